This design comes from an exercise in tuning for small area on the open sky130 flow, not from production work.
RTL that was checked went through simulation tests only; none was proved equivalent to the original.
Order is by start time. A run may have started before the one above it ended, and the first run may already hold edits.
Not every run is shown, and edits may drop behaviour that the tests do not exercise.
No functional check of the RTL was part of runs 4 and 10.
No driver is modelled on the clock port, so clocking that relies on it looks cheaper here than on a real chip.

==> flow/run.sh <==
#!/bin/bash
# synth_recipe.tcl (not shown) runs the flow's synth.tcl, then flattens the netlist and writes it again
# the make line also repeats each setting of config.mk as NAME=value (left out here)
make -C /OpenROAD-flow-scripts/flow DESIGN_CONFIG=/design/flow/config.mk WORK_HOME=/design/flow/orfs CLKGATE_MAP_FILE= SYNTH_SCRIPT=/design/flow/synth_recipe.tcl finish
==> flow/config.mk <==
export PLATFORM = sky130hd
export DESIGN_NAME = I2C_Master
export DESIGN_NICKNAME = I2C_Master
export VERILOG_FILES = /design/flow/design.v
export SDC_FILE = /design/flow/constraint.sdc
export NUM_CORES = 4
export LEC_CHECK = 0
export CAP_MARGIN = 20
export CORE_MARGIN = 2
export CORE_UTILIZATION = 40
export SLEW_MARGIN = 20
==> flow/constraint.sdc <==
create_clock -name core_clock -period 5.0 [get_ports {clk}]
set_input_delay 1.0000 -clock core_clock [delete_from_list [all_inputs] [get_ports {clk}]]
set_output_delay 1.0000 -clock core_clock [all_outputs]
set_load 0.01 [all_outputs]
==> flow/design.v <==
module I2C_Master (
input	wire [7:0] _Data_in,
input	wire [7:0] _Reg_addr,
input	wire [6:0] _Dev_addr,
input	wire	   clk,rst,_RW_sel,
input	wire	 _SDA_in,
output	reg	 	 SDA_out,
output	reg	 	 SCL_out
);
localparam STATE_IDLE 				= 4'd0;
localparam STATE_START 				= 4'd1;
localparam STATE_DEV_SEL 			= 4'd2;
localparam STATE_RW					= 4'd3;
localparam STATE_ACK_RW			 	= 4'd4;
localparam STATE_REG_SEL	 		= 4'd5;
localparam STATE_ACK_REG		 	= 4'd6;
localparam STATE_READ 				= 4'd7;
localparam STATE_WRITE		 		= 4'd8;
localparam STATE_ACK_DATA			= 4'd9;
localparam STATE_RESTART			= 4'd10;
localparam STATE_NACK		 		= 4'd11;
localparam STATE_STOP				= 4'd12;
reg [7:0]  Data_in;
reg [7:0]  Reg_addr;
reg [6:0]  Dev_addr;
reg 	   RW_sel;
reg [3:0]  state;
reg [3:0]  next_state;
reg [3:0]  bit_count;
reg [3:0]  SCL_count;
reg 	   SDA_in;
wire	   SDA;
wire	   SCL;
reg [8:0] count;
reg [3:0] count1;
wire [7:0] Dev_addr8 = {1'b0, Dev_addr};
always @ (posedge clk) begin
	if(!rst)begin
		state <= STATE_IDLE;
	end
	else begin
		state <= next_state;
	end
end
always @ (*) begin
	case (state)
		STATE_IDLE : 				
		if (count == 9'd5) begin
			next_state = STATE_START;
		end
		else begin
			next_state = STATE_IDLE;
		end
		STATE_START : 
		if (count == 9'd10) begin
			next_state = STATE_DEV_SEL;
		end
		else if (count <= 9'd9)begin
			next_state = STATE_START;
		end
		else  begin
			next_state = STATE_IDLE;
		end
		STATE_DEV_SEL :
		if (count == 9'd66) begin
			next_state = STATE_RW;
		end
		else if((count == 9'd218) & RW_sel == 1'b1) begin
			next_state = STATE_RW;
		end
		else begin
			next_state = STATE_DEV_SEL;
		end
		STATE_RW:
		if (count == 9'd74 ) begin
			next_state = STATE_ACK_RW;
		end
		else if ((count == 9'd226) & (RW_sel == 1'b1)) begin
			next_state = STATE_ACK_RW;
		end
		else begin
			next_state = STATE_RW;
            	end
		STATE_ACK_RW :  				
		if (count == 9'd82 & (SDA_in == 1'b0)) begin
			next_state = STATE_REG_SEL;
		end
		else if ((count <= 9'd81) & (SDA_in == 1'b0)) begin
			next_state = STATE_ACK_RW;
		end
		else if((count == 9'd234) & (SDA_in == 1'b0) & (RW_sel == 1'b1)) begin
			next_state = STATE_READ;
		end
		else if((count <= 9'd233) & (SDA_in == 1'b0)) begin
			next_state = STATE_ACK_RW;
		end
		else begin
			next_state = STATE_IDLE;
		end
		STATE_REG_SEL : 				
		if (count == 9'd146 ) begin
			next_state = STATE_ACK_REG;
		end
		else begin
			next_state = STATE_REG_SEL;
		end
		STATE_ACK_REG : 				
		if (count == 9'd154 & (SDA_in == 1'b0)) begin
			if(RW_sel) begin
				next_state = STATE_RESTART;
			end
			else begin
				next_state = STATE_WRITE;
			end
		end
		else if((count<= 9'd154) & (SDA_in == 1'b0)) begin
			next_state = STATE_ACK_REG;
		end
		else begin
			next_state = STATE_IDLE;
		end
		STATE_READ :  				
		if (count == 9'd298) begin
			next_state = STATE_NACK;
		end
		else begin
			next_state = STATE_READ;
		end
		STATE_WRITE : 				
		if (count == 9'd218 ) begin
			next_state = STATE_ACK_DATA;
		end
		else begin
			next_state = STATE_WRITE;
		end
		STATE_ACK_DATA : 				
		if ((count == 9'd226) & (SDA_in == 1'b0)) begin
			next_state = STATE_STOP;
		end
		else if ((count <= 9'd225) & (SDA_in == 1'b0)) begin
			next_state = STATE_ACK_DATA;
		end
		else begin
			next_state = STATE_IDLE;
		end
		STATE_NACK : 				
		if (count == 9'd306) begin
			next_state = STATE_STOP;
		end
		else begin
			next_state = STATE_NACK;
		end
		STATE_STOP : 		
		if ((SCL_out == 1'b1) & (SDA_out == 1'b1)) begin
			next_state = STATE_IDLE;
		end
		else begin
			next_state = STATE_STOP;
		end
		STATE_RESTART :
		if ( (count == 8'd162) & (SDA_out == 1'b0) ) begin
			next_state = STATE_DEV_SEL;
		end
		else begin
			next_state = STATE_RESTART;
		end
		default next_state = STATE_IDLE;
	endcase
end
always @ (posedge clk) begin
	case (state)  
		STATE_IDLE :  
		begin
			Data_in <= _Data_in;
			Reg_addr <= _Reg_addr;
			Dev_addr <= _Dev_addr;
			RW_sel <= _RW_sel;
			bit_count <= 4'd0;
			if(SCL_out == 1'b1)begin
				SDA_out <= 1'b1;
			end
			else begin
				SDA_out <= 1'b0;
			end
		end
		STATE_START :  
		begin
			if(count == 9'd10) begin
				bit_count <= 4'd7;
				SDA_out <= 1'b0;
			end
			else begin
				SDA_out <= 1'b0;
			end
		end
		STATE_DEV_SEL :  
		begin
			if(bit_count) begin
				if(Dev_addr8[bit_count - 4'd1]) begin
					SDA_out <= 1'b1;
				end
				else begin
					SDA_out <= 1'b0;
				end
			end
			else begin
				SDA_out <= 1'd0;
			end
		end
		STATE_RW :	 
		begin	
			if((count >= 9'd218) & (RW_sel == 1'b1)) begin
				SDA_out <= 1'b1;
			end
			else begin
				SDA_out <= 1'b0;
			end
		end
		STATE_ACK_RW :			 
		begin	
			SDA_in <= _SDA_in;
			if(count == 9'd82) begin
				SDA_out <= 1'b0;
				bit_count <= 4'd8;
			end
			else if(count == 9'd234) begin
				SDA_out <= 1'b0;
				bit_count <= 4'd8;
			end
			else begin
				SDA_out <= 1'b0;
			end	
		end
		STATE_REG_SEL :  
		begin
			if(bit_count) begin
				if(Reg_addr[bit_count - 4'd1]) begin
					SDA_out <= 1'b1;
				end
				else begin
					SDA_out <= 1'b0;
				end
			end
			else begin
				SDA_out <= 1'd0;
			end
		end
		STATE_ACK_REG :			 
		begin	
			SDA_in <= _SDA_in;
			if(count == 9'd154 ) begin
				SDA_out <= 1'b0;
				bit_count <= 4'd8;
			end
			else begin
				SDA_out <= 1'b0;
			end
		end
		STATE_WRITE :  
		begin
			if(bit_count) begin
				if(Data_in[bit_count - 4'd1]) begin
					SDA_out <= 1'b1;
				end
				else begin
					SDA_out <= 1'b0;
				end
			end
			else begin
				SDA_out <= 1'd0;
			end
		end
		STATE_READ :  
		begin
			SDA_out <= 1'b0;
			SDA_in <= _SDA_in;
		end
		STATE_ACK_DATA : 	 
		begin
			SDA_out <= 1'b0;
		end
		STATE_NACK : 		 
		begin
			SDA_out <= 1'b1;
		end
		STATE_STOP :  
		begin
			if(SCL_out == 1'b1) begin
				SDA_out <= 1'b1;
			end
			else begin
				SDA_out <= 1'b0;
			end
		end
		STATE_RESTART :  
		begin
			bit_count <= 4'd8;
			if(count >= 9'd159) begin
				SDA_out <= 1'b0;
			end
			else begin
				SDA_out <= 1'b1;
			end
		end
	endcase
	if(rst & (bit_count > 4'd0) & (count1 == 4'd7)) begin
		bit_count <= bit_count - 4'd1;
	end
	if(!rst) begin
		SDA_in <= 1'b0;
	end
end
always @ (posedge clk) begin					     					 
	if(!rst) begin						        						 
		count <= 8'd0;					     							 
	end							        								 
	else begin															 
		if( (SDA_in == 1'b1) & (state != STATE_READ) ) begin													   
			count <= 9'd0;																						   
		end																										   
		else begin																								   
			if( (state == STATE_STOP) & (SCL_out & SDA_out)) begin							   					   
				count <= 9'd0;										   											   
			end												   													   
			else begin											   												   
				count <= count + 8'd1;									   										   
			end																									   
		end									  			   														   
	end													   														   
end														   														   
always @ (posedge clk) begin						 				 
	if ( STATE_START <= state ) begin								 
		if (SCL_count == 3) begin									 
			SCL_count <= 4'd0;										 
			SCL_out <= !SCL_out;									 
		end															 
		else begin													 
			SCL_count <= SCL_count + 4'd1;							 
		end															 
	end																											   
	else begin																				   					   
		SCL_count <= 4'd0;											  	 									       
		SCL_out <= 1'b1;											   											   
	end														   									  				   
end														   													   	   
always @ (posedge clk) begin					  				    
	if(rst)begin						   						    
		if(bit_count >0) begin				   					    
			if ( count1 == 4'd7) begin		  					    
				count1 <= 4'd0;			   						    
			end					   								    
			else begin				  							    
				count1 <= count1 + 4'd1;	  					    
			end					  								    
		end												   														   
		else begin											   													   
			count1 <= 4'd0;										   												   
		end												   														   
	end													   														   
	else begin												   													   
		count1 <= 4'd0;											  												   
	end													   														   
end														   														   
assign SDA = SDA_in + SDA_out;						      				  
assign SCL = SCL_out;							      				      
endmodule
==> run notes, run 1 <==
status timing/DRC/antenna clean; EDFF count, synth 29; family with the most delay on the worst path compound AO/OA/AOI/OAI gates; diode count 0; syn nets 339; metal2 WL 3.38 mm; reg2reg end bit_count[3]; Peak Freq 0.378 GHz; clock latency (worst-skew pair) 0.32 ns; synth top area cells edfxtp_1 29%, dfxtp_1 15%, nor2_1 4.1%; drt wl/cell 16.4 µm; Starting DRT DRC Count 236; DRC violations left 0; Max FO, Critical Path 9; Hold Vio Cnt, Final 0; synthesized area per cell 9.81 µm²; CTS tree yes; asr flop ratio synth 0%; GRT Residual Overflow 0; hold path start SCL_count[0]; Inserted Clock Buffers 5; R2R cell count 6; Final HPWL DP 5.03 mm; Slew HR 40.5%; post-cts hold buffer count 0; share of the synthesized area in the top cell type 29.0%; Unique masters post-synth 66; overall routing resource usage 17.5%; max_cap viols 0; Vias 2483; initial antenna violation count 0; depth of the worst hold-timing path 1; Worst path max stage delay 0.61 ns; DRT Pass-1 Iters 7; number of global-route vias before repair 2404; Tcrit/Tclk final 52.9%; Die X-Extent 90.6 µm; num rows 31; WL met3 347 µm; flop and latch count out of synthesis 52; kind of critical path reg -> reg; Reg clk slew, reported paths 0.11 ns; # clock sinks 52; Final Hold Slack 0.458 ns; share of cells above drive strength 1 10.2%; clk_skew 0.0147 ns; Buffers & Inverters on Critical Path 0; Top Layer Used met4; Critical Path, Cell by Cell ha_1 -> nor3b_1 -> a32oi_1 -> o211ai_1 -> a21oi_1 -> o21ai_0; first-pass GRT wire length 11.6 mm; required time of the critical path 4.96 ns; Synth area leader edfxtp_1; Antenna Nets Post-Route 0; Critical-path top delay cell o21ai_0; reg2reg start count[1]; Tightest Pin Transition 0.892 ns; Slew Viols, Final 0; post-route met1 wirelength 3.02 mm; sequential fraction of the synthesis area 44.3%; die area 8220 µm²; commonest cells after routing, fill and taps aside 33 x nor2_1, 29 x edfxtp_1, 28 x clkdlybuf4s50_1; Syn Inst Count 306; H-tree Lvls 2; CTS root buf clkbuf_8; area grow syn2layout 15.0%; Startpoint Class flop; Die Y-Extent 90.6 µm; largest net degree at the start of global routing 30; Hold EP SCL_count[0]; synth warn 1; nets 357; arrival time worst endpoint 2.61 ns; most common cell after layout, fill and taps aside nor2_1; final setup vio count 0; Clock Path Buffers 2; Mapped Area 3000 µm²; initial core utilization 41.4%; RSZ-0062 raised after global routing no; final wirelength 6.96 mm; Worst R2R Setup Slack 2.36 ns; # IOs 29; Via density 5.86; min Tclk post-route 2.64 ns; TNS Setup 0 ns; top_reg_cell synth edfxtp_1; post-CTS setup buffers 0; Worst setup EP type flop; gpl congestion 0.868; core box area 7250 µm²; hold crit path type reg -> reg; IO buf count 28; post-CTS resize count 0
how the worst max path moves through the flow:
stage / endpoint / slack, ns / startpoint / cells past startpoint
after detailed placement: bit_count[2] / 2.27 / rst / 5
after CTS: bit_count[0] / 2.36 / count[1] / 6
after global placement: bit_count[1] / 2.37 / rst / 5
final: bit_count[3] / 2.36 / count[1] / 6
after floorplan: Data_in[0] / 1.83 / state[1] / 3
after global routing: bit_count[0] / 2.14 / count[1] / 6
synthesized netlist by cell type (all sizes together), types with 9 or more instances:
cell,count
a21oi,9
a221oi,9
a31oi,10
clkbuf,10
dfxtp,23
edfxtp,29
inv,13
nand2,17
nand2b,13
nand3,11
nor2,33
nor3,11
o21ai,11
state kept, by name, summed over array words and instances, names as in the netlist:
name	cells
SDA_out	1
SDA_in	1
SCL_out	1
count1	4
Reg_addr	8
count	9
RW_sel	1
Dev_addr	7
SCL_count	4
Data_in	8
bit_count	4
state	4
cells by family after synthesis:
group / after synthesis / synth area share, %
adders and majority gates: 6 / 2.50
and+or+nand+nor: 134 / 25.7
buffers and inverters: 31 / 5.04
muxes: 3 / 1.46
xor gates and xnor gates: 13 / 3.79
DFF: 52 / 44.3
AOI/OAI and AO/OA: 67 / 17.2
layout make-up:
class / instances / area, µm²
fill: 699 / 3800
multi-input combinational: 223 / 1530
sequential: 52 / 1330
timing repair buffer: 29 / 288
tap: 99 / 124
clock buffer: 5 / 68.8
clock inverter: 3 / 68.8
inverter: 13 / 48.8
through the flow:
stage | worst slack, ns | area (µm²) | cells | util (%)
2_1_floorplan | 1.83 | 3000 | 306 | -
3_3_place_gp | 2.37 | 3320 | 416 | 45.7
3_5_place_dp | 2.27 | 3320 | 416 | 45.7
4_1_cts | 2.36 | 3450 | 424 | 47.6
5_1_grt | 2.14 | 3450 | 424 | 47.6
6_report | 2.36 | 3450 | 424 | 47.6
metal layers:
layer | track usage [%] | vias to the layer above
li1 | - | 1193
met1 | 22.3 | 1175
met2 | 28.9 | 95
met3 | 3.01 | 20
met4 | 8.33 | 0
met5 | 0 | -
Power of run 1 is not shown: the default activity estimate is doubtful for this run.
==> run 2, diff against run 1 <==
==> flow/design.v (replaced) <==
module I2C_Master (
input	wire [7:0] _Data_in,
input	wire [7:0] _Reg_addr,
input	wire [6:0] _Dev_addr,
input	wire	   clk,rst,_RW_sel,
input	wire	 _SDA_in,
output	reg	 	 SDA_out,
output	reg	 	 SCL_out
);
reg [7:0] Data_in;
reg [7:0] Reg_addr;
reg [6:0] Dev_addr;
reg       RW_sel;
reg [8:0] U;
reg       SDA_in;
wire [5:0] b = U[8:3];
wire [2:0] j = U[5:3];
wire idle = (U <= 9'd10);
wire [7:0] dev1 = {Dev_addr[1], Dev_addr[2], Dev_addr[3], Dev_addr[4], Dev_addr[5], Dev_addr[6], 1'b0, Dev_addr[0]};       
wire [7:0] regv = {Reg_addr[3], Reg_addr[4], Reg_addr[5], Reg_addr[6], Reg_addr[7], Reg_addr[0], Reg_addr[1], Reg_addr[2]};  
wire [7:0] datv = {Data_in[4], Data_in[5], Data_in[6], Data_in[7], Data_in[0], Data_in[1], Data_in[2], Data_in[3]};          
wire [7:0] dev2 = {Dev_addr[4], Dev_addr[5], Dev_addr[6], 1'b0, Dev_addr[0], Dev_addr[1], Dev_addr[2], Dev_addr[3]};         
reg sda_n;
always @(*) begin
	if (idle)                 sda_n = SCL_out;
	else if (b <= 6'd1)       sda_n = 1'b0;
	else if (b <= 6'd8)       sda_n = dev1[j];
	else if (b <= 6'd10)      sda_n = 1'b0;
	else if (b <= 6'd18)      sda_n = regv[j];
	else if (b == 6'd19)      sda_n = 1'b0;
	else if (!RW_sel) begin
		if (b <= 6'd27)       sda_n = datv[j];
		else if (b == 6'd29)  sda_n = SCL_out;
		else                  sda_n = 1'b0;
	end
	else begin
		if (b == 6'd20)       sda_n = SDA_in | ~U[2];
		else if (b <= 6'd27)  sda_n = dev2[j];
		else if (b == 6'd28)  sda_n = 1'b1;
		else if (b == 6'd38)  sda_n = 1'b1;
		else if (b == 6'd39)  sda_n = SCL_out;
		else                  sda_n = 1'b0;
	end
end
wire ack_fail = SDA_in & ((b == 6'd10) | (b == 6'd19) | (RW_sel & (b == 6'd29)));
wire stop_end = RW_sel ? (U == 9'd316) : (U == 9'd236);
wire hold = SDA_in & ((b == 6'd0) | (RW_sel & (b == 6'd20)) | (!RW_sel & (b == 6'd28)) | (RW_sel & (b == 6'd38)) | (b == 6'd51));
wire jump = SDA_in & (U == 9'd151);
wire sample = (b == 6'd10) | (b == 6'd19) | (RW_sel & (b >= 6'd29) & (b <= 6'd37));
always @(posedge clk) begin
	if (!rst | ack_fail | stop_end)
		U <= 9'd5;
	else if (hold)
		U <= {U[8:3], U[2:0] + 3'd1};
	else if (jump)
		U <= {3'b110, 6'b011000};
	else
		U <= U + 9'd1;
	if (!rst)
		SDA_in <= 1'b0;
	else if (sample)
		SDA_in <= _SDA_in;
	if (idle) begin
		Data_in <= _Data_in;
		Reg_addr <= _Reg_addr;
		Dev_addr <= _Dev_addr;
		RW_sel <= _RW_sel;
	end
	SDA_out <= sda_n;
	SCL_out <= idle | (SCL_out ^ (U[1:0] == 2'd2));
end
endmodule
--- a/flow/config.mk
+++ b/flow/config.mk
@@ -5,6 +5,7 @@
 export SDC_FILE = /design/flow/constraint.sdc
 export NUM_CORES = 4
 export LEC_CHECK = 0
+export ABC_AREA = 1
 export CAP_MARGIN = 20
 export CORE_MARGIN = 2
 export CORE_UTILIZATION = 40
==> run 2 against run 1 <==
Synthesized area down 37%. Worst setup slack gained 0.31 ns. Largest cell class is now registers. Synthesized cell count shrank 25%. Still clean on timing, DRC and antenna. Count of clock-buffer cells in the layout did not move. Clock skew decreased by 0.0071 ns.
==> run notes, run 2 <==
max_cap viols 0; Inserted Clock Buffers 5; max reg flops 9; die area 5320 µm²; Vias 1615; share of cells above drive strength 1 8.88%; Via density 5.16; overall routing resource usage 18.0%; synthesized area per cell 8.34 µm²; Hold Vio Cnt, Final 0; Critical Path, Cell by Cell clkdlybuf4s50_1; core box area 4660 µm²; min Tclk post-route 2.33 ns; nets 288; Unique masters post-synth 35; CTS root buf clkbuf_8; first-pass GRT wire length 7.16 mm; Buffers & Inverters on Critical Path 1; largest net degree at the start of global routing 26; family with the most delay on the worst path buffers and inverters; kind of critical path reg -> out; Mapped Area 1900 µm²; flop and latch count out of synthesis 36; clock latency (worst-skew pair) 0.29 ns; area grow syn2layout 21.1%; arrival time worst endpoint 1.33 ns; required time of the critical path 4.00 ns; Starting DRT DRC Count 174; Startpoint Class flop; diode count 0; Tightest Pin Transition 0.944 ns; Largest regs U x9, Data_in x8, Reg_addr x8; commonest cells after routing, fill and taps aside 57 x nand2_1, 28 x clkdlybuf4s50_1, 26 x inv_1; DRC violations left 0; most common cell after layout, fill and taps aside nand2_1; Antenna Nets Post-Route 0; # clock sinks 36; synth warn 1; synth top area cells edfxtp_1 38%, dfxtp_1 13%, nand2_1 11%; final setup vio count 0; Peak Freq 0.429 GHz; IO buf count 28; count leader, synth nand2_1; Tcrit/Tclk final 46.7%; sequential fraction of the synthesis area 50.6%; number of global-route vias before repair 1504; share of the synthesized area in the top cell type 37.9%; top_reg_cell synth edfxtp_1; GRT Residual Overflow 0; initial antenna violation count 0; Slew HR 37.0%; clk_skew 0.00761 ns; Die X-Extent 72.9 µm; RSZ-0062 raised after global routing no; Max FO, Critical Path 5; Reg clk slew, reported paths 0.08 ns; H-tree Lvls 2; TNS Setup 0 ns; Worst R2R Setup Slack 2.80 ns; post-CTS resize count 0; Worst setup EP type output pin; Worst path max stage delay 0.58 ns; final wirelength 4.30 mm; CTS tree yes; num rows 25; syn nets 258; Final HPWL DP 3.10 mm; # IOs 29; gpl congestion 0.938; Post-synth top cells 57 x nand2_1, 26 x inv_1, 24 x edfxtp_1; hold crit path type reg -> reg; Slew Viols, Final 0; post-CTS setup buffers 0; status timing/DRC/antenna clean; EDFF count, synth 24; Clock Path Buffers 2; initial core utilization 40.8%; largest register by flop count U; Syn Inst Count 228; post-cts hold buffer count 0; asr flop ratio synth 0%; Synth area leader edfxtp_1; drt wl/cell 13.7 µm; Die Y-Extent 72.9 µm; Critical-path top delay cell clkdlybuf4s50_1; DRT Pass-1 Iters 4
## run 2: cell count changes after synthesis, sizes merged, moves of 6 or more
cell    previous run  this run
nand2b            13         0
dfxtp             23        12
nand2             17        59
a221oi             9         0
nor2              33        25
inv               13        33
xnor2              7         1
clkbuf            10         0
nor3              11         5
## run 2: final timing paths
path / start / endpoint / cells past startpoint
worst max-delay path: SCL_out / SCL_out / 1
worst min-delay path: U[0] / U[0] / 1
worst max register to register: U[5] / Data_in[6] / 5
worst min register to register: U[0] / U[0] / 1
## run 2: routing by layer
layer	track usage [%]	routed length, µm	up-vias
met5	0	0	-
met4	9.47	97	0
met3	6.63	378	10
met2	26.0	1950	79
met1	23.6	1880	701
li1	-	-	825
## run 2: final cells by class
class / count / area (µm²)
Tap cell: 54 / 67.6
Sequential cell: 36 / 961
Timing Repair Buffer: 28 / 280
Fill cell: 446 / 2360
Multi-Input combinational cell: 153 / 773
Inverter: 34 / 128
Clock inverter: 3 / 23.8
Clock buffer: 5 / 68.8
## run 2: stage by stage
step	util [%]	std cells	area, µm²	worst slack, ns	hold slack, ns
3_5_place_dp	47.4	305	2210	2.76	0.495
3_3_place_gp	47.4	305	2210	2.84	0.482
5_1_grt	49.4	313	2300	2.60	0.539
6_report	49.4	313	2300	2.67	0.505
2_1_floorplan	-	228	1900	3.19	0.455
4_1_cts	49.4	313	2300	2.66	0.507
## run 2: logic make-up (layout without fill, tap and decap cells)
family	after synthesis	count (layout)	share of synthesized area, %
simple gates	112	112	26.6
buf+inv	39	70	8.76
compound gates	36	36	11.2
flops	36	36	50.6
fa+ha+maj	3	3	1.98
xor+xnor	2	2	0.922
Power of run 2 is not shown: the default activity estimate is doubtful for this run.
==> run 3, diff against run 2 <==
==> flow/design.v (replaced) <==
module I2C_Master (
input	wire [7:0] _Data_in,
input	wire [7:0] _Reg_addr,
input	wire [6:0] _Dev_addr,
input	wire	   clk,rst,_RW_sel,
input	wire	 _SDA_in,
output	reg	 	 SDA_out,
output	reg	 	 SCL_out
);
reg [7:0] Data_in;
reg [7:0] Reg_addr;
reg [6:0] Dev_addr;
reg       RW_sel;
reg [5:0] b;
reg [2:0] u;
reg       SDA_in;
wire [2:0] j = b[2:0];
wire idle = (b[5] & ~b[4] & ~b[3] & ~b[0]) | (b[5] & ~b[4] & ~b[3] & ~u[2] & ~u[0]) | (b[5] & ~b[4] & ~b[3] & ~u[2] & ~u[1]);
wire selSCL = (b[5] & ~b[4] & ~b[3] & ~b[0]) | (~RW_sel & ~b[5] & b[1] & b[0]) | (~b[5] & b[3] & b[2] & b[0]) | (b[5] & ~b[4] & ~b[3] & ~u[2] & ~u[0]) | (b[5] & ~b[4] & ~b[3] & ~u[2] & ~u[1]);
wire sel1 = (~b[5] & b[3] & b[2] & ~b[0]) | (RW_sel & ~b[4] & ~b[3] & ~b[2] & b[1] & ~b[0]);
wire selR = (RW_sel & b[4] & b[3] & ~b[2] & b[1] & ~b[0]);
wire gDEV1 = (b[5] & ~b[4] & ~b[2]) | (b[5] & ~b[4] & ~b[1]) | (b[5] & ~b[4] & b[3] & ~b[0]);
wire gREG = (b[4] & ~b[3] & b[0]) | (b[4] & ~b[3] & b[2]) | (b[4] & ~b[3] & b[1]) | (b[4] & b[3] & ~b[2] & ~b[1] & ~b[0]);
wire gWR = (~RW_sel & b[4] & b[3] & b[2]) | (~RW_sel & ~b[5] & ~b[4] & ~b[1]) | (~RW_sel & b[4] & b[3] & b[1]);
wire gDEV2 = (RW_sel & b[4] & b[3] & b[2]) | (RW_sel & ~b[4] & ~b[3] & ~b[2] & ~b[1]) | (RW_sel & b[4] & b[3] & b[1] & b[0]);
wire A = (b[5] & ~b[4]) | (b[4] & ~b[3] & ~b[2] & ~b[1] & ~b[0]) | (b[5] & b[3] & ~b[2] & ~b[1] & b[0]) | (RW_sel & ~b[4] & ~b[3] & ~b[2]);
wire stop_end = (~RW_sel & ~b[5] & b[1] & b[0] & u[2]) | (~b[5] & b[3] & b[2] & b[0] & u[2]);
wire holdR = (~b[5] & b[4]) | (~b[5] & b[3] & b[2]) | (~RW_sel & ~b[5] & b[1]) | (RW_sel & b[5] & b[3] & b[1]);
wire jumpc = (b[5] & b[3] & ~b[2] & ~b[1] & ~b[0] & u[2] & u[1] & u[0]);
wire sample = (~b[5] & ~b[3] & b[2]) | (~b[5] & ~b[4] & b[3] & ~b[2]) | (b[4] & ~b[3] & ~b[2] & ~b[1] & ~b[0]) | (b[5] & b[4] & b[3] & ~b[2] & ~b[1] & b[0]) | (RW_sel & ~b[5] & b[1] & b[0]);
wire [7:0] dev1 = {1'b0, Dev_addr[0], Dev_addr[1], Dev_addr[2], Dev_addr[3], Dev_addr[4], Dev_addr[5], Dev_addr[6]};
wire [7:0] regv = {Reg_addr[1], Reg_addr[2], Reg_addr[3], Reg_addr[4], Reg_addr[5], Reg_addr[6], Reg_addr[7], Reg_addr[0]};
wire [7:0] datv = {Data_in[2], Data_in[3], Data_in[4], Data_in[5], Data_in[6], Data_in[7], Data_in[0], Data_in[1]};
wire [7:0] dev2 = {Dev_addr[2], Dev_addr[3], Dev_addr[4], Dev_addr[5], Dev_addr[6], 1'b0, Dev_addr[0], Dev_addr[1]};
wire sda_d = (gDEV1 & dev1[j]) | (gREG & regv[j]) | (gWR & datv[j]) | (gDEV2 & dev2[j]);
wire force0 = ~rst | (SDA_in & A) | stop_end;
wire hold = SDA_in & holdR;
wire jump = SDA_in & jumpc;
always @(posedge clk) begin
	if (force0) begin
		u <= 3'd5;
		b <= 6'd38;
	end
	else begin
		u <= u + 3'd1;
		if (jump)
			b <= 6'd25;
		else if ((u == 3'd7) & ~hold)
			b <= b + 6'd1;
	end
	if (~rst)
		SDA_in <= 1'b0;
	else if (sample)
		SDA_in <= _SDA_in;
	if (idle) begin
		Data_in <= _Data_in;
		Reg_addr <= _Reg_addr;
		Dev_addr <= _Dev_addr;
		RW_sel <= _RW_sel;
	end
	SDA_out <= (selSCL & SCL_out) | sel1 | (selR & (SDA_in | ~u[2])) | sda_d;
	SCL_out <= idle | (SCL_out ^ (u[1] & ~u[0]));
end
endmodule
==> run 3 against run 2 <==
Synthesized area shrank 3.3%. Routed wire length shrank 15%. Critical path depth is the same.
==> run notes, run 3 <==
status timing/DRC/antenna clean; drt wl/cell 12.2 µm; core box area 4380 µm²; Reg clk slew, reported paths 0.08 ns; hold crit path type reg -> reg; flop and latch count out of synthesis 36; Die Y-Extent 71.8 µm; Worst path max stage delay 0.55 ns; synthesized area per cell 8.47 µm²; IO buf count 28; required time of the critical path 4.00 ns; Unique masters post-synth 27; area grow syn2layout 22.5%; most common cell after layout, fill and taps aside nand2_1; RSZ-0062 raised after global routing no; TNS Setup 0 ns; Fillers 438; asr flop ratio synth 0%; Clock Path Buffers 2; xor/xnor cell area share of the yosys netlist 2.38%; Worst setup EP type output pin; # clock sinks 36; share of cells above drive strength 1 6.91%; Largest regs Data_in x8, Reg_addr x8, Dev_addr x7; kind of critical path reg -> out; initial antenna violation count 0; number of global-route vias before repair 1402; EDFF count, synth 24; Via density 5.09; Startpoint Class flop; Tightest Pin Transition 0.866 ns; die area 5150 µm²; first-pass GRT wire length 6.22 mm; largest net degree at the start of global routing 25; post-CTS resize count 0; Post-synth top cells 58 x nand2_1, 28 x nor2_1, 27 x nand3_1; GRT Residual Overflow 0; Die X-Extent 71.8 µm; Buffers & Inverters on Critical Path 1; arrival time worst endpoint 1.21 ns; clock latency (worst-skew pair) 0.29 ns; gpl congestion 0.834; Hold Vio Cnt, Final 0; min Tclk post-route 2.21 ns; Slew HR 42.2%; share of the synthesized area in the top cell type 39.2%; CTS root buf clkbuf_8; Critical-path top delay cell clkdlybuf4s50_1; max_cap viols 0; commonest cells after routing, fill and taps aside 58 x nand2_1, 28 x nor2_1, 28 x clkdlybuf4s50_1; largest family of logic cells by synthesized area simple AND/OR/NAND/NOR gates; clk_skew 0.00713 ns; nets 276; Antenna Nets Post-Route 0; Max FO, Critical Path 3; Inserted Clock Buffers 5; multiplexer area fraction after synthesis 0%; # IOs 29; sequential fraction of the synthesis area 52.3%; final setup vio count 0; Tcrit/Tclk final 44.1%; Synth area leader edfxtp_1; final wirelength 3.64 mm; CTS tree yes; initial core utilization 41.9%; Final HPWL DP 2.59 mm; synth warn 1; compound-cell area share of the yosys netlist 6.40%; count leader, synth nand2_1; Post-Synth Simple-Gate Area 30.5%; Mapped Area 1840 µm²; post-cts hold buffer count 0; post-CTS setup buffers 0; synth top area cells edfxtp_1 39%, dfxtp_1 13%, nand2_1 12%; diode count 0; overall routing resource usage 15.5%; top_reg_cell synth edfxtp_1; syn nets 248; num rows 24; Peak Freq 0.453 GHz; Slew Viols, Final 0; Starting DRT DRC Count 93; Critical Path, Cell by Cell clkdlybuf4s50_1; family with the most delay on the worst path buffers and inverters; Vias 1517; DRC violations left 0; Syn Inst Count 217; H-tree Lvls 2; Adder-Cell Fraction of Synth Area 2.72%; DRT Pass-1 Iters 5
==> run 3: cell count changes in the layout (fill, tap and decap cells not counted), moves of 4 or more <==
cell,delta
a21oi_1,-4
a31oi_1,-5
inv_1,-17
nand3_1,+15
nor2_1,+7
o21ai_0,-6
o21ai_1,+4
==> run 3: cells by family after synthesis <==
kind of cell               Yosys count
AOI/OAI and AO/OA                   21
buffers and inverters               22
and+or+nand+nor                    129
xor gates and xnor gates             5
adders and majority gates            4
DFF                                 36
==> run 3: worst reg2reg max path, cell delays in order (launching register included) <==
cell	delay [ns]
dfxtp_1	0.35
inv_1	0.21
nand2_1	0.13
nor2_1	0.11
nand2_1	0.09
inv_1	0.64
==> run 3: worst paths after layout <==
kind | cells after the start | slack, ns | end | startpoint
max | 1 | 2.79 | SCL_out | SCL_out
min | 1 | 0.46 | u[0] | u[0]
max reg2reg | 5 | 3.10 | Data_in[1] | b[4]
min reg2reg | 1 | 0.46 | u[0] | u[0]
==> run 3: per-stage QoR <==
| step | hold slack (ns) | instances | setup WS, ns | util, % | area [µm²] |
|---|---|---|---|---|---|
| after CTS | 0.469 | 298 | 2.78 | 51.3 | 2250 |
| final | 0.465 | 298 | 2.79 | 51.3 | 2250 |
| after global routing | 0.509 | 298 | 2.76 | 51.3 | 2250 |
| after floorplan | 0.418 | 217 | 3.37 | - | 1840 |
| after global placement | 0.454 | 290 | 2.96 | 48.7 | 2130 |
| after detailed placement | 0.449 | 290 | 2.94 | 48.7 | 2130 |
==> run 3: final cells by class <==
type | instances | area (µm²) | share of cell area (%)
multi-input cells | 159 | 772 | 34.3
clock buffers | 6 | 82.6 | 3.67
flip-flops and latches | 36 | 961 | 42.7
repair buffers | 28 | 280 | 12.5
well taps | 52 | 65.1 | 2.89
inverters | 15 | 56.3 | 2.50
clock inverters | 2 | 33.8 | 1.50
==> run 3: routing by layer <==
metal  track usage [%]  up-vias  wire, µm
met5                 0        -         0
met4              6.71        0        69
li1                  -      786         -
met2              24.0       46      1720
met3              4.08        9       180
met1              20.4      676      1670
Power of run 3 is not shown: the default activity estimate is doubtful for this run.
==> run 4, diff against run 3 <==
==> flow/design.v (replaced) <==
module I2C_Master (
input	wire [7:0] _Data_in,
input	wire [7:0] _Reg_addr,
input	wire [6:0] _Dev_addr,
input	wire	   clk,rst,_RW_sel,
input	wire	 _SDA_in,
output	reg	 	 SDA_out,
output	reg	 	 SCL_out
);
reg       RW_sel;
reg [5:0] b;
reg [2:0] u;
reg       SDA_in;
wire [2:0] j = b[2:0];
wire idle = (b[5] & ~b[4] & ~b[3] & ~b[0]) | (b[5] & ~b[4] & ~b[3] & ~u[2] & ~u[0]) | (b[5] & ~b[4] & ~b[3] & ~u[2] & ~u[1]);
wire selSCL = (b[5] & ~b[4] & ~b[3] & ~b[0]) | (~RW_sel & ~b[5] & b[1] & b[0]) | (~b[5] & b[3] & b[2] & b[0]) | (b[5] & ~b[4] & ~b[3] & ~u[2] & ~u[0]) | (b[5] & ~b[4] & ~b[3] & ~u[2] & ~u[1]);
wire sel1 = (~b[5] & b[3] & b[2] & ~b[0]) | (RW_sel & ~b[4] & ~b[3] & ~b[2] & b[1] & ~b[0]);
wire selR = (RW_sel & b[4] & b[3] & ~b[2] & b[1] & ~b[0]);
wire dp = (b[4] & b[2]) | (b[5] & ~b[4] & ~b[2]) | (~RW_sel & ~b[4] & ~b[1]) | (b[4] & ~b[3] & b[0]) | (~RW_sel & b[4] & b[1]) | (b[5] & b[3] & ~b[1] & ~b[0]) | (~b[4] & ~b[3] & ~b[2] & ~b[1]) | (b[5] & ~b[4] & b[3] & ~b[0]) | (b[5] & b[2] & ~b[1]) | (b[4] & b[1] & b[0]) | (b[4] & ~b[3] & b[1]);
wire shift = (b[4] & b[2] & u[2] & u[1] & u[0]) | (b[5] & ~b[4] & ~b[1] & u[2] & u[1] & u[0]) | (RW_sel & b[5] & b[4] & b[3] & ~b[2] & ~b[1] & b[0]) | (~RW_sel & b[5] & ~b[2] & b[1] & u[2] & u[1] & u[0]) | (~b[4] & ~b[3] & ~b[2] & ~b[1] & u[2] & u[1] & u[0]) | (RW_sel & b[5] & ~b[2] & b[0] & u[2] & u[1] & u[0]) | (b[5] & ~b[4] & b[3] & ~b[0] & u[2] & u[1] & u[0]) | (b[4] & b[3] & ~b[1] & ~b[0] & u[2] & u[1] & u[0]) | (b[4] & ~b[3] & b[0] & u[2] & u[1] & u[0]) | (b[4] & ~b[3] & b[1] & u[2] & u[1] & u[0]);
wire A = (b[5] & ~b[4]) | (b[4] & ~b[3] & ~b[2] & ~b[1] & ~b[0]) | (b[5] & b[3] & ~b[2] & ~b[1] & b[0]) | (RW_sel & ~b[4] & ~b[3] & ~b[2]);
wire stop_end = (~RW_sel & ~b[5] & b[1] & b[0] & u[2]) | (~b[5] & b[3] & b[2] & b[0] & u[2]);
wire holdR = (~b[5] & b[4]) | (~b[5] & b[3] & b[2]) | (~RW_sel & ~b[5] & b[1]) | (RW_sel & b[5] & b[3] & b[1]);
wire jumpc = (b[5] & b[3] & ~b[2] & ~b[1] & ~b[0] & u[2] & u[1] & u[0]);
wire sample = (~b[5] & ~b[3] & b[2]) | (~b[5] & ~b[4] & b[3] & ~b[2]) | (b[4] & ~b[3] & ~b[2] & ~b[1] & ~b[0]) | (b[5] & b[4] & b[3] & ~b[2] & ~b[1] & b[0]) | (RW_sel & ~b[5] & b[1] & b[0]);
reg [22:0] ch;
wire sda_d = dp & ch[22];
wire force0 = ~rst | (SDA_in & A) | stop_end;
wire hold = SDA_in & holdR;
wire jump = SDA_in & jumpc;
always @(posedge clk) begin
	if (force0) begin
		u <= 3'd5;
		b <= 6'd38;
	end
	else begin
		u <= u + 3'd1;
		if (jump)
			b <= 6'd25;
		else if ((u == 3'd7) & ~hold)
			b <= b + 6'd1;
	end
	if (~rst)
		SDA_in <= 1'b0;
	else if (sample)
		SDA_in <= _SDA_in;
	if (idle) begin
		ch <= {_Dev_addr, _Reg_addr, _Data_in};
		RW_sel <= _RW_sel;
	end
	else if (shift)
		ch <= {ch[21:0], ch[22]};
	SDA_out <= (selSCL & SCL_out) | sel1 | (selR & (SDA_in | ~u[2])) | sda_d;
	SCL_out <= idle | (SCL_out ^ (u[1] & ~u[0]));
end
endmodule
==> run 4 against run 3 <==
Still clean. First-iteration DRC count is 14% lower. Non-clock buffer count unchanged. Hold slack lost 0.015 ns. Synthesized area is 10% higher. Critical path depth rose by 4. Sequential share of layout area down 2.3 points. Cell count up 15%. Count of clock-buffer cells in the layout is the same. Clock skew increased by 0.00091 ns. Critical path type is now reg -> reg. Critical endpoint is now ch[2].
==> run notes, run 4 <==
IO buf count 28; synth top area cells edfxtp_1 36%, nand2_1 19%, dfxtp_1 12%; die area 5650 µm²; Inserted Clock Buffers 5; largest net degree at the start of global routing 27; clk_skew 0.00804 ns; final wirelength 4.08 mm; Max FO, Critical Path 23; # clock sinks 36; initial antenna violation count 0; arrival time worst endpoint 2.12 ns; Vias 1635; largest register by flop count ch; sequential fraction of the synthesis area 47.5%; DP Area 2290 µm²; Worst setup EP type flop; Fillers 487; DRT Pass-1 Iters 4; Final HPWL DP 2.91 mm; kind of critical path reg -> reg; fin util 49.4%; Hold Vio Cnt, Final 0; diode count 0; Post-synth top cells 103 x nand2_1, 24 x edfxtp_1, 20 x nor2_1; post-cts hold buffer count 0; clock latency (worst-skew pair) 0.29 ns; post-CTS resize count 0; Clock Path Buffers 2; TNS Setup 0 ns; pre-CTS WS 2.44 ns; # IOs 29; Tcrit/Tclk final 45.3%; required time of the critical path 4.86 ns; core box area 4820 µm²; max_cap viols 0; Startpoint Class flop; count leader, synth nand2_1; num rows 25; Slew Viols, Final 0; Via density 4.78; Starting DRT DRC Count 80; final setup vio count 0; Antenna Nets Post-Route 0; hold crit path type reg -> reg; H-tree Lvls 2; synthesized area per cell 8.10 µm²; Peak Freq 0.441 GHz; first-pass GRT wire length 6.57 mm; EDFF count, synth 24; area grow syn2layout 17.5%; status timing/DRC/antenna clean; nets 305; Reg clk slew, reported paths 0.08 ns; Mapped Area 2020 µm²; number of global-route vias before repair 1424; overall routing resource usage 15.8%; RSZ-0062 raised after global routing no; Tightest Pin Transition 0.588 ns; top_reg_cell synth edfxtp_1; post-CTS setup buffers 0; most common cell after layout, fill and taps aside nand2_1; drt wl/cell 11.9 µm; flop and latch count out of synthesis 36; initial core utilization 42.0%; synth warn 1; Slew HR 60.8%; Largest regs ch x23, b x6, u x3; share of cells above drive strength 1 8.73%; commonest cells after routing, fill and taps aside 103 x nand2_1, 28 x clkdlybuf4s50_1, 24 x edfxtp_1; Die X-Extent 75.1 µm; syn nets 281; CTS root buf clkbuf_8; Die Y-Extent 75.1 µm; Synth area leader edfxtp_1; DRC violations left 0; asr flop ratio synth 0%; share of the synthesized area in the top cell type 35.6%; Unique masters post-synth 32; GRT Residual Overflow 0; gpl congestion 0.895; max reg flops 23; Final WS setup 2.73 ns; Final Cell Area 2380 µm²; min Tclk post-route 2.27 ns; Syn Inst Count 250; CTS tree yes
-- run 4: changes by cell type after synthesis, moves of 4 or more --
cell	before	now
o21ai_0	3	7
o21ai_1	7	2
nand2_1	58	103
inv_1	9	13
nand3_1	27	18
nand2_4	0	4
buf_6	1	5
nor2_1	28	20
-- run 4: final cells by class --
type | instances | area (µm²) | area share (%)
inverter | 18 | 77.6 | 3.26
clock buffer | 6 | 72.6 | 3.05
tap | 67 | 83.8 | 3.52
sequential | 36 | 961 | 40.4
clock inverter | 2 | 11.3 | 0.473
timing repair buffer | 28 | 280 | 11.8
multi-input combinational | 185 | 892 | 37.5
-- run 4: routing by layer --
layer,share of wire [%],up-vias,GRT usage (%)
met4,1.8,0,6.43
met1,50,716,23.0
li1,-,856,-
met5,0,-,0
met3,6.6,6,5.22
met2,42,57,21.4
-- run 4: worst paths after layout --
| kind | from | end | slack (ns) | cells past startpoint |
|---|---|---|---|---|
| max | b[0] | ch[2] | 2.73 | 5 |
| max reg2reg | b[0] | ch[2] | 2.73 | 5 |
| min | u[0] | u[0] | 0.45 | 1 |
| min reg2reg | u[0] | u[0] | 0.45 | 1 |
-- run 4: cell families (layout without fill, tap and decap cells) --
group | after synthesis | count (layout) | synth area share (%)
AOI/OAI and AO/OA | 16 | 16 | 4.45
xor gates and xnor gates | 3 | 3 | 1.30
adders and majority gates | 4 | 4 | 2.47
buffers and inverters | 29 | 54 | 8.71
DFF | 36 | 36 | 47.5
and+or+nand+nor | 162 | 162 | 35.6
-- run 4: per-stage QoR --
step / hold slack (ns) / instances
3_5_place_dp: 0.433 / 334
4_1_cts: 0.451 / 342
2_1_floorplan: 0.407 / 250
6_report: 0.450 / 342
5_1_grt: 0.475 / 342
3_3_place_gp: 0.430 / 334
-- run 4: critical path: stages, from the launching register on --
cell and delay, ns:
dfxtp_1 0.59, inv_1 0.25, nand3_1 0.14, nand3_1 0.11, o21ai_0 0.24, nand3_2 0.50
Power of run 4 is not shown: the default activity estimate is doubtful for this run.
==> run 5, diff against run 4 <==
==> flow/design.v: back to that of run 3 <==
==> flow/flow/run.sh (new file) <==
#!/bin/bash
# Own layout flow: the standard ORFS flow with three changes.
#  - port buffers use the smallest buffer (buf_1) instead of the default pick
#  - after floorplan every logic cell is swapped to its smallest drive
#    strength (repair_design / repair_timing upsize again where needed)
#  - CTS inserts no dummy load cells
# Each tool's full output stays in orfs/logs; this script's own output goes
# to run.log in the work folder.
set -euo pipefail
W=$(pwd)
exec > "$W/run.log" 2>&1
export BUFFER_PORTS_ARGS="-buffer_cell sky130_fd_sc_hd__buf_1"
export CTS_ARGS="-sink_clustering_enable -repair_clock_nets -dont_use_dummy_load"
export POST_FLOORPLAN_TCL="$W/flow/downsize.tcl"
bash standard.sh finish
==> flow/flow/downsize.tcl (new file) <==
# Swap every combinational cell to the smallest-area cell with the same
# function (same base name, other drive strength). Timing repair later in
# the flow upsizes again where it must.
proc my_downsize {} {
  set dont_use {}
  if {[info exists ::env(DONT_USE_CELLS)]} { set dont_use $::env(DONT_USE_CELLS) }
  set block [ord::get_db_block]
  set n 0
  foreach inst [$block getInsts] {
    set m [[$inst getMaster] getName]
    if {![regexp {^(sky130_fd_sc_hd__[a-z0-9]+)_([0-9]+)$} $m -> base sz]} { continue }
    if {[regexp {__(df|edf|sdf|sed|dl|tap|fill|decap|conb|clk|lpflow|probe|diode)} $base]} { continue }
    set best $m
    set cur [get_lib_cells -quiet */$m]
    if {$cur eq ""} { continue }
    set besta [get_property $cur area]
    foreach s {0 1 2 3 4 6 8 12 16} {
      set cand ${base}_$s
      if {$cand eq $m || [lsearch -exact $dont_use $cand] >= 0} { continue }
      set lc [get_lib_cells -quiet */$cand]
      if {$lc eq ""} { continue }
      set a [get_property $lc area]
      if {$a < $besta} { set best $cand; set besta $a }
    }
    if {$best ne $m} {
      replace_cell [$inst getName] $best
      incr n
    }
  }
  puts "my_downsize: resized $n instances"
}
my_downsize
==> flow/standard.sh (new file) <==
#!/bin/bash
# synth_recipe.tcl (not shown) runs the flow's synth.tcl, then flattens the netlist and writes it again
# the make line also repeats each setting of config.mk as NAME=value (left out here)
make -C /OpenROAD-flow-scripts/flow DESIGN_CONFIG=/design/flow/config.mk WORK_HOME=/design/flow/orfs CLKGATE_MAP_FILE= SYNTH_SCRIPT=/design/flow/synth_recipe.tcl "${@:-finish}"
removed: flow/run.sh
==> run 5 against run 4 <==
Hold slack gained 0.022 ns. Non-clock buffer count unchanged. Die area decreased by 8.7%. Worst setup slack improved by 0.35 ns. Flip-flop and latch count is the same. Critical path depth is 1 higher. Count of clock-buffer cells in the layout down 1. Critical endpoint is now u[2]. Highest routed layer unchanged.
==> run notes, run 5 <==
status timing/DRC/antenna clean; core box area 4380 µm²; RSZ-0062 raised after global routing no; EDFF count, synth 24; area of the multi-input gates 757 µm²; die area 5150 µm²; Top Layer Used met4; syn nets 248; synthesized area per cell 8.47 µm²; fin util 45.9%; Post-synth top cells 58 x nand2_1, 28 x nor2_1, 27 x nand3_1; Unique masters post-synth 27; IO buf count 28; count leader, synth nand2_1; TNS Setup 0 ns; Final Cell Area 2010 µm²; DP Area 1940 µm²; synth warn 1; family with the most delay on the worst path flip-flops; commonest cells after routing, fill and taps aside 61 x nand2_1, 29 x nor2_1, 28 x nand3_1, 28 x buf_1, 24 x edfxtp_1; DRC violations left 0; Max FO, Critical Path 21; required time of the critical path 5.17 ns; Peak Freq 0.523 GHz; Tcrit/Tclk final 38.3%; pre-CTS WS 3.07 ns; synth top area cells edfxtp_1 39%, dfxtp_1 13%, nand2_1 12%; area grow syn2layout 9.53%; diode count 0; Via density 4.89; Clock Path Buffers 2; min Tclk post-route 1.91 ns; post-cts hold buffer count 0; first-pass GRT wire length 6.33 mm; # clock sinks 36; hold crit path type reg -> reg; clk_skew 0.0128 ns; final wirelength 3.50 mm; Vias 1444; overall routing resource usage 15.8%; post-route met1 wirelength 1.69 mm; metal2 WL 1.65 mm; Fillers 450; top_reg_cell synth edfxtp_1; share of the synthesized area in the top cell type 39.2%; largest net degree at the start of global routing 25; CTS tree yes; Mapped Area 1840 µm²; H-tree Lvls 2; Worst setup EP type flop; post-CTS resize count 0; Buffers & Inverters on Critical Path 1; WL met3 114 µm; share of cells above drive strength 1 4.12%; initial core utilization 41.9%; asr flop ratio synth 0%; Slew Viols, Final 0; Critical Path, Cell by Cell inv_2 -> nand3_1 -> nand4_1 -> nand2_1 -> nand2_1 -> or2_1; Starting DRT DRC Count 65; # IOs 29; flop and latch count out of synthesis 36; nets 276; arrival time worst endpoint 2.08 ns; Worst path max stage delay 0.77 ns; sequential fraction of the synthesis area 52.3%; Final HPWL DP 2.55 mm; max_cap viols 0; Final WS setup 3.09 ns; initial antenna violation count 0; most common cell after layout, fill and taps aside nand2_1; Hold Vio Cnt, Final 0; Startpoint Class flop; clock latency (worst-skew pair) 0.28 ns; Slew HR 43.7%; FF+latch area 961 µm²; gpl congestion 0.823; CTS root buf clkbuf_8; Reg clk slew, reported paths 0.06 ns; drt wl/cell 11.9 µm; num rows 24; Inserted Clock Buffers 5; Crit path top cell by count nand2_1; GRT Residual Overflow 0; Die Y-Extent 71.8 µm; final setup vio count 0; Tightest Pin Transition 0.844 ns; Critical-path top delay cell dfxtp_1; Die X-Extent 71.8 µm; Synth area leader edfxtp_1; Largest regs Data_in x8, Reg_addr x8, Dev_addr x7; number of global-route vias before repair 1407; Antenna Nets Post-Route 0; post-CTS setup buffers 0; DRT Pass-1 Iters 4; kind of critical path reg -> reg; Syn Inst Count 217
-- run 5: cell count changes in the layout (fill, tap and decap cells not counted), sizes merged, moves of 3 or more --
cell and change:
clkdlybuf4s50 -28, nand2 -50, buf +28, a21oi +3
nand3 +10, nor2 +8, inv -4
-- run 5: worst paths after layout --
path                to  start  depth (start not counted)  slack [ns]
hold / removal    u[0]   u[0]                          1        0.47
setup / recovery  u[2]   b[0]                          6        3.09
setup reg to reg  u[2]   b[0]                          6        3.09
hold reg to reg   u[0]   u[0]                          1        0.47
-- run 5: logic make-up after synthesis --
group	after synthesis	share of synthesized area (%)
XOR/XNOR	5	2.38
AND/OR/NAND/NOR	129	30.5
flip-flops	36	52.3
AO/OA/AOI/OAI	21	6.40
buffers and inverters	22	5.72
adder cells (fa/ha/maj)	4	2.72
-- run 5: cell type report --
cell class	instances	area share, %
Sequential cell	36	47.7
Multi-Input combinational cell	159	37.6
Timing Repair Buffer	28	5.22
Clock buffer	5	3.42
Tap cell	52	3.23
Inverter	15	2.80
-- run 5: per-layer routing --
layer	up-vias	global-route usage (%)
met5	-	0
met4	0	5.66
met3	6	4.64
met2	23	24.9
met1	635	20.8
li1	780	-
-- run 5: per-stage QoR --
stage / hold slack (ns) / std cells
after CTS: 0.475 / 295
final: 0.472 / 295
after floorplan: 0.418 / 217
after global routing: 0.506 / 295
after global placement: 0.465 / 290
after detailed placement: 0.461 / 290
Power of run 5 is not shown: the default activity estimate is doubtful for this run.
==> run 6, diff against run 5 <==
--- a/flow/flow/run.sh
+++ b/flow/flow/run.sh
@@ -10,6 +10,6 @@
 W=$(pwd)
 exec > "$W/run.log" 2>&1
 export BUFFER_PORTS_ARGS="-buffer_cell sky130_fd_sc_hd__buf_1"
-export CTS_ARGS="-sink_clustering_enable -repair_clock_nets -dont_use_dummy_load"
+export CTS_ARGS="-sink_clustering_enable -repair_clock_nets -dont_use_dummy_load -buf_list sky130_fd_sc_hd__clkbuf_4 -root_buf sky130_fd_sc_hd__clkbuf_4"
 export POST_FLOORPLAN_TCL="$W/flow/downsize.tcl"
 bash standard.sh finish
==> run 6 against run 5 <==
Worst setup slack better by 0.0068 ns. Hold slack better by 0.0065 ns. Critical path type unchanged. Fmax is 0.36% higher. Synthesized area stayed put. Still clean on timing, DRC and antenna. Global-route usage is 0.27 points lower. Sequential share of layout area is 0.75 points higher. Die area stayed put. Count of clock-buffer cells in the layout stayed put. Final area is 1.6% lower. Non-clock buffer count stayed put. Via count hardly changed. Register-to-register slack hardly changed.
==> run notes, run 6 <==
status timing/DRC/antenna clean; Starting DRT DRC Count 71; nets 276; depth of the worst hold-timing path 1; most common cell after layout, fill and taps aside nand2_1; Peak Freq 0.525 GHz; Largest regs Data_in x8, Reg_addr x8, Dev_addr x7; first-pass GRT wire length 6.28 mm; # IOs 29; clock latency (worst-skew pair) 0.33 ns; diode count 0; Die Y-Extent 71.8 µm; Tightest Pin Transition 0.843 ns; synth warn 1; GRT Residual Overflow 0; FF+latch area 961 µm²; core box area 4380 µm²; overall routing resource usage 15.5%; Hold Vio Cnt, Final 0; flop and latch count out of synthesis 36; drt wl/cell 11.8 µm; CTS root buf clkbuf_4; required time of the critical path 5.23 ns; Slew Viols, Final 0; final wirelength 3.47 mm; asr flop ratio synth 0%; Fillers 450; area grow syn2layout 7.83%; Vias 1443; area of the multi-input gates 757 µm²; sequential fraction of the synthesis area 52.3%; Syn Inst Count 217; top_reg_cell synth edfxtp_1; Slew HR 43.7%; share of the synthesized area in the top cell type 39.2%; CP Launch Point b[0]; initial antenna violation count 0; Inserted Clock Buffers 5; post-cts hold buffer count 0; min Tclk post-route 1.91 ns; number of global-route vias before repair 1389; arrival time worst endpoint 2.13 ns; num rows 24; Post-synth top cells 58 x nand2_1, 28 x nor2_1, 27 x nand3_1; IO buf count 28; Startpoint Class flop; hold path start u[0]; Max FO, Critical Path 21; pre-CTS WS 3.07 ns; Final HPWL DP 2.55 mm; largest net degree at the start of global routing 25; clk_skew 0.0205 ns; share of cells above drive strength 1 4.12%; TNS Setup 0 ns; RSZ-0062 raised after global routing no; DP Area 1940 µm²; Worst R2R Setup Slack 3.09 ns; DRT Pass-1 Iters 4; Worst setup EP type flop; reg2reg end u[2]; CTS tree yes; initial core utilization 41.9%; syn nets 248; count leader, synth nand2_1; Unique masters post-synth 27; Antenna Nets Post-Route 0; Via density 4.89; DRC violations left 0; Hold EP u[0]; kind of critical path reg -> reg; H-tree Lvls 2; EDFF count, synth 24; # clock sinks 36; gpl congestion 0.823; post-CTS setup buffers 0; max_cap viols 0; commonest cells after routing, fill and taps aside 61 x nand2_1, 29 x nor2_1, 28 x nand3_1, 28 x buf_1, 24 x edfxtp_1; Mapped Area 1840 µm²; Final Cell Area 1980 µm²; synth top area cells edfxtp_1 39%, dfxtp_1 13%, nand2_1 12%; post-CTS resize count 0; synthesized area per cell 8.47 µm²; Synth area leader edfxtp_1; Final WS setup 3.09 ns; hold crit path type reg -> reg; Reg clk slew, reported paths 0.09 ns; R2R cell count 6; reg2reg start b[0]; final setup vio count 0; Clock Path Buffers 2; die area 5150 µm²; Die X-Extent 71.8 µm; Tcrit/Tclk final 38.1%
==> run 6: cell counts after synthesis <==
Identical to the previous run, type by type.
==> run 6: critical path, stage by stage, from the launching register on <==
cell     delay (ns)
dfxtp_1        0.77
inv_2          0.30
nand3_1        0.19
nand4_1        0.10
nand2_1        0.07
nand2_1        0.13
or2_1          0.24
==> run 6: layout make-up <==
class	count	share of cell area, %
Sequential cell	36	48.5
Multi-Input combinational cell	159	38.2
Timing Repair Buffer	28	5.30
Tap cell	52	3.28
Inverter	15	2.84
Clock buffer	5	1.89
==> run 6: how the worst max path moves through the flow <==
stage                             to  depth (start not counted)
after floorplan           Data_in[0]                          5
after global placement    Data_in[2]                          5
after detailed placement  Data_in[3]                          5
after CTS                 Data_in[3]                          5
after global routing            u[2]                          6
final                           u[2]                          6
==> run 6: cells by family (layout without fill, tap and decap cells) <==
| kind of cell | after synthesis | in the layout | share of synthesized area [%] |
|---|---|---|---|
| compound gates | 21 | 21 | 6.40 |
| xor+xnor | 5 | 5 | 2.38 |
| fa+ha+maj | 4 | 4 | 2.72 |
| buf+inv | 22 | 48 | 5.72 |
| flops | 36 | 36 | 52.3 |
| simple gates | 129 | 129 | 30.5 |
==> run 6: layer usage <==
metal	part of all wire [%]	global-route usage, %	routed length, µm	vias to the layer above
met5	0	0	0	-
met4	1.4	5.24	48	0
met3	3.6	3.80	126	6
met2	47	24.9	1640	27
met1	48	20.7	1660	630
li1	-	-	-	780
==> run 6: stage by stage <==
step                      hold slack, ns  instances  utilization, %
after floorplan                    0.418        217               -
after global placement             0.465        290            44.3
after CTS                          0.483        295            45.2
after global routing               0.515        295            45.2
after detailed placement           0.461        290            44.3
final                              0.478        295            45.2
Power of run 6 is not shown: the default activity estimate is doubtful for this run.
==> run 7, diff against run 6 <==
==> flow/design.v (replaced) <==
module I2C_Master (
input	wire [7:0] _Data_in,
input	wire [7:0] _Reg_addr,
input	wire [6:0] _Dev_addr,
input	wire	   clk,rst,_RW_sel,
input	wire	 _SDA_in,
output	reg	 	 SDA_out,
output	reg	 	 SCL_out
);
reg [7:0] Data_in;
reg [7:0] Reg_addr;
reg [6:0] Dev_addr;
reg       RW_sel;
reg [3:0] P;
reg [2:0] j;
reg [2:0] u;
reg       SDA_in;
wire idle = (P[3] & ~P[2] & ~j[0]) | (P[3] & ~P[2] & ~u[2] & ~u[0]) | (P[3] & ~P[2] & ~u[2] & ~u[1]);
wire single = (P[2] & P[0]) | (RW_sel & ~P[3] & ~P[0]) | (~RW_sel & ~P[1] & P[0]) | (~P[2] & P[1] & ~P[0]);
wire selSCL = (~RW_sel & ~P[2] & P[1] & ~j[0]) | (~P[3] & P[2] & ~P[1] & P[0]) | (P[3] & ~P[2] & ~u[2] & ~u[0]) | (P[3] & ~P[2] & ~j[0]) | (P[3] & ~P[2] & ~u[2] & ~u[1]);
wire selN = (~P[3] & P[2] & ~P[0]);
wire selR = (RW_sel & ~P[2] & ~P[1] & ~P[0]);
wire gDEV = (P[3] & ~P[1] & ~P[0]) | (RW_sel & ~P[2] & ~P[1] & P[0]);
wire gDEV2 = (RW_sel & ~P[2] & ~P[1] & P[0]);
wire gREG = (P[3] & P[1] & ~P[0]);
wire gWR = (~RW_sel & ~P[3] & ~P[1] & ~P[0]);
wire A = (P[3] & P[0]) | (~P[3] & P[1] & ~P[0]);
wire stop_end = (~RW_sel & ~P[3] & ~P[2] & P[1] & u[2]) | (~P[3] & P[2] & ~P[1] & P[0] & u[2]);
wire holdR = (~P[3] & P[2]) | (~P[2] & ~P[1] & P[0]) | (RW_sel & ~P[2] & ~P[1]);
wire jumpc = (P[3] & j[2] & j[1] & j[0] & u[2] & u[1] & u[0]);
wire sample = (P[3] & P[2] & P[0]) | (RW_sel & ~P[3] & ~P[2] & P[1]);
wire [7:0] devv = {Dev_addr, gDEV2};
wire sda_d = (gDEV & devv[~j]) | (gREG & Reg_addr[~j]) | (gWR & Data_in[~j]);
wire force0 = ~rst | (SDA_in & A) | stop_end;
wire hold = SDA_in & holdR;
wire jump = SDA_in & jumpc;
wire blk_end = (u == 3'd7) & ~hold;
always @(posedge clk) begin
	if (force0) begin
		u <= 3'd5;
		j <= 3'd6;
		P <= 4'd11;
	end
	else begin
		u <= u + 3'd1;
		if (jump)
			P <= 4'd7;
		else if (blk_end & (single | (j == 3'd7)))
			P <= P + 4'd1;
		if (blk_end & ~single)
			j <= j + 3'd1;
	end
	if (~rst)
		SDA_in <= 1'b0;
	else if (sample)
		SDA_in <= _SDA_in;
	if (idle) begin
		Data_in <= _Data_in;
		Reg_addr <= _Reg_addr;
		Dev_addr <= _Dev_addr;
		RW_sel <= _RW_sel;
	end
	SDA_out <= (selSCL & SCL_out) | selN | (selR & (SDA_in | ~u[2])) | sda_d;
	SCL_out <= idle | (SCL_out ^ (u[1] & ~u[0]));
end
endmodule
==> run 7 against run 6 <==
Still clean on timing, DRC and antenna. Non-clock buffer count rose by 1. Die area shrank 4.7%. Hold slack got worse by 0.030 ns. Clock skew rose by 0.0020 ns. Synthesized area shrank 5.0%. Register-to-register slack better by 0.03 ns. First-iteration DRC count is 25% higher. Global-route usage fell by 1.1 points. Fmax up 0.20%. Via count down 6.7%. Routed wire length down 7.6%. Synthesized cell count decreased by 12%. Largest cell class unchanged.
==> run notes, run 7 <==
Slew Viols, Final 0; num rows 24; Final HPWL DP 2.27 mm; drt wl/cell 11.8 µm; clock latency (worst-skew pair) 0.34 ns; EDFF count, synth 24; Antenna Nets Post-Route 0; Worst setup EP type output pin; DRC violations left 0; TNS Setup 0 ns; area of the multi-input gates 643 µm²; synthesized area per cell 9.14 µm²; Die Y-Extent 70.1 µm; Vias 1347; final wirelength 3.20 mm; core box area 4290 µm²; min Tclk post-route 1.90 ns; CTS tree yes; Fillers 426; pre-CTS WS 3.03 ns; count leader, synth nand2_1; Max FO, Critical Path 3; commonest cells after routing, fill and taps aside 43 x nand2_1, 28 x buf_1, 25 x nor2_1; flop and latch count out of synthesis 37; most common cell after layout, fill and taps aside nand2_1; synth warn 1; syn nets 224; Starting DRT DRC Count 89; Slew HR 65.8%; Reg clk slew, reported paths 0.09 ns; Final Hold Slack 0.449 ns; Via density 4.95; diode count 0; CTS root buf clkbuf_4; Buffers & Inverters on Critical Path 1; post-CTS setup buffers 0; required time of the critical path 4.00 ns; top_reg_cell synth edfxtp_1; IO buf count 28; Final WS setup 3.10 ns; hold path start u[0]; Hold Vio Cnt, Final 0; post-cts hold buffer count 0; FF+latch area 981 µm²; Tcrit/Tclk final 38.0%; initial core utilization 40.7%; largest net degree at the start of global routing 27; Peak Freq 0.526 GHz; max_cap viols 0; synth top area cells edfxtp_1 41%, dfxtp_1 15%, nand2_1 9.0%; Tightest Pin Transition 0.512 ns; kind of critical path reg -> out; asr flop ratio synth 0%; GRT Residual Overflow 0; Worst path max stage delay 0.41 ns; Mapped Area 1750 µm²; sequential fraction of the synthesis area 56.2%; Post-synth top cells 42 x nand2_1, 24 x edfxtp_1, 22 x nor2_1; area grow syn2layout 9.60%; DRT Pass-1 Iters 4; H-tree Lvls 2; Die X-Extent 70.1 µm; post-CTS resize count 0; number of global-route vias before repair 1185; Critical-path top delay cell dfxtp_1; nets 255; # clock sinks 37; gpl congestion 0.858; overall routing resource usage 14.4%; Worst R2R Setup Slack 3.12 ns; clk_skew 0.0225 ns; Inserted Clock Buffers 5; arrival time worst endpoint 0.90 ns; hold crit path type reg -> reg; Hold EP u[0]; R2R cell count 8; RSZ-0062 raised after global routing no; # IOs 29; Unique masters post-synth 24; status timing/DRC/antenna clean; Syn Inst Count 191; die area 4910 µm²; Clock Path Buffers 2; depth of the worst hold-timing path 1; final setup vio count 0; share of the synthesized area in the top cell type 41.3%; share of cells above drive strength 1 6.36%; initial antenna violation count 0; Largest regs Data_in x8, Reg_addr x8, Dev_addr x7; Startpoint Class flop; reg2reg start j[0]; reg2reg end SDA_out; Critical Path, Cell by Cell buf_1; family with the most delay on the worst path flip-flops; first-pass GRT wire length 5.44 mm; Synth area leader edfxtp_1
-- run 7: layout make-up --
| class | count | share of cell area (%) |
|---|---|---|
| sequential | 37 | 51.2 |
| multi-input combinational | 129 | 33.6 |
| timing repair buffer | 29 | 5.88 |
| inverter | 20 | 3.92 |
| tap | 52 | 3.40 |
| clock buffer | 5 | 1.96 |
-- run 7: worst register-to-register path: cells and delay by family, from the launching register on --
family	cells	cell delay (ns)
flops	1	0.66
buf+inv	2	0.48
compound gates	2	0.37
simple gates	4	0.25
-- run 7: per-layer routing --
layer,vias to the layer above,part of all wire (%),routed length (µm),track usage (%)
met5,-,0,0,0
met1,597,46,1480,19.2
met2,40,47,1500,21.9
li1,703,-,-,-
met4,0,1.8,59,6.84
met3,7,5.1,162,3.90
-- run 7: through the flow --
stage / utilization, % / instances / cell area, µm²
floorplan: - / 191 / 1750
global placement: 43.7 / 267 / 1880
detailed placement: 43.7 / 267 / 1880
CTS: 44.6 / 272 / 1910
global route: 44.6 / 272 / 1910
finish: 44.6 / 272 / 1910
-- run 7: logic make-up (layout without fill, tap and decap cells) --
kind of cell             after synthesis  after routing  share of synthesized area (%)
AND/OR/NAND/NOR                       98             98                           25.1
flip-flops                            37             37                           56.2
buffers and inverters                 25             54                           5.87
AO/OA/AOI/OAI                         22             22                           7.09
adder cells (fa/ha/maj)                6              6                           4.30
XOR/XNOR                               3              3                           1.50
-- run 7: how the worst max path moves through the flow --
stage / end / cells after the start / slack [ns] / from
finish: SCL_out / 1 / 3.10 / SCL_out
global route: SDA_out / 8 / 2.98 / j[0]
CTS: SCL_out / 1 / 3.07 / SCL_out
detailed placement: P[1] / 6 / 3.03 / rst
global placement: P[1] / 6 / 3.03 / rst
floorplan: Data_in[0] / 2 / 2.29 / P[3]
Power of run 7 is not shown: the default activity estimate is doubtful for this run.
==> run 8, diff against run 7 <==
==> flow/flow/run.sh (replaced) <==
#!/bin/bash
# Own layout flow: the standard ORFS flow (standard.sh) with these changes.
#  - synthesis maps with an area-oriented ABC script (flow/abc_area.script:
#    strash; dch -f; amap) instead of ORFS's delay-driven one; everything else
#    in synthesis, register naming included, is ORFS's own
#  - port buffers use the smallest buffer (buf_1)
#  - after floorplan every logic cell is swapped to its smallest drive
#    strength (repair_design / repair_timing upsize again where needed)
#  - CTS uses clkbuf_4 and inserts no dummy load cells
# Each tool's full output stays in orfs/logs; this script's own output goes
# to run.log in the work folder.
set -euo pipefail
W=$(pwd)
exec > "$W/run.log" 2>&1
rm -rf "$W/scripts_area"
cp -r "$FLOW_HOME/scripts" "$W/scripts_area"
cp "$W/flow/abc_area.script" "$W/scripts_area/abc_area.script"
SCRIPTS_DIR="$W/scripts_area" bash standard.sh synth
export BUFFER_PORTS_ARGS="-buffer_cell sky130_fd_sc_hd__buf_1"
export CTS_ARGS="-sink_clustering_enable -repair_clock_nets -dont_use_dummy_load -buf_list sky130_fd_sc_hd__clkbuf_4 -root_buf sky130_fd_sc_hd__clkbuf_4"
export POST_FLOORPLAN_TCL="$W/flow/downsize.tcl"
bash standard.sh finish
==> flow/flow/abc_area.script (new file) <==
strash
dch -f
amap
topo
==> run 8 against run 7 <==
Die area decreased by 9.3%. Register-to-register slack lost 0.46 ns. First-iteration DRC count increased by 37%. Global-route usage is 1.7 points higher. Via count is 9.2% lower. Sequential share of layout area up 3.6 points. Clock skew rose by 0.0064 ns. Critical endpoint is now SDA_out. Largest cell class unchanged.
==> run notes, run 8 <==
status timing/DRC/antenna clean; max_cap viols 0; initial core utilization 42.4%; Critical-path top delay cell dfxtp_1; GRT Residual Overflow 0; count leader, synth edfxtp_1; CTS tree yes; EDFF count, synth 24; Top Layer Used met4; WL met3 200 µm; gpl congestion 0.862; fin util 48.1%; arrival time worst endpoint 2.55 ns; Starting DRT DRC Count 122; drt wl/cell 14.1 µm; final wirelength 3.08 mm; RSZ-0062 raised after global routing no; # IOs 29; min Tclk post-route 2.34 ns; Startpoint Class flop; Worst path max stage delay 0.68 ns; Final HPWL DP 2.23 mm; commonest cells after routing, fill and taps aside 28 x buf_1, 24 x edfxtp_1, 15 x clkinv_1; nets 205; Worst setup EP type flop; Reg clk slew, reported paths 0.10 ns; Die Y-Extent 66.7 µm; kind of critical path reg -> reg; required time of the critical path 5.21 ns; Slew HR 49.5%; initial antenna violation count 0; number of global-route vias before repair 1174; die area 4450 µm²; Vias 1223; hold crit path type reg -> reg; core box area 3720 µm²; syn nets 169; top_reg_cell synth edfxtp_1; Critical Path, Cell by Cell clkinv_1 -> a21oi_1 -> nor3_2 -> buf_4 -> a311oi_1 -> o221ai_1; diode count 0; share of the synthesized area in the top cell type 45.8%; synth top area cells edfxtp_1 46%, dfxtp_1 17%, ha_1 4.8%; post-CTS resize count 0; synth warn 1; Mapped Area 1570 µm²; H-tree Lvls 2; Slew Viols, Final 0; flop and latch count out of synthesis 37; clock latency (worst-skew pair) 0.35 ns; Antenna Nets Post-Route 0; num rows 22; post-CTS setup buffers 0; Tightest Pin Transition 0.754 ns; Max FO, Critical Path 17; Post-synth top cells 24 x edfxtp_1, 15 x clkinv_1, 13 x dfxtp_1; IO buf count 28; clk_skew 0.0289 ns; CP Launch Point j[0]; DRT Pass-1 Iters 4; Buffers & Inverters on Critical Path 2; Tcrit/Tclk final 46.7%; sequential fraction of the synthesis area 62.3%; area grow syn2layout 13.7%; depth of the worst hold-timing path 1; # clock sinks 37; Levels on crit path 6; Peak Freq 0.428 GHz; Inserted Clock Buffers 5; final setup vio count 0; first-pass GRT wire length 5.17 mm; TNS Setup 0 ns; CTS root buf clkbuf_4; Syn Inst Count 136; share of cells above drive strength 1 4.12%; Unique masters post-synth 26; reg2reg start j[0]; asr flop ratio synth 0%; Die X-Extent 66.7 µm; R2R cell count 6; Hold Vio Cnt, Final 0; Via density 5.61; CP endpoint SDA_out; DRC violations left 0; largest net degree at the start of global routing 18; post-route met1 wirelength 1.34 mm; post-cts hold buffer count 0; reg2reg end SDA_out; Synth area leader edfxtp_1; synthesized area per cell 11.6 µm²; most common cell after layout, fill and taps aside buf_1; family with the most delay on the worst path buffers and inverters; Largest regs Data_in x8, Reg_addr x8, Dev_addr x7; Clock Path Buffers 2; overall routing resource usage 16.1%; metal2 WL 1.46 mm; Worst R2R Setup Slack 2.66 ns
==> run 8: how the worst min path moves through the flow <==
stage,start,endpoint,slack (ns)
finish,u[0],u[0],0.43
global route,u[0],u[0],0.45
CTS,u[0],u[0],0.43
detailed placement,u[0],u[0],0.41
global placement,u[0],u[0],0.41
floorplan,u[0],u[0],0.39
==> run 8: kinds of logic (layout without fill, tap and decap cells) <==
kind of cell,count (synthesis),in the layout,synth area share (%)
AO/OA/AOI/OAI,49,49,20.9
adder cells (fa/ha/maj),6,6,4.77
buffers and inverters,15,49,3.58
flip-flops,37,37,62.3
AND/OR/NAND/NOR,29,29,8.43
==> run 8: metal layers <==
metal | global-route usage (%) | vias to the layer above
met4 | 9.18 | 0
li1 | - | 607
met5 | 0 | -
met3 | 4.73 | 9
met2 | 24.5 | 50
met1 | 20.4 | 557
==> run 8: layout make-up <==
cell class,count,area (µm²)
Inverter,15,56.3
Clock buffer,5,37.5
Multi-Input combinational cell,84,542
Tap cell,48,60.1
Sequential cell,37,981
Timing Repair Buffer,29,113
Fill cell,363,1930
==> run 8: per-stage QoR <==
step | cell area, µm² | hold WS (ns) | cells | setup slack, ns
after floorplan | 1570 | 0.392 | 136 | 2.05
after global placement | 1750 | 0.407 | 213 | 2.73
after detailed placement | 1750 | 0.409 | 213 | 2.66
after CTS | 1790 | 0.433 | 218 | 2.65
after global routing | 1790 | 0.452 | 218 | 2.35
final | 1790 | 0.430 | 218 | 2.66
Power of run 8 is not shown: the default activity estimate is doubtful for this run.
==> run 9, diff against run 8 <==
==> flow/design.v (replaced) <==
module I2C_Master (
input	wire [7:0] _Data_in,
input	wire [7:0] _Reg_addr,
input	wire [6:0] _Dev_addr,
input	wire	   clk,rst,_RW_sel,
input	wire	 _SDA_in,
output	reg	 	 SDA_out,
output	reg	 	 SCL_out
);
reg [7:0] Data_in;
reg [7:0] Reg_addr;
reg [6:0] Dev_addr;
reg       RW_sel;
reg [3:0] P;
reg [2:0] j;
reg [2:0] u;
reg       SDA_in;
wire idle = (P[3] & ~P[2] & ~j[0]) | (P[3] & ~P[2] & ~u[2] & u[1]) | (P[3] & ~P[2] & ~u[2] & u[0]);
wire single = (P[2] & P[0]) | (RW_sel & ~P[3] & ~P[0]) | (~RW_sel & ~P[1] & P[0]) | (~P[2] & P[1] & ~P[0]);
wire selSCL = (~RW_sel & ~P[2] & P[1] & ~j[0]) | (~P[3] & P[2] & ~P[1] & P[0]) | (P[3] & ~P[2] & ~u[2] & u[1]) | (P[3] & ~P[2] & ~j[0]) | (P[3] & ~P[2] & ~u[2] & u[0]);
wire selN = (~P[3] & P[2] & ~P[0]);
wire selR = (RW_sel & ~P[2] & ~P[1] & ~P[0]);
wire gDEV = (P[3] & ~P[1] & ~P[0]) | (RW_sel & ~P[2] & ~P[1] & P[0]);
wire gDEV2 = (RW_sel & ~P[2] & ~P[1] & P[0]);
wire gREG = (P[3] & P[1] & ~P[0]);
wire gWR = (~RW_sel & ~P[3] & ~P[1] & ~P[0]);
wire A = (P[3] & P[0]) | (~P[3] & P[1] & ~P[0]);
wire stop_end = (~RW_sel & ~P[3] & ~P[2] & P[1] & u[2] & u[0]) | (~P[3] & P[2] & ~P[1] & P[0] & u[2] & u[0]);
wire holdR = (~P[3] & P[2]) | (~P[2] & ~P[1] & P[0]) | (RW_sel & ~P[2] & ~P[1]);
wire jumpc = (P[3] & j[2] & j[1] & j[0] & ~u[2] & ~u[1] & ~u[0]);
wire sample = (P[3] & P[2] & P[0]) | (RW_sel & ~P[3] & ~P[2] & P[1]);
wire blk = (~u[2] & ~u[1] & ~u[0]);
wire sclu = (u[2] & ~u[1]) | (u[2] & ~u[0]) | (~u[2] & u[1] & u[0]);
wire rsu = (~u[2] & u[0]) | (~u[2] & u[1]) | (u[2] & ~u[1] & ~u[0]);
wire [7:0] devv = {Dev_addr, gDEV2};
wire sda_d = (gDEV & devv[~j]) | (gREG & Reg_addr[~j]) | (gWR & Data_in[~j]);
wire force0 = ~rst | (SDA_in & A) | stop_end;
wire hold = SDA_in & holdR;
wire jump = SDA_in & jumpc;
wire blk_end = blk & ~hold;
wire [2:0] u_inc = {u[2] ^ (u[1] & u[0]), u[1] ^ u[0], ~u[0]};
wire [2:0] j_inc = {j[2] ^ (j[1] & j[0]), j[1] ^ j[0], ~j[0]};
wire [3:0] P_inc = {P[3] ^ (P[2] & P[1] & P[0]), P[2] ^ (P[1] & P[0]), P[1] ^ P[0], ~P[0]};
always @(posedge clk) begin
	if (force0) begin
		u <= 3'd6;
		j <= 3'd6;
		P <= 4'd11;
	end
	else begin
		u <= u_inc;
		if (jump)
			P <= 4'd7;
		else if (blk_end & (single | (j == 3'd7)))
			P <= P_inc;
		if (blk_end & ~single)
			j <= j_inc;
	end
	if (~rst)
		SDA_in <= 1'b0;
	else if (sample)
		SDA_in <= _SDA_in;
	if (idle) begin
		Data_in <= _Data_in;
		Reg_addr <= _Reg_addr;
		Dev_addr <= _Dev_addr;
		RW_sel <= _RW_sel;
	end
	SDA_out <= (selSCL & SCL_out) | selN | (selR & (SDA_in | rsu)) | sda_d;
	SCL_out <= idle | sclu;
end
endmodule
--- a/flow/flow/run.sh
+++ b/flow/flow/run.sh
@@ -2,7 +2,8 @@
 # Own layout flow: the standard ORFS flow (standard.sh) with these changes.
 #  - synthesis maps with an area-oriented ABC script (flow/abc_area.script:
 #    strash; dch -f; amap) instead of ORFS's delay-driven one; everything else
-#    in synthesis, register naming included, is ORFS's own
+#    in synthesis, register naming included, is ORFS's own, except that
+#    adders are left to ABC as plain gates (ADDER_MAP_FILE empty)
 #  - port buffers use the smallest buffer (buf_1)
 #  - after floorplan every logic cell is swapped to its smallest drive
 #    strength (repair_design / repair_timing upsize again where needed)
@@ -15,7 +16,7 @@
 rm -rf "$W/scripts_area"
 cp -r "$FLOW_HOME/scripts" "$W/scripts_area"
 cp "$W/flow/abc_area.script" "$W/scripts_area/abc_area.script"
-SCRIPTS_DIR="$W/scripts_area" bash standard.sh synth
+ADDER_MAP_FILE= SCRIPTS_DIR="$W/scripts_area" bash standard.sh synth
 export BUFFER_PORTS_ARGS="-buffer_cell sky130_fd_sc_hd__buf_1"
 export CTS_ARGS="-sink_clustering_enable -repair_clock_nets -dont_use_dummy_load -buf_list sky130_fd_sc_hd__clkbuf_4 -root_buf sky130_fd_sc_hd__clkbuf_4"
 export POST_FLOORPLAN_TCL="$W/flow/downsize.tcl"
==> run 9 against run 8 <==
Count of clock-buffer cells in the layout stayed put. Fmax increased by 0.57%. Routed wire length decreased by 2.4%. Worst setup slack improved by 0.013 ns. Utilization decreased by 0.57 points. Non-clock buffer count did not move. Hold slack better by 0.049 ns. Global-route usage barely moved. Critical path type unchanged. Highest routed layer unchanged.
==> run notes, run 9 <==
commonest cells after routing, fill and taps aside 28 x buf_1, 24 x edfxtp_1, 18 x nor2_1; share of cells above drive strength 1 4.00%; H-tree Lvls 2; Inserted Clock Buffers 5; Worst path max stage delay 0.65 ns; EDFF count, synth 24; fin cells 223; largest net degree at the start of global routing 26; arrival time worst endpoint 2.51 ns; Die Y-Extent 65.8 µm; Post-synth top cells 24 x edfxtp_1, 18 x nor2_1, 13 x clkinv_1, 13 x dfxtp_1, 11 x o22ai_1; max_cap viols 0; Crit path top cell by count a22oi_1; Clock Path Buffers 2; number of global-route vias before repair 1167; Synth area leader edfxtp_1; gpl congestion 1.00; post-CTS setup buffers 0; Peak Freq 0.431 GHz; diode count 0; IO buf count 28; Final WS setup 2.68 ns; Max FO, Critical Path 15; Startpoint Class flop; Via density 5.50; count leader, synth edfxtp_1; # clock sinks 37; asr flop ratio synth 0%; Syn Inst Count 141; clk_skew 0.0148 ns; DRT Pass-1 Iters 4; final setup vio count 0; family with the most delay on the worst path compound AO/OA/AOI/OAI gates; drt wl/cell 13.5 µm; num rows 22; TNS Setup 0 ns; Largest regs Data_in x8, Reg_addr x8, Dev_addr x7; most common cell after layout, fill and taps aside buf_1; Final HPWL DP 2.21 mm; Critical-path top delay cell dfxtp_1; nets 204; die area 4330 µm²; RSZ-0062 raised after global routing no; area grow syn2layout 14.1%; DRC violations left 0; synth warn 1; first-pass GRT wire length 5.09 mm; Hold Vio Cnt, Final 0; syn nets 168; required time of the critical path 5.19 ns; share of the synthesized area in the top cell type 47.2%; sequential fraction of the synthesis area 64.3%; kind of critical path reg -> reg; Buffers & Inverters on Critical Path 1; CTS tree yes; top_reg_cell synth edfxtp_1; CTS root buf clkbuf_4; dpl cells 218; Final Hold Slack 0.479 ns; Critical Path, Cell by Cell clkinv_1 -> a22oi_1 -> o22ai_1 -> a22oi_1 -> nor4_1 -> nor3_1 -> o211ai_1; Slew HR 65.5%; final wirelength 3.01 mm; initial antenna violation count 0; clock latency (worst-skew pair) 0.33 ns; # IOs 29; Antenna Nets Post-Route 0; min Tclk post-route 2.32 ns; Mapped Area 1530 µm²; post-CTS resize count 0; Worst setup EP type flop; Fillers 348; core box area 3660 µm²; Reg clk slew, reported paths 0.09 ns; Starting DRT DRC Count 62; synthesized area per cell 10.8 µm²; overall routing resource usage 16.1%; Tcrit/Tclk final 46.4%; synth top area cells edfxtp_1 47%, dfxtp_1 17%, o22ai_1 4.5%; Die X-Extent 65.8 µm; Slew Viols, Final 0; GRT Residual Overflow 0; flop and latch count out of synthesis 37; Tightest Pin Transition 0.516 ns; FF+latch area 981 µm²; pre-CTS WS 2.68 ns; status timing/DRC/antenna clean; hold crit path type reg -> reg; post-cts hold buffer count 0; Vias 1227; Unique masters post-synth 21; initial core utilization 41.7%; area of the multi-input gates 502 µm²
## run 9: cell count changes in the layout (fill, tap and decap cells not counted), moves of 2 or more
cell	previous run	this run
nor2_1	8	18
o22ai_1	7	11
ha_1	6	0
clkinv_1	15	13
a31oi_1	4	2
nor3_1	4	8
o211ai_1	0	2
## run 9: area by class of cell
cell class | instances | share of cell area, %
clock buffers | 5 | 2.16
inverters | 13 | 2.80
multi-input cells | 91 | 28.8
flip-flops and latches | 37 | 56.3
well taps | 48 | 3.45
repair buffers | 29 | 6.47
## run 9: through the flow
step | util, % | area [µm²]
6_report | 47.6 | 1740
5_1_grt | 47.6 | 1740
4_1_cts | 47.6 | 1740
3_5_place_dp | 46.5 | 1700
3_3_place_gp | 46.5 | 1700
2_1_floorplan | - | 1530
## run 9: metal layers
| layer | up-vias | share of wire [%] | GRT usage (%) |
|---|---|---|---|
| li1 | 611 | - | - |
| met1 | 560 | 43 | 20.5 |
| met2 | 51 | 47 | 25.4 |
| met3 | 5 | 8.4 | 5.11 |
| met4 | 0 | 1.5 | 6.51 |
| met5 | - | 0 | 0 |
## run 9: path summary, 6_finish.rpt
check / from / end / slack (ns) / cells after the start
max: j[0] / SDA_out / 2.68 / 7
min: u[0] / u[0] / 0.48 / 1
max reg2reg: j[0] / SDA_out / 2.68 / 7
min reg2reg: u[0] / u[0] / 0.48 / 1
## run 9: logic make-up after synthesis
logic type / count (synthesis) / share of synthesized area, %
flops: 37 / 64.3
simple gates: 45 / 13.2
buf+inv: 13 / 3.20
compound gates: 46 / 19.3
Power of run 9 is not shown: the default activity estimate is doubtful for this run.
==> run 10, diff against run 9 <==
==> flow/design.v (replaced) <==
module I2C_Master (
input	wire [7:0] _Data_in,
input	wire [7:0] _Reg_addr,
input	wire [6:0] _Dev_addr,
input	wire	   clk,rst,_RW_sel,
input	wire	 _SDA_in,
output	reg	 	 SDA_out,
output	reg	 	 SCL_out
);
reg [7:0] Data_in;
reg [7:0] Reg_addr;
reg [6:0] Dev_addr;
reg       RW_sel;
reg [3:0] P;
reg [2:0] j;
reg [2:0] u;
reg       SDA_in;
wire idle = (~P[3] & ~P[0] & j[2] & ~j[0]) | (~P[3] & ~P[0] & j[2] & ~u[2] & ~u[0]) | (~P[3] & ~P[0] & j[2] & ~u[2] & ~u[1]);
wire single = (P[2] & ~P[0]) | (P[3] & P[0]) | (~RW_sel & P[3]) | (RW_sel & P[2] & P[1]);
wire selSCL = (~P[3] & ~P[0] & j[2] & ~j[0]) | (P[3] & P[2] & ~P[1]) | (~RW_sel & P[3] & P[0]) | (~P[3] & ~P[0] & j[2] & ~u[2] & ~u[0]) | (~P[3] & ~P[0] & j[2] & ~u[2] & ~u[1]);
wire selN = (P[3] & P[1] & P[0]);
wire selR = (RW_sel & P[2] & P[1] & P[0]);
wire gDEV = (~P[3] & ~P[2] & P[0]) | (RW_sel & ~P[2] & ~P[1] & ~P[0]);
wire gDEV2 = (RW_sel & ~P[2] & ~P[1] & ~P[0]);
wire gREG = (~P[3] & ~P[1] & P[0]);
wire gWR = (~RW_sel & P[2] & P[1] & P[0]);
wire A = (~P[3] & ~P[0]) | (~P[2] & ~P[1] & P[0]);
wire stop_end = (P[3] & P[2] & ~P[1] & u[2]) | (~RW_sel & P[3] & P[0] & u[2]);
wire holdR = (~RW_sel & P[3]) | (RW_sel & P[1] & P[0]) | (P[3] & P[2]);
wire jumpc = (~P[1] & j[2] & j[1] & j[0] & u[2] & u[1] & u[0]);
wire sample = (~P[3] & P[2] & ~P[0]) | (P[3] & ~P[2] & P[1] & ~P[0]) | (RW_sel & ~P[2] & ~P[1] & P[0]);
wire blk = (u[2] & u[1] & u[0]);
wire sclu = (u[2] & ~u[1]) | (~u[2] & u[1]);
wire rsu = (~u[2]);
wire [7:0] devv = {Dev_addr, gDEV2};
wire [7:0] gv = ({8{gDEV}} & devv) | ({8{gREG}} & Reg_addr) | ({8{gWR}} & Data_in);
wire sda_d = gv[~j];
wire force0 = ~rst | (SDA_in & A) | stop_end;
wire hold = SDA_in & holdR;
wire jump = SDA_in & jumpc;
wire blk_end = blk & ~hold;
wire [2:0] u_inc = {u[2] ^ (u[1] & u[0]), u[1] ^ u[0], ~u[0]};
wire [2:0] j_inc = {j[2] ^ (j[1] & j[0]), j[1] ^ j[0], ~j[0]};
wire [3:0] P_inc = {P[3] ^ (P[2] & P[1] & P[0]), P[2] ^ (P[1] & P[0]), P[1] ^ P[0], ~P[0]};
always @(posedge clk) begin
	if (force0) begin
		u <= 3'd5;
		j <= 3'd6;
		P <= 4'd2;
	end
	else begin
		u <= u_inc;
		if (jump)
			P <= 4'd14;
		else if (blk_end & (single | (j == 3'd7)))
			P <= P_inc;
		if (blk_end & ~single)
			j <= j_inc;
	end
	if (~rst)
		SDA_in <= 1'b0;
	else if (sample)
		SDA_in <= _SDA_in;
	if (idle) begin
		Data_in <= _Data_in;
		Reg_addr <= _Reg_addr;
		Dev_addr <= _Dev_addr;
		RW_sel <= _RW_sel;
	end
	SDA_out <= (selSCL & SCL_out) | selN | (selR & (SDA_in | rsu)) | sda_d;
	SCL_out <= idle | sclu;
end
endmodule
==> run 10 against run 9 <==
Still clean. Critical endpoint is now P[0]. Largest cell class unchanged. Cell count down 3.1%. Critical path type unchanged. Synthesized cell count is 5.7% lower. Register-to-register slack got worse by 0.09 ns. Global-route usage is 0.56 points lower. Flip-flop and latch count unchanged. Final area decreased by 1.6%.
==> run notes, run 10 <==
Levels on crit path 6; Critical-path top delay cell dfxtp_1; hold crit path type reg -> reg; xor/xnor cell area share of the yosys netlist 0%; Slew HR 43.9%; CP endpoint P[0]; Post-Synth Simple-Gate Area 11.4%; status timing/DRC/antenna clean; sequential fraction of the synthesis area 65.8%; hold path start u[0]; Post-synth top cells 24 x edfxtp_1, 22 x nor2_1, 17 x clkinv_1; EDFF count, synth 24; Mapped Area 1490 µm²; synthesized area per cell 11.2 µm²; RSZ-0062 raised after global routing no; IO buf count 28; syn nets 160; arrival time worst endpoint 2.59 ns; Syn Inst Count 133; Synth area leader edfxtp_1; num rows 22; largest family of logic cells by synthesized area compound AO/OA/AOI/OAI gates; Reg clk slew, reported paths 0.10 ns; initial core utilization 41.0%; min Tclk post-route 2.41 ns; Critical Path, Cell by Cell clkinv_1 -> o22ai_1 -> o21ai_0 -> a21oi_1 -> clkinv_1 -> a2111oi_0; TNS Setup 0 ns; overall routing resource usage 15.5%; Final HPWL DP 2.24 mm; count leader, synth edfxtp_1; Tightest Pin Transition 0.836 ns; initial antenna violation count 0; Slew Viols, Final 0; number of global-route vias before repair 1035; Tcrit/Tclk final 48.3%; drt wl/cell 13.5 µm; H-tree Lvls 2; area grow syn2layout 15.0%; Worst R2R Setup Slack 2.59 ns; Crit path top cell by count clkinv_1; Peak Freq 0.414 GHz; post-CTS setup buffers 0; DRC violations left 0; Worst setup EP type flop; Via density 5.30; kind of critical path reg -> reg; DRT Pass-1 Iters 4; required time of the critical path 5.18 ns; final setup vio count 0; synth warn 1; R2R cell count 6; asr flop ratio synth 0%; top_reg_cell synth edfxtp_1; diode count 0; Die X-Extent 65.0 µm; Die Y-Extent 65.0 µm; reg2reg start P[0]; largest net degree at the start of global routing 15; Unique masters post-synth 27; compound-cell area share of the yosys netlist 18.5%; nets 197; share of cells above drive strength 1 4.76%; commonest cells after routing, fill and taps aside 28 x buf_1, 24 x edfxtp_1, 22 x nor2_1; Worst path max stage delay 0.51 ns; clk_skew 0.00993 ns; CTS tree yes; CP Launch Point P[0]; Fillers 352; Largest regs Data_in x8, Reg_addr x8, Dev_addr x7; max_cap viols 0; final wirelength 2.92 mm; first-pass GRT wire length 4.82 mm; Max FO, Critical Path 10; die area 4230 µm²; post-cts hold buffer count 0; Vias 1144; Startpoint Class flop; Hold Vio Cnt, Final 0; # clock sinks 37; most common cell after layout, fill and taps aside buf_1; multiplexer area fraction after synthesis 0%; share of the synthesized area in the top cell type 48.4%; clock latency (worst-skew pair) 0.33 ns; flop and latch count out of synthesis 37; post-CTS resize count 0; Clock Path Buffers 2; GRT Residual Overflow 0; CTS root buf clkbuf_4; gpl congestion 0.988; core box area 3630 µm²; Inserted Clock Buffers 5; Adder-Cell Fraction of Synth Area 0%; family with the most delay on the worst path compound AO/OA/AOI/OAI gates; reg2reg end P[0]; # IOs 29; synth top area cells edfxtp_1 48%, dfxtp_1 17%, nor2_1 5.5%; Starting DRT DRC Count 75; Antenna Nets Post-Route 0; Buffers & Inverters on Critical Path 2
run 10: changes by cell type in the layout (fill, tap and decap cells not counted), sizes merged, moves of 4 or more:
cell,change
o22ai,-7
a222oi,+6
a21oi,-5
a22oi,-4
clkinv,+4
nor2,+4
nor3,-4
run 10: metal layers:
layer	part of all wire (%)	vias up	track usage [%]
met5	0	-	0
met4	1.6	0	7.03
met3	5.9	6	5.21
met2	49	35	24.2
met1	43	520	19.6
li1	-	583	-
run 10: area by class of cell:
class                           instances  area, µm²  area share [%]
Sequential cell                        37        981            57.2
Multi-Input combinational cell         79        452            26.4
Timing Repair Buffer                   30        120            7.01
Inverter                               17       63.8            3.72
Tap cell                               48       60.1            3.50
Clock buffer                            5       37.5            2.19
run 10: cells by family after synthesis:
group / count (synthesis)
AO/OA/AOI/OAI: 38
buffers and inverters: 17
flip-flops: 37
AND/OR/NAND/NOR: 41
run 10: worst min-delay path by stage:
stage	endpoint	slack, ns	cells past startpoint
3_3_place_gp	u[0]	0.37	1
5_1_grt	u[0]	0.42	1
6_report	u[0]	0.40	1
2_1_floorplan	u[0]	0.36	1
4_1_cts	u[0]	0.40	1
3_5_place_dp	u[0]	0.38	1
run 10: stage by stage:
stage / area, µm² / setup slack (ns) / std cells / hold WS, ns / util [%]
detailed placement: 1680 / 2.47 / 211 / 0.377 / 46.1
global route: 1710 / 2.21 / 216 / 0.419 / 47.2
floorplan: 1490 / 1.41 / 133 / 0.362 / -
CTS: 1710 / 2.65 / 216 / 0.402 / 47.2
global placement: 1680 / 2.50 / 211 / 0.369 / 46.1
finish: 1710 / 2.59 / 216 / 0.399 / 47.2
Power of run 10 is not shown: the default activity estimate is doubtful for this run.
==> run 11, diff against run 10 <==
--- a/flow/design.v
+++ b/flow/design.v
@@ -34,7 +34,8 @@
 wire rsu = (~u[2]);
 wire [7:0] devv = {Dev_addr, gDEV2};
 wire [7:0] gv = ({8{gDEV}} & devv) | ({8{gREG}} & Reg_addr) | ({8{gWR}} & Data_in);
-wire sda_d = gv[~j];
+wire [7:0] gvr = {gv[7], gv[3], gv[5], gv[1], gv[6], gv[2], gv[4], gv[0]};
+wire sda_d = gvr[{~j[0], ~j[1], ~j[2]}];
 wire force0 = ~rst | (SDA_in & A) | stop_end;
 wire hold = SDA_in & holdR;
 wire jump = SDA_in & jumpc;
==> run 11 against run 10 <==
First-iteration DRC count increased by 16%. Hold slack got worse by 0.0068 ns. Critical path depth increased by 1. Count of clock-buffer cells in the layout unchanged. Register-to-register slack improved by 0.03 ns. Worst setup slack improved by 0.025 ns. Clock skew increased by 0.0016 ns. Fmax increased by 1.0%. Die area decreased by 0.63%. Sequential share of layout area increased by 0.29 points. Final area decreased by 0.51%.
==> run notes, run 11 <==
R2R cell count 7; Adder-Cell Fraction of Synth Area 0%; final setup vio count 0; synth top area cells edfxtp_1 49%, dfxtp_1 18%, a222oi_1 4.7%; Die X-Extent 64.8 µm; Peak Freq 0.419 GHz; most common cell after layout, fill and taps aside buf_1; Starting DRT DRC Count 87; Slew HR 42.8%; synth warn 1; min Tclk post-route 2.39 ns; first-pass GRT wire length 5.00 mm; Slew Viols, Final 0; Via density 5.60; nets 189; count leader, synth edfxtp_1; initial antenna violation count 0; Antenna Nets Post-Route 0; drt wl/cell 14.9 µm; Buffers & Inverters on Critical Path 1; hold path start u[0]; Mapped Area 1480 µm²; DRC violations left 0; top_reg_cell synth edfxtp_1; status timing/DRC/antenna clean; arrival time worst endpoint 2.66 ns; required time of the critical path 5.27 ns; num rows 22; clock latency (worst-skew pair) 0.34 ns; compound-cell area share of the yosys netlist 20.7%; TNS Setup 0 ns; flop and latch count out of synthesis 37; family with the most delay on the worst path compound AO/OA/AOI/OAI gates; core box area 3610 µm²; # clock sinks 37; EDFF count, synth 24; Clock Path Buffers 2; Fillers 337; Reg clk slew, reported paths 0.10 ns; multiplexer area fraction after synthesis 0%; reg2reg end SDA_out; Final HPWL DP 2.30 mm; IO buf count 28; Hold Vio Cnt, Final 0; post-CTS setup buffers 0; Worst path max stage delay 0.71 ns; Post-synth top cells 24 x edfxtp_1, 15 x nor2_1, 13 x clkinv_1, 13 x dfxtp_1, 11 x o21ai_0; syn nets 153; CTS root buf clkbuf_4; overall routing resource usage 16.3%; gpl congestion 0.994; sequential fraction of the synthesis area 66.3%; largest net degree at the start of global routing 16; area grow syn2layout 15.2%; Max FO, Critical Path 10; hold crit path type reg -> reg; CTS tree yes; Worst setup EP type flop; H-tree Lvls 2; post-CTS resize count 0; Vias 1165; largest family of logic cells by synthesized area compound AO/OA/AOI/OAI gates; number of global-route vias before repair 1105; max_cap viols 0; synthesized area per cell 11.7 µm²; DRT Pass-1 Iters 5; commonest cells after routing, fill and taps aside 28 x buf_1, 24 x edfxtp_1, 15 x nor2_1; RSZ-0062 raised after global routing no; Unique masters post-synth 27; Die Y-Extent 64.8 µm; share of cells above drive strength 1 4.38%; # IOs 29; Inserted Clock Buffers 5; Tightest Pin Transition 0.852 ns; diode count 0; die area 4200 µm²; final wirelength 3.09 mm; Critical-path top delay cell nor3_1; Tcrit/Tclk final 47.8%; reg2reg start P[0]; Worst R2R Setup Slack 2.61 ns; clk_skew 0.0115 ns; asr flop ratio synth 0%; Hold EP u[0]; share of the synthesized area in the top cell type 48.7%; Critical Path, Cell by Cell clkinv_1 -> nor3_1 -> a222oi_1 -> o22ai_1 -> a22oi_1 -> o221a_1 -> o21ai_0; depth of the worst hold-timing path 1; post-cts hold buffer count 0; initial core utilization 41.0%; xor/xnor cell area share of the yosys netlist 0%; Synth area leader edfxtp_1; GRT Residual Overflow 0; Largest regs Data_in x8, Reg_addr x8, Dev_addr x7; Post-Synth Simple-Gate Area 9.72%; Syn Inst Count 126; kind of critical path reg -> reg; Startpoint Class flop
run 11: cell count changes in the layout (fill, tap and decap cells not counted), moves of 2 or more:
cell	delta
nor2_1	-7
nand2_1	-3
clkinv_1	-4
o21ai_0	+3
a211oi_1	+2
run 11: cell families after synthesis:
logic type	Yosys count
compound gates	43
flops	37
simple gates	33
buf+inv	13
run 11: worst max path at each step:
stage	cells past startpoint	from	end
3_5_place_dp	5	rst	j[0]
2_1_floorplan	5	j[2]	SDA_out
6_report	7	P[0]	SDA_out
3_3_place_gp	5	rst	u[1]
5_1_grt	7	P[0]	SDA_out
4_1_cts	7	P[0]	SDA_out
run 11: final cells by class:
| class | count | area, µm² | share of cell area (%) |
|---|---|---|---|
| Clock buffer | 5 | 37.5 | 2.20 |
| Tap cell | 48 | 60.1 | 3.52 |
| Multi-Input combinational cell | 76 | 465 | 27.3 |
| Sequential cell | 37 | 981 | 57.5 |
| Timing Repair Buffer | 29 | 113 | 6.60 |
| Inverter | 13 | 48.8 | 2.86 |
run 11: worst reg2reg max path, stage by stage, from the launching register on:
cell and delay [ns]:
dfxtp_1 0.55, clkinv_1 0.26, nor3_1 0.71, a222oi_1 0.22, o22ai_1 0.21, a22oi_1 0.11, o221a_1 0.21, o21ai_0 0.06
run 11: metrics by stage:
step | worst slack, ns | hold WS (ns) | util (%) | std cells | instance area, µm²
6_report | 2.61 | 0.392 | 47.3 | 208 | 1710
5_1_grt | 2.37 | 0.443 | 47.3 | 208 | 1710
4_1_cts | 2.60 | 0.395 | 47.3 | 208 | 1710
3_5_place_dp | 2.55 | 0.373 | 46.3 | 203 | 1670
3_3_place_gp | 2.64 | 0.369 | 46.0 | 203 | 1660
2_1_floorplan | 1.26 | 0.362 | - | 126 | 1480
run 11: layer usage:
metal	global-route usage [%]	part of all wire (%)	wire length, µm
met5	0	0	0
met4	10.6	3.8	118
met3	6.25	6.2	193
met2	23.6	45	1390
met1	20.2	45	1390
Power of run 11 is not shown: the default activity estimate is doubtful for this run.
==> run 12, diff against run 11 <==
--- a/flow/config.mk
+++ b/flow/config.mk
@@ -6,7 +6,7 @@
 export NUM_CORES = 4
 export LEC_CHECK = 0
 export ABC_AREA = 1
-export CAP_MARGIN = 20
+export CAP_MARGIN = 0
 export CORE_MARGIN = 2
 export CORE_UTILIZATION = 40
-export SLEW_MARGIN = 20
+export SLEW_MARGIN = 0
==> run 12 against run 11 <==
Synthesized cell count stayed put. Hold slack worse by 0.0014 ns. Cell count stayed put. Count of clock-buffer cells in the layout stayed put. Worst setup slack worse by 0.027 ns.
==> run notes, run 12 <==
Hold Vio Cnt, Final 0; post-CTS setup buffers 0; Worst setup EP type flop; Clock Path Buffers 2; Startpoint Class flop; CTS tree yes; Via density 5.71; gpl congestion 0.994; Peak Freq 0.414 GHz; post-CTS resize count 0; commonest cells after routing, fill and taps aside 28 x buf_1, 24 x edfxtp_1, 15 x nor2_1; synth warn 1; first-pass GRT wire length 5.18 mm; clock latency (worst-skew pair) 0.35 ns; asr flop ratio synth 0%; overall routing resource usage 16.5%; # IOs 29; Starting DRT DRC Count 121; number of global-route vias before repair 1105; kind of critical path reg -> reg; final setup vio count 0; post-cts hold buffer count 0; Final HPWL DP 2.25 mm; synth top area cells edfxtp_1 49%, dfxtp_1 18%, a222oi_1 4.7%; Slew Viols, Final 0; Tightest Pin Transition 1.17 ns; initial antenna violation count 0; Reg clk slew, reported paths 0.11 ns; final wirelength 3.06 mm; most common cell after layout, fill and taps aside buf_1; synthesized area per cell 11.7 µm²; Critical Path, Cell by Cell clkinv_1 -> nor4_2 -> buf_4; area grow syn2layout 14.6%; drt wl/cell 14.7 µm; core box area 3610 µm²; max_cap viols 0; GRT Residual Overflow 0; Max FO, Critical Path 15; diode count 0; min Tclk post-route 2.42 ns; die area 4200 µm²; Inserted Clock Buffers 5; num rows 22; share of the synthesized area in the top cell type 48.7%; Tcrit/Tclk final 48.3%; Slew HR 21.1%; IO buf count 28; nets 189; Die X-Extent 64.8 µm; largest net degree at the start of global routing 16; arrival time worst endpoint 2.45 ns; required time of the critical path 5.03 ns; status timing/DRC/antenna clean; # clock sinks 37; count leader, synth edfxtp_1; Post-synth top cells 24 x edfxtp_1, 15 x nor2_1, 13 x clkinv_1, 13 x dfxtp_1, 11 x o21ai_0; Antenna Nets Post-Route 0; syn nets 153; Largest regs Data_in x8, Reg_addr x8, Dev_addr x7; RSZ-0062 raised after global routing no; DRC violations left 0; flop and latch count out of synthesis 37; clk_skew 0.0198 ns; H-tree Lvls 2; initial core utilization 41.0%; share of cells above drive strength 1 4.38%; CTS root buf clkbuf_4; hold crit path type reg -> reg; EDFF count, synth 24; Unique masters post-synth 27; top_reg_cell synth edfxtp_1; DRT Pass-1 Iters 4; Synth area leader edfxtp_1; Worst path max stage delay 1.01 ns; sequential fraction of the synthesis area 66.3%; TNS Setup 0 ns; Die Y-Extent 64.8 µm; Vias 1188; Mapped Area 1480 µm²; Syn Inst Count 126; Critical-path top delay cell nor4_2
## run 12: critical path: cells and delay by family, from the launching register on
family / cells / cell delay, ns
flip-flops: 1 / 0.44
buffers and inverters: 2 / 0.64
AND/OR/NAND/NOR: 1 / 1.01
## run 12: worst paths after layout
| kind | cells after the start | to | slack (ns) | from |
|---|---|---|---|---|
| worst max-delay path | 3 | Reg_addr[3] | 2.58 | j[2] |
| worst min-delay path | 1 | u[0] | 0.39 | u[0] |
| worst max register to register | 3 | Reg_addr[3] | 2.58 | j[2] |
| worst min register to register | 1 | u[0] | 0.39 | u[0] |
## run 12: kinds of logic (layout without fill, tap and decap cells)
logic type | after synthesis | after routing | synth area share, %
AND/OR/NAND/NOR | 33 | 33 | 9.72
flip-flops | 37 | 37 | 66.3
AO/OA/AOI/OAI | 43 | 43 | 20.7
buffers and inverters | 13 | 47 | 3.30
## run 12: layer usage
layer | wire length [µm] | GRT usage (%) | up-vias
li1 | - | - | 564
met1 | 1380 | 23.2 | 564
met2 | 1400 | 23.7 | 53
met3 | 217 | 3.65 | 7
met4 | 63 | 8.78 | 0
met5 | 0 | 0 | -
## run 12: layout make-up
class / instances / area (µm²)
Inverter: 13 / 48.8
Sequential cell: 37 / 981
Fill cell: 328 / 1910
Timing Repair Buffer: 29 / 113
Clock buffer: 5 / 37.5
Multi-Input combinational cell: 76 / 457
Tap cell: 48 / 60.1
## run 12: per-stage QoR
step	area [µm²]	util [%]	hold slack [ns]	setup slack [ns]	instances
floorplan	1480	-	0.362	1.26	126
global placement	1660	46.0	0.369	2.64	203
detailed placement	1660	46.0	0.375	2.59	203
CTS	1700	47.1	0.396	2.55	208
global route	1700	47.1	0.425	2.41	208
finish	1700	47.1	0.390	2.58	208
Power of run 12 is not shown: the default activity estimate is doubtful for this run.
==> run 13, diff against run 12 <==
--- a/flow/flow/run.sh
+++ b/flow/flow/run.sh
@@ -18,6 +18,8 @@
 cp "$W/flow/abc_area.script" "$W/scripts_area/abc_area.script"
 ADDER_MAP_FILE= SCRIPTS_DIR="$W/scripts_area" bash standard.sh synth
 export BUFFER_PORTS_ARGS="-buffer_cell sky130_fd_sc_hd__buf_1"
-export CTS_ARGS="-sink_clustering_enable -repair_clock_nets -dont_use_dummy_load -buf_list sky130_fd_sc_hd__clkbuf_4 -root_buf sky130_fd_sc_hd__clkbuf_4"
+export FLOW_CLKTREE="sky130_fd_sc_hd__clkbuf_1 sky130_fd_sc_hd__clkbuf_4 4"
+export PRE_CTS_TCL="$W/flow/clktree.tcl"
+export CTS_ARGS="-clk_nets clk -dont_use_dummy_load"
 export POST_FLOORPLAN_TCL="$W/flow/downsize.tcl"
 bash standard.sh finish
==> flow/flow/clktree.tcl (new file) <==
# Build the clock tree by hand before CTS: a few leaf buffers, driven by the
# clock port directly (root "none") or through one root buffer, each leaf driving the clock pins of a group of
# registers split by position. CTS is then run on the clock port's net only,
# which has a single sink, so it adds nothing.
proc my_clock_tree {root_cell leaf_cell nleaves} {
  set db [ord::get_db]
  set block [ord::get_db_block]
  set clknet [$block findNet clk]
  set sinks {}
  foreach it [$clknet getITerms] {
    set i [$it getInst]
    set loc [$i getLocation]
    lappend sinks [list [lindex $loc 0] [lindex $loc 1] $it]
  }
  set n [llength $sinks]
  # split along the longer side of the sinks' bounding box
  set xs [lsort -integer [lmap s $sinks {lindex $s 0}]]
  set ys [lsort -integer [lmap s $sinks {lindex $s 1}]]
  set key [expr {([lindex $xs end] - [lindex $xs 0]) >= ([lindex $ys end] - [lindex $ys 0]) ? 0 : 1}]
  set sinks [lsort -integer -index $key $sinks]
  if {$root_cell eq "none"} {
    set rootnet $clknet
  } else {
    set rootnet [odb::dbNet_create $block clknet_root]
    $rootnet setSigType CLOCK
    set root [odb::dbInst_create $block [$db findMaster $root_cell] clkbuf_root]
    [$root findITerm A] connect $clknet
    [$root findITerm X] connect $rootnet
  }
  set rx 0; set ry 0
  for {set g 0} {$g < $nleaves} {incr g} {
    set lo [expr {$g * $n / $nleaves}]
    set hi [expr {($g + 1) * $n / $nleaves - 1}]
    set net [odb::dbNet_create $block clknet_leaf_$g]
    $net setSigType CLOCK
    set leaf [odb::dbInst_create $block [$db findMaster $leaf_cell] clkbuf_leaf_$g]
    [$leaf findITerm A] connect $rootnet
    [$leaf findITerm X] connect $net
    set sx 0; set sy 0; set m 0
    foreach s [lrange $sinks $lo $hi] {
      set it [lindex $s 2]
      $it disconnect
      $it connect $net
      incr sx [lindex $s 0]; incr sy [lindex $s 1]; incr m
    }
    set lx [expr {$sx / $m}]; set ly [expr {$sy / $m}]
    $leaf setLocation $lx $ly
    $leaf setPlacementStatus PLACED
    incr rx $lx; incr ry $ly
    puts "my_clock_tree: leaf $g $leaf_cell drives $m sinks"
  }
  if {$root_cell ne "none"} {
    $root setLocation [expr {$rx / $nleaves}] [expr {$ry / $nleaves}]
    $root setPlacementStatus PLACED
  }
}
if {[info exists ::env(FLOW_CLKTREE)]} {
  my_clock_tree {*}$::env(FLOW_CLKTREE)
}
==> run 13 against run 12 <==
Worst setup slack better by 0.047 ns. Via count fell by 0.67%. Sequential share of layout area increased by 0.13 points. Die area unchanged. Clock skew decreased by 0.017 ns. Cell count stayed put. Final area is 0.22% lower. Register-to-register slack better by 0.05 ns. Global-route usage is 1.2 points lower. Flip-flop and latch count unchanged. Synthesized cell count did not move. Utilization shrank 0.10 points.
==> run notes, run 13 <==
post-CTS setup buffers 0; reg2reg end SDA_out; DRT Pass-1 Iters 4; top_reg_cell synth edfxtp_1; compound-cell area share of the yosys netlist 20.7%; FF+latch area 981 µm²; Tightest Pin Transition 1.15 ns; Worst path max stage delay 0.73 ns; post-cts hold buffer count 0; largest net degree at the start of global routing 16; Die Y-Extent 64.8 µm; CP Launch Point P[0]; max_cap viols 0; Adder-Cell Fraction of Synth Area 0%; # IOs 29; Critical-path top delay cell nor3_1; arrival time worst endpoint 2.74 ns; overall routing resource usage 15.3%; hold crit path type reg -> reg; Levels on crit path 7; synthesized area per cell 11.7 µm²; Critical Path, Cell by Cell nand2_1 -> nor3_1 -> a222oi_1 -> o22ai_1 -> a22oi_1 -> o221a_1 -> o21ai_0; depth of the worst hold-timing path 1; Buffers & Inverters on Critical Path 0; flop and latch count out of synthesis 37; number of global-route vias before repair 1102; nets 189; Antenna Nets Post-Route 0; Reg clk slew, reported paths 0.10 ns; Final Hold Slack 0.395 ns; Slew Viols, Final 0; Post-synth top cells 24 x edfxtp_1, 15 x nor2_1, 13 x clkinv_1, 13 x dfxtp_1, 11 x o21ai_0; core box area 3610 µm²; Fillers 331; Hold Vio Cnt, Final 0; multiplexer area fraction after synthesis 0%; post-CTS resize count 0; Synth area leader edfxtp_1; DRC violations left 0; share of cells above drive strength 1 3.75%; Vias 1180; Via density 5.67; diode count 0; Max FO, Critical Path 10; asr flop ratio synth 0%; count leader, synth edfxtp_1; Slew HR 22.7%; RSZ-0062 raised after global routing no; die area 4200 µm²; Worst setup EP type flop; Die X-Extent 64.8 µm; drt wl/cell 14.6 µm; min Tclk post-route 2.37 ns; kind of critical path reg -> reg; area grow syn2layout 14.4%; Final Cell Area 1690 µm²; commonest cells after routing, fill and taps aside 28 x buf_1, 24 x edfxtp_1, 15 x nor2_1; initial core utilization 41.0%; Startpoint Class flop; Starting DRT DRC Count 108; required time of the critical path 5.37 ns; DP Area 1660 µm²; largest family of logic cells by synthesized area compound AO/OA/AOI/OAI gates; share of the synthesized area in the top cell type 48.7%; xor/xnor cell area share of the yosys netlist 0%; first-pass GRT wire length 5.20 mm; dpl cells 203; final wirelength 3.05 mm; clock latency (worst-skew pair) 0.44 ns; CP endpoint SDA_out; IO buf count 28; EDFF count, synth 24; family with the most delay on the worst path simple AND/OR/NAND/NOR gates; final setup vio count 0; Mapped Area 1480 µm²; initial antenna violation count 0; area of the multi-input gates 457 µm²; Largest regs Data_in x8, Reg_addr x8, Dev_addr x7; synth warn 1; clk_skew 0.00274 ns; most common cell after layout, fill and taps aside buf_1; Post-Synth Simple-Gate Area 9.72%; R2R cell count 7; synth top area cells edfxtp_1 49%, dfxtp_1 18%, a222oi_1 4.7%; syn nets 153; num rows 22; Worst R2R Setup Slack 2.63 ns; Peak Freq 0.422 GHz; GRT Residual Overflow 0; status timing/DRC/antenna clean; fin cells 208; sequential fraction of the synthesis area 66.3%; Final HPWL DP 2.25 mm; Unique masters post-synth 27; Syn Inst Count 126; reg2reg start P[0]; Tcrit/Tclk final 47.4%; TNS Setup 0 ns; gpl congestion 0.994
[run 13: stage by stage]
step	worst slack (ns)	utilization, %
2_1_floorplan	1.26	-
3_5_place_dp	2.59	46.0
5_1_grt	2.41	46.9
4_1_cts	2.58	46.9
6_report	2.63	46.9
3_3_place_gp	2.64	46.0
[run 13: logic make-up after synthesis]
family	Yosys count
compound gates	43
flops	37
simple gates	33
buf+inv	13
[run 13: cell type report]
cell class                      count  area share [%]
Timing Repair Buffer               29            6.65
Multi-Input combinational cell     76            27.0
Inverter                           13            2.88
Tap cell                           48            3.55
Buffer                              5            2.00
Sequential cell                    37            57.9
[run 13: how the worst min path moves through the flow]
stage	start	endpoint	slack [ns]
floorplan	u[0]	u[0]	0.36
global placement	u[0]	u[0]	0.37
detailed placement	u[0]	u[0]	0.38
CTS	u[0]	u[0]	0.37
global route	u[0]	u[0]	0.43
finish	u[0]	u[0]	0.39
[run 13: layer usage]
metal	share of wire [%]	up-vias	wire length (µm)	GRT usage (%)
li1	-	568	-	-
met2	46	45	1390	22.3
met1	47	559	1420	24.4
met4	2.2	0	68	4.52
met5	0	-	0	0
met3	5.4	8	164	1.04
Power of run 13 is not shown: the default activity estimate is doubtful for this run.
==> run 14, diff against run 13 <==
--- a/flow/flow/run.sh
+++ b/flow/flow/run.sh
@@ -18,7 +18,7 @@
 cp "$W/flow/abc_area.script" "$W/scripts_area/abc_area.script"
 ADDER_MAP_FILE= SCRIPTS_DIR="$W/scripts_area" bash standard.sh synth
 export BUFFER_PORTS_ARGS="-buffer_cell sky130_fd_sc_hd__buf_1"
-export FLOW_CLKTREE="sky130_fd_sc_hd__clkbuf_1 sky130_fd_sc_hd__clkbuf_4 4"
+export FLOW_CLKTREE="sky130_fd_sc_hd__clkbuf_1 sky130_fd_sc_hd__clkbuf_8 2"
 export PRE_CTS_TCL="$W/flow/clktree.tcl"
 export CTS_ARGS="-clk_nets clk -dont_use_dummy_load"
 export POST_FLOORPLAN_TCL="$W/flow/downsize.tcl"
==> run 14 against run 13 <==
Sequential share of layout area is 0.086 points higher. Global-route usage is 0.26 points lower. Fmax is 0.63% lower. Utilization is 0.069 points lower. Flip-flop and latch count stayed put. Die area stayed put. Critical endpoint is now Data_in[7]. Largest cell class unchanged.
==> run notes, run 14 <==
hold path start u[0]; CP Launch Point j[2]; overall routing resource usage 15.0%; Fillers 330; arrival time worst endpoint 2.46 ns; post-CTS setup buffers 0; Final HPWL DP 2.25 mm; share of the synthesized area in the top cell type 48.7%; reg2reg start j[2]; synth warn 1; TNS Setup 0 ns; Reg clk slew, reported paths 0.12 ns; initial antenna violation count 0; required time of the critical path 5.08 ns; Synth area leader edfxtp_1; Vias 1167; most common cell after layout, fill and taps aside buf_1; count leader, synth edfxtp_1; Tightest Pin Transition 1.18 ns; largest net degree at the start of global routing 20; Worst path max stage delay 1.02 ns; Slew HR 20.7%; clock latency (worst-skew pair) 0.38 ns; EDFF count, synth 24; # IOs 29; Largest regs Data_in x8, Reg_addr x8, Dev_addr x7; post-CTS resize count 0; num rows 22; sequential fraction of the synthesis area 66.3%; Via density 5.67; status timing/DRC/antenna clean; min Tclk post-route 2.38 ns; DRC violations left 0; die area 4200 µm²; nets 187; Final Cell Area 1690 µm²; Slew Viols, Final 0; DP Area 1660 µm²; Unique masters post-synth 27; Worst setup EP type flop; DRT Pass-1 Iters 4; core box area 3610 µm²; initial core utilization 41.0%; Peak Freq 0.420 GHz; diode count 0; Die X-Extent 64.8 µm; Max FO, Critical Path 15; Post-synth top cells 24 x edfxtp_1, 15 x nor2_1, 13 x clkinv_1, 13 x dfxtp_1, 11 x o21ai_0; asr flop ratio synth 0%; synth top area cells edfxtp_1 49%, dfxtp_1 18%, a222oi_1 4.7%; clk_skew 0.00897 ns; Mapped Area 1480 µm²; commonest cells after routing, fill and taps aside 28 x buf_1, 24 x edfxtp_1, 15 x nor2_1; gpl congestion 0.994; Critical-path top delay cell nor4_2; IO buf count 28; hold crit path type reg -> reg; area grow syn2layout 14.2%; Die Y-Extent 64.8 µm; Syn Inst Count 126; Hold Vio Cnt, Final 0; number of global-route vias before repair 1077; final setup vio count 0; max_cap viols 0; top_reg_cell synth edfxtp_1; drt wl/cell 14.5 µm; GRT Residual Overflow 0; Startpoint Class flop; Critical Path, Cell by Cell clkinv_1 -> nor4_2 -> buf_4; RSZ-0062 raised after global routing no; syn nets 153; Tcrit/Tclk final 47.7%; synthesized area per cell 11.7 µm²; final wirelength 2.98 mm; flop and latch count out of synthesis 37; Antenna Nets Post-Route 0; share of cells above drive strength 1 2.53%; post-cts hold buffer count 0; first-pass GRT wire length 5.13 mm; Starting DRT DRC Count 127; kind of critical path reg -> reg
## run 14: cell counts after synthesis
Identical to the previous run, type by type.
## run 14: cell families after synthesis
family,share of synthesized area [%]
flip-flops,66.3
AND/OR/NAND/NOR,9.72
AO/OA/AOI/OAI,20.7
buffers and inverters,3.30
## run 14: cell type report
cell class	count	area (µm²)	area share [%]
plain buffers	3	31.3	1.85
inverters	13	48.8	2.89
repair buffers	29	113	6.66
flip-flops and latches	37	981	58.0
multi-input cells	76	457	27.0
well taps	48	60.1	3.55
## run 14: worst paths after layout
kind              slack (ns)          to  depth (start not counted)
setup / recovery        2.62  Data_in[7]                          3
hold / removal          0.40        u[0]                          1
setup reg to reg        2.62  Data_in[7]                          3
hold reg to reg         0.40        u[0]                          1
## run 14: metal layers
layer	up-vias	track usage [%]	wire, µm
li1	562	-	-
met1	546	24.4	1380
met2	53	22.0	1360
met3	6	0.694	192
met4	0	3.72	58
met5	-	0	0
## run 14: stage by stage
stage / worst slack, ns / instances / hold slack (ns) / util (%)
2_1_floorplan: 1.26 / 126 / 0.362 / -
3_3_place_gp: 2.64 / 203 / 0.369 / 46.0
3_5_place_dp: 2.59 / 203 / 0.375 / 46.0
4_1_cts: 2.58 / 206 / 0.375 / 46.9
5_1_grt: 2.40 / 206 / 0.430 / 46.9
6_report: 2.62 / 206 / 0.397 / 46.9
## run 14: critical path, delay by kind of cell, from the launching register on
family	cells	cell delay, ns
simple gates	1	1.02
buf+inv	2	0.64
flops	1	0.42
Power of run 14 is not shown: the default activity estimate is doubtful for this run.
==> run 15, diff against run 14 <==
--- a/flow/flow/run.sh
+++ b/flow/flow/run.sh
@@ -6,8 +6,11 @@
 #    adders are left to ABC as plain gates (ADDER_MAP_FILE empty)
 #  - port buffers use the smallest buffer (buf_1)
 #  - after floorplan every logic cell is swapped to its smallest drive
-#    strength (repair_design / repair_timing upsize again where needed)
-#  - CTS uses clkbuf_4 and inserts no dummy load cells
+#    strength (flow/downsize.tcl; repair_design / repair_timing upsize again
+#    where needed)
+#  - the clock tree is built before CTS by flow/clktree.tcl: the clock port
+#    drives one clkbuf_1, which drives two clkbuf_8, each clocking half of the
+#    registers (split by position); CTS then finds nothing left to buffer
 # Each tool's full output stays in orfs/logs; this script's own output goes
 # to run.log in the work folder.
 set -euo pipefail
==> run 15 against run 14 <==
Still clean on timing, DRC and antenna. Routed wire length did not move. Critical path depth did not move. Sequential share of layout area did not move. Clock skew did not move. Utilization did not move. Critical path type unchanged.
==> run notes, run 15 <==
status timing/DRC/antenna clean; DRC violations left 0; Vias 1167; Critical-path top delay cell nor4_2; Slew HR 20.7%; Tightest Pin Transition 1.18 ns; Syn Inst Count 126; Via density 5.67; arrival time worst endpoint 2.46 ns; Reg clk slew, reported paths 0.12 ns; gpl congestion 0.994; first-pass GRT wire length 5.13 mm; Final Cell Area 1690 µm²; Largest regs Data_in x8, Reg_addr x8, Dev_addr x7; final setup vio count 0; Post-synth top cells 24 x edfxtp_1, 15 x nor2_1, 13 x clkinv_1, 13 x dfxtp_1, 11 x o21ai_0; post-CTS resize count 0; Hold Vio Cnt, Final 0; most common cell after layout, fill and taps aside buf_1; min Tclk post-route 2.38 ns; Starting DRT DRC Count 127; initial core utilization 41.0%; Mapped Area 1480 µm²; kind of critical path reg -> reg; num rows 22; commonest cells after routing, fill and taps aside 28 x buf_1, 24 x edfxtp_1, 15 x nor2_1; DP Area 1660 µm²; IO buf count 28; number of global-route vias before repair 1077; overall routing resource usage 15.0%; Unique masters post-synth 27; area grow syn2layout 14.2%; Die X-Extent 64.8 µm; DRT Pass-1 Iters 4; largest net degree at the start of global routing 20; flop and latch count out of synthesis 37; hold crit path type reg -> reg; Antenna Nets Post-Route 0; required time of the critical path 5.08 ns; synth top area cells edfxtp_1 49%, dfxtp_1 18%, a222oi_1 4.7%; Die Y-Extent 64.8 µm; Slew Viols, Final 0; Tcrit/Tclk final 47.7%; nets 187; sequential fraction of the synthesis area 66.3%; max_cap viols 0; final wirelength 2.98 mm; share of the synthesized area in the top cell type 48.7%; Peak Freq 0.420 GHz; asr flop ratio synth 0%; TNS Setup 0 ns; GRT Residual Overflow 0; share of cells above drive strength 1 2.53%; Synth area leader edfxtp_1; syn nets 153; Final HPWL DP 2.25 mm; clk_skew 0.00897 ns; post-cts hold buffer count 0; core box area 3610 µm²; Critical Path, Cell by Cell clkinv_1 -> nor4_2 -> buf_4; Max FO, Critical Path 15; synth warn 1; Worst setup EP type flop; diode count 0; initial antenna violation count 0; top_reg_cell synth edfxtp_1; Startpoint Class flop; Worst path max stage delay 1.02 ns; count leader, synth edfxtp_1; clock latency (worst-skew pair) 0.38 ns; EDFF count, synth 24; RSZ-0062 raised after global routing no; drt wl/cell 14.5 µm; synthesized area per cell 11.7 µm²; die area 4200 µm²; post-CTS setup buffers 0; # IOs 29
[run 15: cell counts in the layout (fill, tap and decap cells not counted)]
No cell type changed its count.
[run 15: worst max-delay path: cells and delay by family, from the launching register on]
kind / cells / cell delay, ns
buffers and inverters: 2 / 0.64
and+or+nand+nor: 1 / 1.02
DFF: 1 / 0.42
[run 15: cells by family (layout without fill, tap and decap cells)]
family,Yosys count,after routing,share of synthesized area [%]
buf+inv,13,45,3.30
flops,37,37,66.3
simple gates,33,33,9.72
compound gates,43,43,20.7
[run 15: path summary, 6_finish.rpt]
kind	slack, ns	cells after the start	from	to
max	2.62	3	j[2]	Data_in[7]
min	0.40	1	u[0]	u[0]
max reg2reg	2.62	3	j[2]	Data_in[7]
min reg2reg	0.40	1	u[0]	u[0]
[run 15: final cells by class]
type	instances	area (µm²)
inverter	13	48.8
tap	48	60.1
fill	330	1920
buffer	3	31.3
sequential	37	981
multi-input combinational	76	457
timing repair buffer	29	113
[run 15: per-stage QoR]
stage / cells / setup slack (ns) / hold slack [ns] / util [%]
floorplan: 126 / 1.26 / 0.362 / -
global placement: 203 / 2.64 / 0.369 / 46.0
detailed placement: 203 / 2.59 / 0.375 / 46.0
CTS: 206 / 2.58 / 0.375 / 46.9
global route: 206 / 2.40 / 0.430 / 46.9
finish: 206 / 2.62 / 0.397 / 46.9
[run 15: layer usage]
metal  track usage, %  vias to the layer above  routed length, µm
met5                0                        -                  0
met4             3.72                        0                 58
met3            0.694                        6                192
met2             22.0                       53               1360
met1             24.4                      546               1380
li1                 -                      562                  -
Power of run 15 is not shown: the default activity estimate is doubtful for this run.

separate check: timing with driven ports:
How much do the figures lean on ideal ports? The routed layouts below were timed once more, with nothing changed but the port constraints. Step 1 (the two cells are an assumption about what drives the block):
set clk [get_ports {clk}]
set_driving_cell -lib_cell sky130_fd_sc_hd__clkbuf_16 $clk
set_driving_cell -lib_cell sky130_fd_sc_hd__buf_2 [delete_from_list [all_inputs] $clk]
Step 2 times the ports against the registers' clock, not the clock port: input delays grow and output delays shrink by t, the midpoint of the rising clock arrivals with the driver on. a / b / c = no drivers / after step 1 / after step 2; a / b = the first two.
| run | shift t [ns] | setup WS [ns] | clock arrival spread, ns | worst slew at a driven data input, ns | cell pins on the clock port's net |
|---|---|---|---|---|---|
| run 1 | 0.340 | 2.357 / 2.357 / 2.253 | 0.015 / 0.015 | 0.03 | 1 |
| run 2 | 0.315 | 2.667 / 2.640 / 2.801 | 0.008 / 0.008 | 0.03 | 1 |
| run 3 | 0.309 | 2.795 / 2.769 / 2.957 | 0.007 / 0.007 | 0.03 | 1 |
| run 4 | 0.318 | 2.733 / 2.733 / 2.733 | 0.008 / 0.008 | 0.03 | 1 |
| run 5 | 0.302 | 3.087 / 3.087 / 3.087 | 0.013 / 0.012 | 0.03 | 1 |
| run 6 | 0.348 | 3.094 / 3.094 / 3.094 | 0.020 / 0.021 | 0.03 | 1 |
| run 7 | 0.354 | 3.098 / 3.075 / 3.018 | 0.023 / 0.022 | 0.03 | 1 |
| run 8 | 0.359 | 2.665 / 2.665 / 2.665 | 0.029 / 0.028 | 0.03 | 1 |
| run 9 | 0.351 | 2.678 / 2.678 / 2.678 | 0.015 / 0.014 | 0.03 | 1 |
| run 10 | 0.350 | 2.586 / 2.586 / 2.423 | 0.010 / 0.010 | 0.03 | 1 |
| run 11 | 0.352 | 2.611 / 2.611 / 2.565 | 0.012 / 0.012 | 0.03 | 1 |
| run 12 | 0.359 | 2.584 / 2.584 / 2.584 | 0.020 / 0.019 | 0.03 | 1 |
| run 13 | 0.458 | 2.632 / 2.632 / 2.537 | 0.003 / 0.002 | 0.03 | 1 |
| run 14 | 0.392 | 2.617 / 2.617 / 2.556 | 0.009 / 0.010 | 0.03 | 1 |
| run 15 | 0.392 | 2.617 / 2.617 / 2.556 | 0.009 / 0.010 | 0.03 | 1 |
After both steps every run listed still meets setup and hold. For run 10, which loses most, drivers alone change the setup slack by 0.000 ns; drivers and shift together by -0.163 ns.
